Background: an optimization exercise with open tools, aiming at small area. Do not read the settings as production practice.
Function was checked by simulation only, so behaviour that the tests miss may differ from the original.
Runs are listed by start time; runs that overlapped did not see each other's results, and the first one shown may already differ from the original design.
The series may have gaps, and a smaller design here may also do less where the tests do not look.
In runs 6 to 13 the design's own scripts or RTL, not TritonCTS, make the clock network.
The clock port is modelled as an ideal driver, which makes a skipped or thinned clock tree look cheaper than it is; a real chip needs a root buffer or a tree.

==> design/flow/run.sh <==
#!/bin/bash
# synth_recipe.tcl (not shown) runs the flow's synth.tcl, then flattens the netlist and writes it again
# the make line also repeats each setting of config.mk as NAME=value (left out here)
make -C /OpenROAD-flow-scripts/flow DESIGN_CONFIG=/design/flow/config.mk WORK_HOME=/design/flow/orfs CLKGATE_MAP_FILE= SYNTH_SCRIPT=/design/flow/synth_recipe.tcl finish
==> design/flow/config.mk <==
export PLATFORM = sky130hd
export DESIGN_NAME = reaction_timer_top
export DESIGN_NICKNAME = reaction_timer_top
export VERILOG_FILES = /design/flow/design.v
export SDC_FILE = /design/flow/constraint.sdc
export NUM_CORES = 4
export LEC_CHECK = 0
export CAP_MARGIN = 20
export CORE_MARGIN = 2
export CORE_UTILIZATION = 40
export SLEW_MARGIN = 20
==> design/flow/constraint.sdc <==
create_clock -name core_clock -period 18.0 [get_ports {clk}]
set_input_delay 3.6000 -clock core_clock [delete_from_list [all_inputs] [get_ports {clk}]]
set_output_delay 3.6000 -clock core_clock [all_outputs]
set_load 0.01 [all_outputs]
==> design/flow/design.v <==
module clock_divider
	#(parameter DIVISOR = 50000)	 
	(input logic clk_in,	 
	input logic rst,	 
	output logic clk_out,	 
	output logic tick);	 
	logic [$clog2(DIVISOR)-1:0] counter;
	assign tick = (counter == DIVISOR-1) && !clk_out;
	always_ff @(posedge clk_in, posedge rst)	 
		if (rst) begin
			counter <= '0;
			clk_out <= 1'b0;
		end
		else if (counter == DIVISOR-1) begin
			counter <= '0;
			clk_out <= ~clk_out;
		end
		else counter <= counter + 1;
endmodule
module random_number_generator(input logic clk,
								input logic rst,	 
								input logic generate_num,	 
								output logic [7:0] random_number);
	always_ff @(posedge clk, posedge rst)
		if (rst) 
			random_number <= 'd100;	 
		else if (generate_num)
			random_number <= {random_number[6:0], random_number[7] ^ random_number[5] ^ random_number[4] ^ random_number[3]};
endmodule
module seven_segment_digit(input logic [3:0] digit,
							output logic [6:0] display_bits	 
);
	always_comb
		case(digit)
			0:			display_bits = 7'b000_0001;
			1:			display_bits = 7'b100_1111;
			2:			display_bits = 7'b001_0010;
			3:			display_bits = 7'b000_0110;
			4:			display_bits = 7'b100_1100;
			5:			display_bits = 7'b010_0100;
			6:			display_bits = 7'b010_0000;
			7:			display_bits = 7'b000_1111;
			8:			display_bits = 7'b000_0000;
			9:			display_bits = 7'b000_1100;
			default:	display_bits = 7'b111_1111;
		endcase
endmodule
module stopwatch(input logic clk,	 
				input logic rst,	 
				input logic start_watch,	 
				output logic [$clog2(10000)-1:0] elapsed_time
);
	logic clk_in;	 
	logic tick;	 
	clock_divider #(10) my_clk(clk, rst, clk_in, tick);	 
	always_ff @(posedge clk, posedge rst)
		if (rst)
			elapsed_time <= '0;
		else if (tick) begin
			if (elapsed_time == 9999 && start_watch == 1)
				elapsed_time <= '0;
			else if (start_watch == 1)
				elapsed_time <= elapsed_time + 1;
		end
endmodule
module binary_to_ssd(input logic [$clog2(10000)-1:0] binary_in,	 
					output logic [27:0] display_out	 
);
	logic [3:0] decimal_in_0, decimal_in_1, decimal_in_2, decimal_in_3;
	logic [6:0] display_bits_0, display_bits_1, display_bits_2, display_bits_3;
	always_comb begin
		decimal_in_0 = binary_in % 10;
		decimal_in_1 = (binary_in/10) % 10;
		decimal_in_2 = (binary_in/100) % 10;
		decimal_in_3 = (binary_in/1000) % 10;
	end
	seven_segment_digit ssd_0(decimal_in_0, display_bits_0);
	seven_segment_digit ssd_1(decimal_in_1, display_bits_1);
	seven_segment_digit ssd_2(decimal_in_2, display_bits_2);
	seven_segment_digit ssd_3(decimal_in_3, display_bits_3);
	always_comb begin
		display_out[6:0]   = display_bits_0;		 
		display_out[13:7]  = display_bits_1;		 
		display_out[20:14] = display_bits_2;		 
		display_out[27:21] = display_bits_3;		 
	end
endmodule
module basys_ssd(input logic clk,	 
				input logic rst,	 
				input logic [27:0] ssd_in,	 
				output logic [3:0] an,	 
				output logic [6:0] seg	 
);
	logic clk_in;	 
	logic tick;	 
	clock_divider #(10) my_clock(clk, rst, clk_in, tick);	 
	logic [1:0] counter;	 
	always_ff @(posedge clk, posedge rst)
		if (rst) counter <= 0;
		else if (tick) counter <= counter + 1;
	always_comb begin
		case (counter)
			2'd0:	an = 4'b1110;	 
			2'd1:	an = 4'b1101;	 
			2'd2:	an = 4'b1011;	 
			default:	an = 4'b0111;	 
		endcase
		case (counter)
			2'd0:	seg = ssd_in[6:0];
			2'd1:	seg = ssd_in[13:7];
			2'd2:	seg = ssd_in[20:14];
			default:	seg = ssd_in[27:21];
		endcase
	end
endmodule
module reaction_timer_top(
	input logic 		clk,			 
	input logic 		rst,			 
	input logic 		start_stop_btn,	 
	output logic 		led,			 
	output logic [3:0] 	an,				 
	output logic [6:0] 	seg				 
);
	typedef enum logic [1:0] {S0, S1, S2, S3} statetype;
	statetype state, nextstate;
	logic start_btn_d;
	logic start_pulse;
	logic my_clk;
	logic my_tick;
	logic [7:0] delay;
	logic [7:0] delay_counter;
	logic delay_done;
	logic stopwatch_en;
	logic [$clog2(10000)-1:0] elapsed_time;
	logic [$clog2(10000)-1:0] display_value;
	logic [27:0] ssd_digits;
	random_number_generator my_rng(clk, rst, state == S0, delay);
	stopwatch my_stopwatch(clk, rst, stopwatch_en, elapsed_time);
	binary_to_ssd my_b2ssd(display_value, ssd_digits);
	basys_ssd my_ssd(clk, rst, ssd_digits, an, seg);
	clock_divider #(100) my_clock_divider(clk, rst, my_clk, my_tick);	 
	always_ff @(posedge clk or posedge rst) begin
		if (rst) begin
			start_btn_d <= 0;
			start_pulse <= 0;
		end 
		else begin
			start_pulse <= start_stop_btn & ~start_btn_d;
			start_btn_d <= start_stop_btn;
		end
	end
	always_ff @(posedge clk, posedge rst) begin
		if (rst) begin
			delay_counter <= 0;
			delay_done <= 0;
		end
		else if (!my_tick) begin
		end
		else if (state == S1) begin
			if (delay_counter >= delay)
				delay_done <= 1;
			else begin
				delay_counter <= delay_counter + 1;
				delay_done <= 0;
			end
		end
		else begin
			delay_counter <= 0;
			delay_done <= 0;
		end
	end
	always_ff @(posedge clk, posedge rst)
		if (rst) state <= S0;
		else state <= nextstate;
	always_comb begin
		nextstate = state;
		stopwatch_en = 0;
		led = 0;
		case(state)
			S0:	begin	 
				if (start_pulse) nextstate = S1;
				else nextstate = S0;
			end
			S1: begin 	 
				if (delay_done) nextstate = S2;
				else nextstate = S1;
			end
			S2:	begin	 
				stopwatch_en = 1;	 
				led = 1;	 
				if (start_pulse)
					nextstate = S3;
				else nextstate = S2;
			end
			S3:	begin	 
			end
		endcase
	end
	always_comb begin		
		if (state == S2 || state == S3)
			display_value = elapsed_time;
		else
			display_value = 0;
	end
endmodule
==> flow_metrics.py, run 1 <==
metrics = {
    "run_status": {
        "status": "complete, no violations",
    },
    "clock_network": {
        "clockRootBuffer": "clkbuf_16",
        "clkLatencyLatePin_ps": 310,
        "cts_sinks": 55,
        "cts_inserted_buffers": 5,
        "h-tree-depth": 2,
        "ctsHoldBuffers": 0,
        "cts_resized": 0,
        "cts_setup_buffers": 0,
        "path_clk_slew_ps": 80,
        "cts_buffer_depth": 2,
        "cts_tree": "yes",
    },
    "critical_path": {
        "reg2reg_from": "delay_counter[0]$_DFFE_PP0P_",
        "timing.reg2reg.setup_slack_ps": 14820,
        "critPathLaunchType": "flop",
        "startpoint": "state[0]$_DFFE_PP0N_",
        "arrival_ps": 12530,
        "endpoint_kind": "primary output",
        "critPathMaxFanout": 20,
        "cpMostUsedCell": "o21a_1",
        "cp.required_ps": 14400,
        "worst_r2r_path_depth": 18,
        "critPathMaxStageDelay_ps": 600,
        "crit_type": "reg2out",
        "worst_path_max_delay_cell": "nand3_1",
        "timing.rr.end": "delay_counter[5]$_DFFE_PP0P_",
    },
    "logic_synthesis": {
        "synth_commonest_cells": "nand2_1, nor2_1, o21ai_0, a21oi_1, ha_1",
        "avgSynthCellArea_um2": 7.002,
        "yosysTopAreaCellShare_pct": 11.83,
        "syn_inst": 1571,
        "synth.distinct_cells": 112,
        "synth_area_leaders": "dfrtp_1, ha_1, nand2_1",
        "synth-main-ff-cell": "dfrtp_1",
        "ys_warn_count": 8,
        "synth_area_um2": 11000,
        "async_flop_share_pct": 100.0,
        "synth.most_common_cell": "nand2_1",
        "synth_edf_count": 0,
        "ys_seq_area_share_pct": 12.55,
        "post-synth-top-area-cell": "dfrtp_1",
        "syn-num-nets": 1638,
        "ys_ff_latch": 55,
    },
    "drt": {
        "ant_nets": 0,
        "wl_um": 34730,
        "drc": 0,
        "vias": 12120,
        "first_iter_violations": 1118,
        "first_pass_iters": 5,
        "viasPerCell": 6.503,
        "wl_per_cell_um": 18.63,
    },
    "placement": {
        "port_buffers": 14,
        "pre_cts_ws_ps": 2307,
        "globalplace.congestion": 0.9547,
        "dp.final_hpwl_um": 26670,
    },
    "grt": {
        "antenna_found_initial": 0,
        "grt_first_pass_wirelength_um": 57540,
        "grt_pass1_vias": 11270,
        "grt_max_degree": 56,
        "track_usage_pct": 24.04,
        "gr-total-overflow": 0,
    },
    "floorplan": {
        "start_util_pct": 40.82,
        "dieArea_um2": 28840,
        "die_y_um": 169.8,
        "fp.dieW_um": 169.8,
        "rows": 60,
        "io-pin-count": 15,
        "core-area_um2": 26950,
    },
    "finish": {
        "final_nets": 1589,
        "diodes": 0,
        "drive_above_1_share_pct": 6.369,
        "area_delta_synth_final_pct": 4.242,
    },
    "timing": {
        "post-route-period-util_pct": 89.64,
        "slew_violations": 0,
        "fmax_mhz": 61.98,
        "setup_tns_ps": 0,
        "tightest_slew_ps": 1041,
        "fin_skew_ps": 11.59,
        "layout_setup_ws_ps": 1865,
        "relSlewSlack_pct": 30.59,
        "finalHoldViolations": 0,
        "period_needed_ps": 16130,
        "rsz0062_at_grt": "false",
        "setup_viol": 0,
    },
    "flow_run": {
        "max_cap_violations": 0,
    },
    "min_path": {
        "hold_start": "start_btn_d$_DFF_PP0_",
        "hp-class": "reg2reg",
        "min_delay_path_depth": 1,
        "hold_path_end": "start_pulse$_DFF_PP0_",
    },
}
-- registers in the layout, indices dropped and copies added, names as in the netlist --
register                     cells
delay_counter                    8
delay_done                       1
my_clock_divider.clk_out         1
my_clock_divider.counter         7
my_rng.random_number             8
my_ssd.counter                   2
my_ssd.my_clock.clk_out          1
my_ssd.my_clock.counter          4
my_stopwatch.elapsed_time       14
my_stopwatch.my_clk.clk_out      1
my_stopwatch.my_clk.counter      4
start_btn_d                      1
start_pulse                      1
state                            2
-- layout by cell type (no fill, tap or decap), drive strengths merged, types with 13 or more instances in the layout --
cell type,instances
a21o,19
a211oi,30
xor2,21
o21a,25
dfrtp,52
nor2,160
or3,24
a221oi,13
buf,13
ha,64
nand2,165
o22ai,16
o211ai,34
clkdlybuf4s50,14
a21oi,101
a31oi,29
and2,24
nand4,24
nor4,14
mux2i,17
o221ai,18
nand3,62
nor3,48
nand2b,19
inv,64
and3,16
o31ai,15
xnor2,63
o21ai,134
-- worst max-delay path by stage --
stage / end / slack (ps) / cells after the start
floorplan: seg[2] / 5650 / 38
global placement: seg[3] / 2720 / 32
detailed placement: seg[3] / 2310 / 32
CTS: seg[3] / 1970 / 32
global route: seg[2] / 810 / 36
finish: seg[2] / 1870 / 36
-- cell families (layout without fill, tap and decap cells) --
family          after synthesis  after routing  synth area share (%)
simple gates                609            609                 27.23
compound gates              577            577                 37.19
buf+inv                     150            102                 5.755
xor+xnor                     84             84                 6.824
fa+ha+maj                    71             71                 7.939
flops                        55             55                 12.55
mux                          25             25                 2.514
-- through the flow --
step | std cells | hold WS (ps) | util (%) | area [µm²]
after floorplan | 1571 | 377.7 | - | 11000
after global placement | 1855 | 425.3 | 41.86 | 11280
after detailed placement | 1855 | 425.6 | 41.86 | 11280
after CTS | 1863 | 429.3 | 42.51 | 11460
after global routing | 1864 | 451.5 | 42.55 | 11470
final | 1864 | 432.5 | 42.55 | 11470
-- area by class of cell --
type / count / area, µm²
clock buffers: 5 / 125.1
clock inverters: 3 / 50.05
fillers: 2784 / 15480
inverters: 66 / 250.2
multi-input cells: 1366 / 8992
flip-flops and latches: 55 / 1380
well taps: 341 / 426.7
repair buffers: 28 / 242.7
-- worst max-delay path, delay by kind of cell (launching register included) --
| family | cells | cell delay (ps) |
|---|---|---|
| flip-flops | 1 | 400 |
| AO/OA/AOI/OAI | 17 | 5200 |
| adder cells (fa/ha/maj) | 3 | 1080 |
| buffers and inverters | 3 | 840 |
| AND/OR/NAND/NOR | 11 | 4000 |
| multiplexers | 1 | 440 |
| XOR/XNOR | 1 | 210 |
-- metal layers --
| metal | global-route usage, % | vias up | wire length [µm] |
|---|---|---|---|
| met3 | 1.698 | 54 | 1938 |
| li1 | - | 5845 | - |
| met5 | 0 | - | 0 |
| met2 | 39.47 | 464 | 15900 |
| met4 | 7.358 | 0 | 828 |
| met1 | 33.72 | 5759 | 16060 |
Power of run 1 is not shown: the default activity estimate is doubtful for this run.
==> inputs of run 2 (changes only) <==
==> design/flow/design.v (replaced) <==
module reaction_timer_top(
	input  logic       clk,
	input  logic       rst,
	input  logic       start_stop_btn,
	output logic       led,
	output logic [3:0] an,
	output logic [6:0] seg
);
	localparam logic [1:0] S0 = 2'd0, S1 = 2'd1, S2 = 2'd2, S3 = 2'd3;
	logic [1:0] state;
	logic btn_d1, btn_d2;
	always_ff @(posedge clk, posedge rst)
		if (rst) btn_d1 <= 1'b0;
		else btn_d1 <= start_stop_btn;
	always_ff @(posedge clk)
		btn_d2 <= btn_d1;
	wire pulse = btn_d1 & ~btn_d2;
	logic [1:0] m4;
	logic [2:0] m5;
	always_ff @(posedge clk, posedge rst)
		if (rst) begin
			m4 <= 2'd0;
			m5 <= 3'd0;
		end else begin
			m4 <= m4 + 2'd1;
			m5 <= m5[2] ? 3'd0 : m5 + 3'd1;
		end
	wire p9  = m5[2] & m4[0] & ~m4[1];	 
	wire p19 = m5[2] & m4[0] &  m4[1];	 
	wire tick = p9;
	logic [1:0] dcnt;
	logic [2:0] t5;
	always_ff @(posedge clk, posedge rst)
		if (rst) begin
			dcnt <= 2'd0;
			t5 <= 3'd4;
		end else if (tick) begin
			dcnt <= dcnt + 2'd1;
			t5 <= t5[2] ? 3'd0 : t5 + 3'd1;
		end
	wire dtick = p19 & dcnt[0] & t5[2];
	logic [15:0] r;
	wire inc = (state == S1) ? dtick : (state == S2) ? tick : 1'b0;
	wire bin = (state == S1);
	logic [15:0] rinc;
	logic c1, c2, c3;
	always_comb begin
		logic w0, w1, wb0, wb1;
		w0 = bin ? &r[3:0] : (r[3] & r[0]);
		wb0 = ~bin & r[3] & r[0];
		rinc[0] = ~r[0];
		rinc[1] = (r[1] ^ r[0]) & ~wb0;
		rinc[2] = r[2] ^ (r[1] & r[0]);
		rinc[3] = (r[3] ^ (r[2] & r[1] & r[0])) & ~wb0;
		c1 = w0;
		w1 = bin ? &r[7:4] : (r[7] & r[4]);
		wb1 = ~bin & r[7] & r[4];
		rinc[4] = r[4] ^ c1;
		rinc[5] = (r[5] ^ (c1 & r[4])) & ~(c1 & wb1);
		rinc[6] = r[6] ^ (c1 & r[5] & r[4]);
		rinc[7] = (r[7] ^ (c1 & r[6] & r[5] & r[4])) & ~(c1 & wb1);
		c2 = c1 & w1;
		rinc[8] = r[8] ^ c2;
		rinc[9] = (r[9] ^ (c2 & r[8])) & ~(c2 & r[11] & r[8]);
		rinc[10] = r[10] ^ (c2 & r[9] & r[8]);
		rinc[11] = (r[11] ^ (c2 & r[10] & r[9] & r[8])) & ~(c2 & r[11] & r[8]);
		c3 = c2 & r[11] & r[8];
		rinc[12] = r[12] ^ c3;
		rinc[13] = (r[13] ^ (c3 & r[12])) & ~(c3 & r[15] & r[12]);
		rinc[14] = r[14] ^ (c3 & r[13] & r[12]);
		rinc[15] = (r[15] ^ (c3 & r[14] & r[13] & r[12])) & ~(c3 & r[15] & r[12]);
	end
	wire done = (state == S1) & r[8];
	always_ff @(posedge clk, posedge rst)
		if (rst) r[7:0] <= 8'h9B;	 
		else if (state == S0) r[7:0] <= {r[6:0], ~(r[7] ^ r[5] ^ r[4] ^ r[3])};
		else if (inc) r[7:0] <= rinc[7:0];
	always_ff @(posedge clk)
		if (state == S0 || done) r[11:8] <= 4'd0;
		else if (inc) r[11:8] <= rinc[11:8];
	always_ff @(posedge clk, posedge rst)
		if (rst) r[15:12] <= 4'd0;
		else if (inc) r[15:12] <= rinc[15:12];
	always_ff @(posedge clk, posedge rst)
		if (rst) state <= S0;
		else case (state)
			S0: if (pulse) state <= S1;
			S1: if (done) state <= S2;
			S2: if (pulse) state <= S3;
			default: ;
		endcase
	assign led = (state == S2);
	wire [1:0] sel = dcnt | {2{~state[1]}};
	logic [3:0] dig;
	always_comb
		case (sel)
			2'd0: dig = r[3:0];
			2'd1: dig = r[7:4];
			2'd2: dig = r[11:8];
			default: dig = r[15:12];
		endcase
	always_comb
		case (dcnt)
			2'd0: an = 4'b1110;
			2'd1: an = 4'b1101;
			2'd2: an = 4'b1011;
			default: an = 4'b0111;
		endcase
	always_comb
		case (dig)
			4'd0: seg = 7'b0000001;
			4'd1: seg = 7'b1001111;
			4'd2: seg = 7'b0010010;
			4'd3: seg = 7'b0000110;
			4'd4: seg = 7'b1001100;
			4'd5: seg = 7'b0100100;
			4'd6: seg = 7'b0100000;
			4'd7: seg = 7'b0001111;
			4'd8: seg = 7'b0000000;
			4'd9: seg = 7'b0001100;
			default: seg = 7'bxxxxxxx;
		endcase
endmodule
==> run 2 against run 1 <==
  * Sequential share of layout area is 21 points higher
  * Largest cell class unchanged
  * Clock-buffer cell count up 1
  * Critical path depth fell by 30
  * Via count decreased by 88%
  * Global-route usage is 9.0 points lower
  * Still clean
  * Register-to-register slack better by 480 ps
==> flow_metrics.py, run 2 <==
metrics = {
    "critical_path": {
        "endpoint_kind": "primary output",
        "critPathMaxFanout": 12,
        "timing.reg2reg.setup_slack_ps": 15300,
        "path_delay_family": "flip-flops",
        "path_cells": "mux2_2, o22ai_1, a21o_1, ha_1, o22ai_1, clkdlybuf4s50_1",
        "critPathMaxStageDelay_ps": 590,
        "arrival_ps": 2620,
        "worst_path_max_delay_cell": "dfrtp_1",
        "reg2reg_from": "state[1]$_DFFE_PP0P_",
        "cpMostUsedCell": "o22ai_1",
        "timing.rr.end": "r[11]$_SDFFE_PP0P_",
        "crit_buf_inv": 1,
        "crit_type": "reg2out",
        "worst_r2r_path_depth": 7,
        "critPathLaunchType": "flop",
        "cp.required_ps": 14400,
    },
    "drt": {
        "first_iter_violations": 125,
        "wl_um": 3589,
        "drc": 0,
        "vias": 1451,
        "wl_per_cell_um": 12.96,
        "ant_nets": 0,
        "first_pass_iters": 4,
        "viasPerCell": 5.238,
    },
    "logic_synthesis": {
        "avgSynthCellArea_um2": 9.187,
        "ys_ff_latch": 30,
        "synth_area_leaders": "dfrtp_1, ha_1, dfstp_2",
        "ys_warn_count": 1,
        "syn_inst": 210,
        "post-synth-top-area-cell": "dfrtp_1",
        "yosysTopAreaCellShare_pct": 24.64,
        "synth.distinct_cells": 45,
        "ys_seq_area_share_pct": 38.00,
        "syn-num-nets": 231,
        "synth_edf_count": 0,
        "synth_commonest_cells": "dfrtp_1, ha_1, nand2_1, inv_1",
        "synth.most_common_cell": "dfrtp_1",
        "synth-main-ff-cell": "dfrtp_1",
        "synth_area_um2": 1929,
        "async_flop_share_pct": 83.33,
    },
    "min_path": {
        "hold_start": "btn_d1$_DFF_PP0_",
        "min_delay_path_depth": 0,
        "hold_path_end": "btn_d2$_DFF_P_",
        "hp-class": "reg2reg",
    },
    "floorplan": {
        "start_util_pct": 41.12,
        "fp.dieW_um": 73.45,
        "core-area_um2": 4692,
        "die_y_um": 73.45,
        "rows": 25,
        "dieArea_um2": 5395,
        "io-pin-count": 15,
    },
    "placement": {
        "dp.final_hpwl_um": 2561,
        "numPlacedInstances": 268,
        "port_buffers": 14,
        "globalplace.congestion": 0.8094,
        "place_area_um2": 2095,
    },
    "grt": {
        "grt_pass1_vias": 1351,
        "grt_max_degree": 26,
        "track_usage_pct": 14.99,
        "gr-total-overflow": 0,
        "antenna_found_initial": 0,
        "grt_first_pass_wirelength_um": 6244,
    },
    "finish": {
        "layout_common_cells": "dfrtp_1, nand2_1, ha_1",
        "diodes": 0,
        "drive_above_1_share_pct": 11.21,
        "largest-register": "r",
        "final_nets": 243,
        "largestRegisters": "r x16, m5 x3, t5 x3",
        "mostFrequentLayoutCell": "dfrtp_1",
        "largest_reg_flops": 16,
        "area_delta_synth_final_pct": 14.92,
        "stdcell_count": 277,
        "final_cell_area_um2": 2217,
        "fillCellCount": 464,
    },
    "clock_network": {
        "cts_setup_buffers": 0,
        "cts_inserted_buffers": 5,
        "cts_tree": "yes",
        "cts_resized": 0,
        "cts_buffer_depth": 2,
        "cts_sinks": 30,
        "clockRootBuffer": "clkbuf_8",
        "h-tree-depth": 2,
        "clkLatencyLatePin_ps": 280,
        "path_clk_slew_ps": 70,
        "ctsHoldBuffers": 0,
    },
    "timing": {
        "tightest_slew_ps": 554.8,
        "fin_skew_ps": 8.022,
        "finalHoldWorstSlack_ps": 369.3,
        "setup_viol": 0,
        "post-route-period-util_pct": 34.56,
        "setup_tns_ps": 0,
        "slew_violations": 0,
        "fmax_mhz": 160.8,
        "finalHoldViolations": 0,
        "period_needed_ps": 6221,
        "relSlewSlack_pct": 62.93,
        "rsz0062_at_grt": "false",
    },
    "run_status": {
        "status": "complete, no violations",
    },
    "flow_run": {
        "max_cap_violations": 0,
    },
}
run 2: how the worst max path moves through the flow:
stage	from	to	depth (start not counted)
after floorplan	state[1]$_DFFE_PP0P_	seg[1]	8
after global placement	dcnt[0]$_DFFE_PP0P_	seg[3]	6
final	dcnt[0]$_DFFE_PP0P_	seg[3]	6
after global routing	dcnt[0]$_DFFE_PP0P_	seg[1]	8
after detailed placement	dcnt[0]$_DFFE_PP0P_	seg[3]	6
after CTS	dcnt[0]$_DFFE_PP0P_	seg[3]	6
run 2: layout make-up:
cell class	count	area, µm²	share of cell area [%]
multi-input combinational	153	1090	49.15
sequential	30	733.2	33.07
timing repair buffer	15	167.7	7.562
clock buffer	6	82.58	3.725
tap	54	67.56	3.047
inverter	17	63.81	2.878
clock inverter	2	12.51	0.5643
run 2: logic make-up (layout without fill, tap and decap cells):
logic type | count (synthesis) | in the layout | share of synthesized area, %
compound gates | 50 | 50 | 16.80
xor+xnor | 10 | 10 | 4.539
fa+ha+maj | 18 | 18 | 11.67
buf+inv | 27 | 40 | 5.512
flops | 30 | 30 | 38.00
mux | 11 | 11 | 6.031
simple gates | 64 | 64 | 17.45
run 2: worst reg2reg max path: stages, from the launching register on:
cell and delay, ps:
dfrtp_1 540, inv_1 150, ha_1 340, or3b_4 430
a21oi_4 490, nand4_2 180, or3b_1 370, a21oi_1 140
run 2: per-stage QoR:
stage / util (%) / worst slack [ps]
2_1_floorplan: - / 12690
3_3_place_gp: 44.64 / 12130
3_5_place_dp: 44.64 / 12060
4_1_cts: 46.67 / 11760
5_1_grt: 47.25 / 11550
6_report: 47.25 / 11780
run 2: per-layer routing:
layer  vias up  GRT usage [%]  part of all wire [%]
li1        743              -                     -
met5         -              0                     0
met1       687          20.10                    50
met4         0          6.667                   2.1
met2        13          23.41                    45
met3         8          2.881                   2.2
Power of run 2 is not shown: the default activity estimate is doubtful for this run.
==> inputs of run 3 (changes only) <==
==> design/flow/flow/run.sh (new file) <==
#!/bin/bash
# Own layout flow: the standard synthesis, then an area-oriented ABC
# re-mapping of the combinational logic only (every flip-flop instance is
# kept as synthesised, with its name and cell), then the standard layout
# with small port buffers and a clock tree without dummy loads.
set -euo pipefail
W=$PWD
R=$W/orfs/results/$FLOW_PLATFORM/reaction_timer_top/base
LIB=$FLOW_HOME/platforms/$FLOW_PLATFORM/lib/sky130_fd_sc_hd__tt_025C_1v80.lib

# 1. standard synthesis (netlist only)
bash standard.sh $R/1_2_yosys.v > $W/log_1_synth.txt 2>&1
cp $R/1_2_yosys.v $W/1_2_yosys_standard.v

# 2. re-map the combinational logic for area
sed -e "s|@IN@|$W/1_2_yosys_standard.v|" -e "s|@OUT@|$R/1_2_yosys.v|" -e "s|@LIB@|$LIB|g" \
	$W/flow/reopt.ys > $W/reopt_run.ys
yosys -s $W/reopt_run.ys > $W/log_2_reopt.txt 2>&1

# 3. standard layout from the re-mapped netlist
bash standard.sh \
	"BUFFER_PORTS_ARGS=-buffer_cell sky130_fd_sc_hd__buf_1" \
	"CTS_ARGS=-sink_clustering_enable -repair_clock_nets -dont_use_dummy_load" \
	finish > $W/log_3_layout.txt 2>&1
==> design/flow/flow/reopt.ys (new file) <==
read_liberty -ignore_miss_func @LIB@
read_verilog @IN@
hierarchy -top reaction_timer_top
blackbox sky130_fd_sc_hd__df* sky130_fd_sc_hd__conb_1
flatten
opt_clean -purge
abc -liberty @LIB@ -dont_use sky130_fd_sc_hd__lpflow_* -dont_use sky130_fd_sc_hd__probe* -script +strash;&get,-n;&deepsyn,-T,60;&put;dch,-f;map,-a;topo
opt_clean -purge
hilomap -singleton -hicell sky130_fd_sc_hd__conb_1 HI -locell sky130_fd_sc_hd__conb_1 LO
splitnets
opt_clean -purge
stat -liberty @LIB@
write_verilog -noattr -nohex -nodec @OUT@
==> design/flow/standard.sh (new file) <==
#!/bin/bash
# synth_recipe.tcl (not shown) runs the flow's synth.tcl, then flattens the netlist and writes it again
# the make line also repeats each setting of config.mk as NAME=value (left out here)
make -C /OpenROAD-flow-scripts/flow DESIGN_CONFIG=/design/flow/config.mk WORK_HOME=/design/flow/orfs CLKGATE_MAP_FILE= SYNTH_SCRIPT=/design/flow/synth_recipe.tcl "${@:-finish}"
removed: design/flow/run.sh
==> run 3 against run 2 <==
  * Final area down 28%
  * Highest routed layer unchanged
  * Synthesized area down 25%
  * Critical endpoint is now seg[1]
  * Flip-flop and latch count unchanged
  * Clock skew up 6.4 ps
  * Critical path type unchanged
  * Critical path depth up 9
==> flow_metrics.py, run 3 <==
metrics = {
    "run_status": {
        "status": "complete, no violations",
    },
    "floorplan": {
        "dieArea_um2": 4106,
        "fp.dieW_um": 64.08,
        "core-area_um2": 3390,
        "rows": 21,
        "io-pin-count": 15,
        "start_util_pct": 42.60,
        "die_y_um": 64.08,
    },
    "clock_network": {
        "cts_setup_buffers": 0,
        "cts_inserted_buffers": 5,
        "cts_resized": 0,
        "clockRootBuffer": "clkbuf_4",
        "ctsHoldBuffers": 0,
        "cts_buffer_depth": 2,
        "path_clk_slew_ps": 80,
        "h-tree-depth": 2,
        "cts_sinks": 30,
        "cts_tree": "yes",
        "clkLatencyLatePin_ps": 330,
    },
    "critical_path": {
        "path_delay_family": "simple AND/OR/NAND/NOR gates",
        "startpoint": "dcnt[1]$_DFFE_PP0P_",
        "path_cells": "nor2_1, clkinv_1, o221ai_1, o21ai_0, clkinv_1, nand3_1, nand2_1, clkinv_1, o21ai_0, clkinv_1, nor3_1, nor3_1, nand2_1, nand2_1, buf_1",
        "critPathLaunchType": "flop",
        "cp.required_ps": 14400,
        "arrival_ps": 2780,
        "cpMostUsedCell": "clkinv_1",
        "worst_path_max_delay_cell": "dfrtp_1",
        "crit_buf_inv": 5,
        "reg2reg_from": "dcnt[0]$_DFFE_PP0P_",
        "endpoint_kind": "primary output",
        "timing.reg2reg.setup_slack_ps": 14640,
        "critPathMaxStageDelay_ps": 460,
        "timing.rr.end": "r[15]$_DFFE_PP0P_",
        "worst_r2r_path_depth": 17,
        "critPathMaxFanout": 7,
        "crit_type": "reg2out",
    },
    "timing": {
        "setup_viol": 0,
        "tightest_slew_ps": 857.3,
        "setup_tns_ps": 0,
        "post-route-period-util_pct": 35.42,
        "finalHoldViolations": 0,
        "slew_violations": 0,
        "rsz0062_at_grt": "false",
        "fmax_mhz": 156.9,
        "relSlewSlack_pct": 42.49,
        "period_needed_ps": 6375,
        "fin_skew_ps": 14.44,
    },
    "logic_synthesis": {
        "ys_warn_count": 1,
        "syn-num-nets": 191,
        "avgSynthCellArea_um2": 7.680,
        "syn_inst": 188,
        "synth_area_um2": 1444,
    },
    "grt": {
        "gr-total-overflow": 0,
        "grt_max_degree": 26,
        "grt_pass1_vias": 1230,
        "antenna_found_initial": 0,
        "grt_first_pass_wirelength_um": 5444,
        "track_usage_pct": 17.34,
    },
    "placement": {
        "globalplace.congestion": 0.8570,
        "place_area_um2": 1554,
        "dp.final_hpwl_um": 2341,
        "port_buffers": 14,
    },
    "min_path": {
        "min_delay_path_depth": 0,
        "hp-class": "reg2reg",
        "hold_start": "btn_d1$_DFF_PP0_",
        "hold_path_end": "btn_d2$_DFF_P_",
    },
    "drt": {
        "met1Wirelength_um": 1427,
        "wl_um": 2987,
        "met2WireLength_um": 1444,
        "wl_per_cell_um": 11.81,
        "vias": 1263,
        "first_iter_violations": 51,
        "viasPerCell": 4.992,
        "first_pass_iters": 4,
        "drc": 0,
        "top_layer": "met4",
        "met3WireLength_um": 74,
        "ant_nets": 0,
    },
    "finish": {
        "largest-register": "r",
        "largest_reg_flops": 16,
        "mostFrequentLayoutCell": "nor2_1",
        "diodes": 0,
        "layout_common_cells": "nor2_1, clkinv_1, nand2_1",
        "seqCellArea_um2": 733.2,
        "area_delta_synth_final_pct": 10.23,
        "multiInputGateArea_um2": 579.3,
        "fillCellCount": 345,
        "largestRegisters": "r x16, m5 x3, t5 x3",
        "drive_above_1_share_pct": 5.797,
        "final_cell_area_um2": 1592,
        "final_nets": 212,
    },
    "flow_run": {
        "max_cap_violations": 0,
    },
}
==> run 3: layout make-up <==
type | count | area share (%)
multi-input combinational | 123 | 36.40
tap | 46 | 3.616
sequential | 30 | 46.07
timing repair buffer | 14 | 3.302
inverter | 35 | 8.255
clock buffer | 5 | 2.358
==> run 3: worst max-delay path by stage <==
stage                         to  slack, ps  cells after the start
after global routing      seg[1]      11330                     14
after global placement    seg[1]      12140                     15
after floorplan           seg[1]      12010                     14
final                     seg[1]      11620                     15
after CTS                 seg[1]      11670                     15
after detailed placement  seg[1]      12040                     15
==> run 3: per-stage QoR <==
step,util [%],std cells,hold slack (ps),setup slack (ps)
2_1_floorplan,-,188,347.4,12010
3_5_place_dp,45.85,248,371.7,12040
6_report,46.95,253,391.5,11620
5_1_grt,46.95,253,413.5,11330
3_3_place_gp,45.85,248,353.8,12140
4_1_cts,46.95,253,395.5,11670
==> run 3: per-layer routing <==
layer	vias up	GRT usage [%]
li1	652	-
met1	591	20.16
met2	15	29.43
met3	5	6.338
met4	0	5.707
met5	-	0
Power of run 3 is not shown: the default activity estimate is doubtful for this run.
==> inputs of run 4 (changes only) <==
==> design/flow/flow/reopt.ys (replaced) <==
read_liberty -ignore_miss_func @LIB@
read_verilog @IN@
hierarchy -top reaction_timer_top
blackbox sky130_fd_sc_hd__df* sky130_fd_sc_hd__conb_1
flatten
opt_clean -purge
abc -liberty @LIB@ -dont_use sky130_fd_sc_hd__lpflow_* -dont_use sky130_fd_sc_hd__probe* -script +strash;&get,-n;&deepsyn,-T,60;&put;&get,-n;&nf,-R,1000,-p;&put
opt_clean -purge
hilomap -singleton -hicell sky130_fd_sc_hd__conb_1 HI -locell sky130_fd_sc_hd__conb_1 LO
splitnets
opt_clean -purge
stat -liberty @LIB@
write_verilog -noattr -nohex -nodec @OUT@
==> run 4 against run 3 <==
  * Non-clock buffer count unchanged
  * Core utilization shrank 0.90 points
  * Final area shrank 2.7%
  * Worst setup slack lost 140 ps
  * Clock skew shrank 1.1 ps
  * Hold slack got worse by 12 ps
  * Critical path depth fell by 5
  * Global-route usage down 0.30 points
  * Wire length down 3.1%
  * Synthesized area fell by 2.9%
  * Maximum frequency down 2.2%
  * Flip-flop and latch count unchanged
  * Critical endpoint unchanged
  * Largest cell class unchanged
==> flow_metrics.py, run 4 <==
metrics = {
    "run_status": {
        "status": "complete, no violations",
    },
    "clock_network": {
        "cts_inserted_buffers": 5,
        "ctsHoldBuffers": 0,
        "h-tree-depth": 2,
        "clkLatencyLatePin_ps": 340,
        "cts_resized": 0,
        "cts_tree": "yes",
        "clockRootBuffer": "clkbuf_4",
        "cts_setup_buffers": 0,
        "cts_buffer_depth": 2,
        "path_clk_slew_ps": 90,
        "cts_sinks": 30,
    },
    "finish": {
        "fillCellCount": 359,
        "drive_above_1_share_pct": 6.215,
        "final_cell_area_um2": 1549,
        "final_nets": 182,
        "diodes": 0,
        "mostFrequentLayoutCell": "nand2_1",
        "layout_common_cells": "nand2_1, nor2_1, dfrtp_1",
        "largest-register": "r",
        "fin_util_pct": 46.06,
        "area_delta_synth_final_pct": 10.54,
        "largest_reg_flops": 16,
        "largestRegisters": "r x16, m5 x3, t5 x3",
    },
    "drt": {
        "drc": 0,
        "wl_um": 2895,
        "first_pass_iters": 4,
        "vias": 1180,
        "wl_per_cell_um": 12.98,
        "viasPerCell": 5.291,
        "ant_nets": 0,
        "first_iter_violations": 37,
    },
    "grt": {
        "grt_pass1_vias": 1178,
        "grt_max_degree": 26,
        "grt_first_pass_wirelength_um": 5202,
        "antenna_found_initial": 0,
        "gr-total-overflow": 0,
        "track_usage_pct": 17.04,
    },
    "critical_path": {
        "cpMostUsedCell": "a21oi_1",
        "crit_type": "reg2out",
        "worst_path_max_delay_cell": "dfrtp_1",
        "worst_r2r_path_depth": 14,
        "critPathMaxStageDelay_ps": 470,
        "critPathLaunchType": "flop",
        "arrival_ps": 2920,
        "cp_num_cells": 10,
        "path_delay_family": "compound AO/OA/AOI/OAI gates",
        "crit_buf_inv": 2,
        "critPathMaxFanout": 7,
        "cp.required_ps": 14400,
        "path_cells": "clkinv_1, nor2_1, a222oi_1, o21ai_0, or3_1, a21oi_1, a21oi_1, nor3_1, o41ai_1, buf_1",
        "endpoint_kind": "primary output",
    },
    "floorplan": {
        "start_util_pct": 41.67,
        "rows": 21,
        "fp.dieW_um": 63.19,
        "dieArea_um2": 3993,
        "io-pin-count": 15,
        "core-area_um2": 3363,
        "die_y_um": 63.19,
    },
    "timing": {
        "setup_tns_ps": 0,
        "tightest_slew_ps": 891.8,
        "relSlewSlack_pct": 40.18,
        "fin_skew_ps": 13.35,
        "period_needed_ps": 6518,
        "fmax_mhz": 153.4,
        "rsz0062_at_grt": "false",
        "slew_violations": 0,
        "post-route-period-util_pct": 36.21,
        "finalHoldViolations": 0,
        "setup_viol": 0,
    },
    "placement": {
        "globalplace.congestion": 0.8102,
        "dp.final_hpwl_um": 2195,
        "place_area_um2": 1511,
        "port_buffers": 14,
    },
    "logic_synthesis": {
        "syn_inst": 158,
        "synth_area_um2": 1401,
        "avgSynthCellArea_um2": 8.869,
        "syn-num-nets": 161,
        "ys_warn_count": 1,
    },
    "flow_run": {
        "max_cap_violations": 0,
    },
    "min_path": {
        "hp-class": "reg2reg",
        "min_delay_path_depth": 0,
    },
}
[run 4: path summary, 6_finish.rpt]
path                                 startpoint                  end  slack, ps
setup / recovery            dcnt[0]$_DFFE_PP0P_               seg[1]      11480
hold / removal                 btn_d1$_DFF_PP0_       btn_d2$_DFF_P_        380
setup reg to reg           state[0]$_DFFE_PP0P_    r[14]$_DFFE_PP0P_      14390
hold reg to reg                btn_d1$_DFF_PP0_       btn_d2$_DFF_P_        380
max in group asynchronous                   rst  dcnt[1]$_DFFE_PP0P_      14270
min in group asynchronous                   rst      m5[0]$_DFF_PP0_       3300
[run 4: area by class of cell]
type                    instances  area (µm²)  area share, %
clock buffers                   5       37.54          2.423
inverters                      11       41.29          2.666
multi-input cells             117       626.9          40.47
well taps                      46       57.56          3.716
flip-flops and latches         30       733.2          47.33
repair buffers                 14       52.55          3.393
[run 4: per-layer routing]
layer	wire length, µm	vias to the layer above	share of wire, %	global-route usage [%]
li1	-	594	-	-
met1	1271	551	44	19.52
met4	80	0	2.8	10.60
met5	0	-	0	0
met3	150	8	5.2	4.643
met2	1393	27	48	28.19
[run 4: worst reg2reg max path, delay by kind of cell (launching register included)]
family	cells	cell delay [ps]
DFF	1	490
and+or+nand+nor	9	2020
AOI/OAI and AO/OA	3	680
buffers and inverters	1	200
xor gates and xnor gates	1	130
[run 4: stage by stage]
step / cells / hold slack [ps] / setup WS [ps]
3_3_place_gp: 218 / 355.0 / 12120
2_1_floorplan: 158 / 347.5 / 12010
3_5_place_dp: 218 / 362.1 / 11930
4_1_cts: 223 / 384.1 / 11510
5_1_grt: 223 / 402.2 / 11170
6_report: 223 / 380.0 / 11480
Power of run 4 is not shown: the default activity estimate is doubtful for this run.
==> inputs of run 5 (changes only) <==
--- a/design/flow/flow/run.sh
+++ b/design/flow/flow/run.sh
@@ -20,5 +20,5 @@
 # 3. standard layout from the re-mapped netlist
 bash standard.sh \
 	"BUFFER_PORTS_ARGS=-buffer_cell sky130_fd_sc_hd__buf_1" \
-	"CTS_ARGS=-sink_clustering_enable -repair_clock_nets -dont_use_dummy_load" \
+	"CTS_ARGS=-sink_clustering_enable -repair_clock_nets -dont_use_dummy_load -sink_clustering_size 40 -sink_clustering_max_diameter 300" \
 	finish > $W/log_3_layout.txt 2>&1
==> run 5 against run 4 <==
  * Hold slack is the same
  * Maximum frequency is the same
  * Core utilization is the same
  * Synthesized cell count is the same
  * Non-clock buffer count is the same
  * Still clean on timing, DRC and antenna
  * Highest routed layer unchanged
  * Flip-flop and latch count is the same
  * Synthesized area is the same
  * First-iteration DRC count is the same
  * Critical path type unchanged
  * Via count is the same
  * Register-to-register slack is essentially flat
==> flow_metrics.py, run 5 <==
metrics = {
    "run_status": {
        "status": "complete, no violations",
    },
    "timing": {
        "finalHoldViolations": 0,
        "period_needed_ps": 6518,
        "setup_viol": 0,
        "setup_tns_ps": 0,
        "relSlewSlack_pct": 40.18,
        "fmax_mhz": 153.4,
        "fin_skew_ps": 13.35,
        "rsz0062_at_grt": "false",
        "slew_violations": 0,
        "post-route-period-util_pct": 36.21,
        "tightest_slew_ps": 891.8,
    },
    "finish": {
        "largest-register": "r",
        "final_nets": 182,
        "diodes": 0,
        "largest_reg_flops": 16,
        "drive_above_1_share_pct": 6.215,
        "mostFrequentLayoutCell": "nand2_1",
        "area_delta_synth_final_pct": 10.54,
        "layout_common_cells": "nand2_1, nor2_1, dfrtp_1",
        "largestRegisters": "r x16, m5 x3, t5 x3",
    },
    "drt": {
        "viasPerCell": 5.291,
        "vias": 1180,
        "first_pass_iters": 4,
        "wl_per_cell_um": 12.98,
        "drc": 0,
        "ant_nets": 0,
        "wl_um": 2895,
        "first_iter_violations": 37,
    },
    "placement": {
        "port_buffers": 14,
        "globalplace.congestion": 0.8102,
        "dp.final_hpwl_um": 2195,
    },
    "critical_path": {
        "crit_buf_inv": 2,
        "critPathLaunchType": "flop",
        "worst_r2r_path_depth": 14,
        "critPathMaxStageDelay_ps": 470,
        "arrival_ps": 2920,
        "path_delay_family": "compound AO/OA/AOI/OAI gates",
        "cp_num_cells": 10,
        "endpoint_kind": "primary output",
        "crit_type": "reg2out",
        "cp.required_ps": 14400,
        "cpMostUsedCell": "a21oi_1",
        "worst_path_max_delay_cell": "dfrtp_1",
        "path_cells": "clkinv_1, nor2_1, a222oi_1, o21ai_0, or3_1, a21oi_1, a21oi_1, nor3_1, o41ai_1, buf_1",
        "critPathMaxFanout": 7,
    },
    "grt": {
        "track_usage_pct": 17.04,
        "gr-total-overflow": 0,
        "grt_max_degree": 26,
        "grt_pass1_vias": 1178,
        "grt_first_pass_wirelength_um": 5202,
        "antenna_found_initial": 0,
    },
    "floorplan": {
        "die_y_um": 63.19,
        "core-area_um2": 3363,
        "io-pin-count": 15,
        "start_util_pct": 41.67,
        "dieArea_um2": 3993,
        "rows": 21,
        "fp.dieW_um": 63.19,
    },
    "clock_network": {
        "ctsHoldBuffers": 0,
        "cts_buffer_depth": 2,
        "cts_inserted_buffers": 5,
        "clkLatencyLatePin_ps": 340,
        "h-tree-depth": 2,
        "clockRootBuffer": "clkbuf_4",
        "cts_sinks": 30,
        "cts_tree": "yes",
        "path_clk_slew_ps": 90,
        "cts_setup_buffers": 0,
        "cts_resized": 0,
    },
    "logic_synthesis": {
        "syn_inst": 158,
        "synth_area_um2": 1401,
        "avgSynthCellArea_um2": 8.869,
        "ys_warn_count": 1,
        "syn-num-nets": 161,
    },
    "min_path": {
        "min_delay_path_depth": 0,
        "hp-class": "reg2reg",
    },
    "flow_run": {
        "max_cap_violations": 0,
    },
}
-- run 5: worst reg2reg max path, delay by kind of cell, from the launching register on --
family | cells | cell delay, ps
buffers and inverters | 1 | 200
flip-flops | 1 | 490
AND/OR/NAND/NOR | 9 | 2020
AO/OA/AOI/OAI | 3 | 680
XOR/XNOR | 1 | 130
-- run 5: cell type report --
class	instances	area (µm²)
Inverter	11	41.29
Fill cell	359	1814
Sequential cell	30	733.2
Multi-Input combinational cell	117	626.9
Clock buffer	5	37.54
Timing Repair Buffer	14	52.55
Tap cell	46	57.56
-- run 5: worst paths after layout --
kind,start,to,slack [ps]
hold / removal,btn_d1$_DFF_PP0_,btn_d2$_DFF_P_,380
setup / recovery,dcnt[0]$_DFFE_PP0P_,seg[1],11480
max in group asynchronous,rst,dcnt[1]$_DFFE_PP0P_,14270
setup reg to reg,state[0]$_DFFE_PP0P_,r[14]$_DFFE_PP0P_,14390
min in group asynchronous,rst,m5[0]$_DFF_PP0_,3300
hold reg to reg,btn_d1$_DFF_PP0_,btn_d2$_DFF_P_,380
-- run 5: per-layer routing --
layer / share of wire, % / track usage, % / wire (µm) / vias to the layer above
li1: - / - / - / 594
met1: 44 / 19.52 / 1271 / 551
met2: 48 / 28.19 / 1393 / 27
met3: 5.2 / 4.643 / 150 / 8
met4: 2.8 / 10.60 / 80 / 0
met5: 0 / 0 / 0 / -
-- run 5: through the flow --
stage | util [%] | cell area (µm²) | setup WS [ps] | instances | hold WS [ps]
6_report | 46.06 | 1549 | 11480 | 223 | 380.0
5_1_grt | 46.06 | 1549 | 11170 | 223 | 402.2
4_1_cts | 46.06 | 1549 | 11510 | 223 | 384.1
3_5_place_dp | 44.94 | 1511 | 11930 | 218 | 362.1
3_3_place_gp | 44.94 | 1511 | 12120 | 218 | 355.0
2_1_floorplan | - | 1401 | 12010 | 158 | 347.5
Power of run 5 is not shown: the default activity estimate is doubtful for this run.
==> inputs of run 6 (changes only) <==
--- a/design/flow/design.v
+++ b/design/flow/design.v
@@ -8,6 +8,7 @@
 );
 	localparam logic [1:0] S0 = 2'd0, S1 = 2'd1, S2 = 2'd2, S3 = 2'd3;
 	logic [1:0] state;
+	logic [15:0] r;	 
 	logic btn_d1, btn_d2;
 	always_ff @(posedge clk, posedge rst)
 		if (rst) btn_d1 <= 1'b0;
@@ -29,17 +30,13 @@
 	wire p19 = m5[2] & m4[0] &  m4[1];	 
 	wire tick = p9;
 	logic [1:0] dcnt;
+	always_ff @(posedge clk, posedge rst)
+		if (rst) dcnt <= 2'd0;
+		else if (tick) dcnt <= dcnt + 2'd1;
 	logic [2:0] t5;
-	always_ff @(posedge clk, posedge rst)
-		if (rst) begin
-			dcnt <= 2'd0;
-			t5 <= 3'd4;
-		end else if (tick) begin
-			dcnt <= dcnt + 2'd1;
-			t5 <= t5[2] ? 3'd0 : t5 + 3'd1;
-		end
+	assign t5 = r[11:9];
+	wire [2:0] t5n = t5[2] ? 3'd0 : t5 + 3'd1;
 	wire dtick = p19 & dcnt[0] & t5[2];
-	logic [15:0] r;
 	wire inc = (state == S1) ? dtick : (state == S2) ? tick : 1'b0;
 	wire bin = (state == S1);
 	logic [15:0] rinc;
@@ -76,8 +73,14 @@
 		else if (state == S0) r[7:0] <= {r[6:0], ~(r[7] ^ r[5] ^ r[4] ^ r[3])};
 		else if (inc) r[7:0] <= rinc[7:0];
 	always_ff @(posedge clk)
-		if (state == S0 || done) r[11:8] <= 4'd0;
-		else if (inc) r[11:8] <= rinc[11:8];
+		if (state == S0 || done) r[8] <= 1'b0;
+		else if (inc) r[8] <= rinc[8];
+	always_ff @(posedge clk, posedge rst)
+		if (rst) r[11:9] <= 3'd4;
+		else if (!state[1]) begin
+			if (done) r[11:9] <= 3'd0;
+			else if (tick) r[11:9] <= t5n;
+		end else if (inc) r[11:9] <= rinc[11:9];
 	always_ff @(posedge clk, posedge rst)
 		if (rst) r[15:12] <= 4'd0;
 		else if (inc) r[15:12] <= rinc[15:12];
==> design/flow/flow/run.sh (replaced) <==
#!/bin/bash
# Own layout flow: the standard synthesis, then an area-oriented ABC
# re-mapping of the combinational logic only (every flip-flop instance is
# kept as synthesised, with its name and cell), then the standard layout
# with small port buffers and a one-buffer clock tree.
set -euo pipefail
W=$PWD
R=$W/orfs/results/$FLOW_PLATFORM/reaction_timer_top/base
LIB=$FLOW_HOME/platforms/$FLOW_PLATFORM/lib/sky130_fd_sc_hd__tt_025C_1v80.lib

# 1. standard synthesis (netlist only)
bash standard.sh $R/1_2_yosys.v > $W/log_1_synth.txt 2>&1
cp $R/1_2_yosys.v $W/1_2_yosys_standard.v

# 2. re-map the combinational logic for area
sed -e "s|@IN@|$W/1_2_yosys_standard.v|" -e "s|@OUT@|$R/1_2_yosys.v|" -e "s|@LIB@|$LIB|g" \
	$W/flow/reopt.ys > $W/reopt_run.ys
yosys -s $W/reopt_run.ys > $W/log_2_reopt.txt 2>&1

# 3. standard floorplan and placement from the re-mapped netlist
bash standard.sh \
	"BUFFER_PORTS_ARGS=-buffer_cell sky130_fd_sc_hd__buf_1" \
	$R/3_place.odb $R/3_place.sdc > $W/log_3_place.txt 2>&1

# 4. clock tree: one buffer between the clock port and all flip-flops
MCTS_RESULTS=$R MCTS_LIB=$LIB MCTS_PLATFORM_DIR=$FLOW_HOME/platforms/$FLOW_PLATFORM \
	MCTS_CLK=clk MCTS_CELL=sky130_fd_sc_hd__buf_12 \
	openroad -no_init -exit $W/flow/manual_cts.tcl > $W/log_4_cts.txt 2>&1

# 5. standard routing and finishing
bash standard.sh \
	"BUFFER_PORTS_ARGS=-buffer_cell sky130_fd_sc_hd__buf_1" \
	finish > $W/log_5_finish.txt 2>&1
==> design/flow/flow/manual_cts.tcl (new file) <==
# Manual clock tree: the clock port drives one buffer (MCTS_CELL), placed at
# the centre of the flip-flops, which drives every clock sink.
set R $::env(MCTS_RESULTS)
read_db $R/3_place.odb
read_liberty $::env(MCTS_LIB)
read_sdc $R/3_place.sdc
source $::env(MCTS_PLATFORM_DIR)/setRC.tcl
set db [ord::get_db]
set block [ord::get_db_block]
set clkNet [$block findNet $::env(MCTS_CLK)]
set master [$db findMaster $::env(MCTS_CELL)]
set sinks [$clkNet getITerms]
set sx 0; set sy 0; set n 0
foreach it $sinks {
	set inst [$it getInst]
	set loc [$inst getLocation]
	incr sx [lindex $loc 0]; incr sy [lindex $loc 1]; incr n
}
puts "manual_cts: [llength $sinks] sinks"
set buf [odb::dbInst_create $block $master clkbuf_manual_0]
set net [odb::dbNet_create $block clknet_manual_0]
$net setSigType CLOCK
foreach it $sinks {
	$it disconnect
	$it connect $net
}
[$buf findITerm A] connect $clkNet
[$buf findITerm X] connect $net
$buf setLocation [expr {$sx / $n}] [expr {$sy / $n}]
$buf setPlacementStatus PLACED
detailed_placement
check_placement
set_propagated_clock [all_clocks]
estimate_parasitics -placement
set m 0
foreach p [get_pins -hierarchical */CLK] {
	set s [get_property $p slew_max]
	if {$s > $m} { set m $s }
}
puts "manual_cts: worst clock pin slew $m"
report_checks -path_delay min -format end -group_path_count 3
write_db $R/4_1_cts.odb
write_sdc -no_timestamp $R/4_cts.sdc
==> run 6 against run 5 <==
  * Still clean on timing, DRC and antenna
  * Clock skew fell by 11 ps
  * Largest cell class unchanged
  * Final cell count fell by 5.8%
  * First-iteration DRC count fell by 41%
  * Highest routed layer unchanged
==> flow_metrics.py, run 6 <==
metrics = {
    "run_status": {
        "status": "complete, no violations",
    },
    "timing": {
        "slew_violations": 0,
        "relSlewSlack_pct": 41.58,
        "tightest_slew_ps": 870.8,
        "fin_skew_ps": 2.524,
        "period_needed_ps": 6385,
        "rsz0062_at_grt": "false",
        "post-route-period-util_pct": 35.47,
        "finalHoldViolations": 0,
        "setup_tns_ps": 0,
        "setup_viol": 0,
        "layout_setup_ws_ps": 11610,
        "fmax_mhz": 156.6,
    },
    "floorplan": {
        "dieArea_um2": 3799,
        "fp.dieW_um": 61.64,
        "die_y_um": 61.64,
        "rows": 20,
        "io-pin-count": 15,
        "start_util_pct": 42.82,
        "core-area_um2": 3103,
    },
    "drt": {
        "first_iter_violations": 22,
        "viasPerCell": 5.290,
        "wl_per_cell_um": 12.95,
        "ant_nets": 0,
        "met1Wirelength_um": 1269,
        "drc": 0,
        "top_layer": "met4",
        "vias": 1111,
        "first_pass_iters": 4,
        "met3WireLength_um": 137,
        "wl_um": 2720,
        "met2WireLength_um": 1289,
    },
    "grt": {
        "grt_pass1_vias": 1054,
        "track_usage_pct": 15.51,
        "antenna_found_initial": 0,
        "grt_max_degree": 28,
        "grt_first_pass_wirelength_um": 4623,
        "gr-total-overflow": 0,
    },
    "logic_synthesis": {
        "syn-num-nets": 154,
        "syn_inst": 151,
        "synth_area_um2": 1329,
        "ys_warn_count": 1,
        "avgSynthCellArea_um2": 8.800,
    },
    "critical_path": {
        "timing.rr.end": "r[15]$_DFFE_PP0P_",
        "critPathMaxStageDelay_ps": 480,
        "worst_r2r_path_depth": 14,
        "endpoint_kind": "primary output",
        "cpMostUsedCell": "a21oi_1",
        "arrival_ps": 2790,
        "crit_type": "reg2out",
        "cp_num_cells": 12,
        "startpoint": "state[1]$_DFFE_PP0P_",
        "path_cells": "clkinv_1, a21oi_1, o221ai_1, a21oi_1, a21oi_1, nor3_1, or2_0, nand2_1, nor2b_1, nand3b_1, a21boi_0, buf_1",
        "cp.required_ps": 14400,
        "timing.reg2reg.setup_slack_ps": 14790,
        "reg2reg_from": "state[1]$_DFFE_PP0P_",
        "cp-endpoint": "seg[0]",
        "path_delay_family": "compound AO/OA/AOI/OAI gates",
        "crit_buf_inv": 2,
        "critPathMaxFanout": 8,
        "critPathLaunchType": "flop",
        "worst_path_max_delay_cell": "dfrtp_1",
    },
    "flow_run": {
        "max_cap_violations": 0,
    },
    "finish": {
        "stdcell_count": 210,
        "largestRegisters": "r x16, m5 x3",
        "mostFrequentLayoutCell": "nand2_1",
        "largest_reg_flops": 16,
        "final_cell_area_um2": 1456,
        "largest-register": "r",
        "layout_common_cells": "nand2_1, dfrtp_1, nor2_1",
        "final_nets": 171,
        "fillCellCount": 313,
        "area_delta_synth_final_pct": 9.605,
        "diodes": 0,
        "drive_above_1_share_pct": 4.217,
    },
    "min_path": {
        "hp-class": "reg2reg",
        "min_delay_path_depth": 0,
    },
    "clock_network": {
        "path_clk_slew_ps": 100,
        "clkLatencyLatePin_ps": 130,
    },
    "placement": {
        "numPlacedInstances": 209,
        "globalplace.congestion": 0.8946,
        "place_area_um2": 1436,
        "pre_cts_ws_ps": 11850,
        "port_buffers": 14,
        "dp.final_hpwl_um": 2136,
    },
}
[run 6: area by class of cell]
class                      count  area (µm²)  area share, %
tap                           44       55.05          3.780
inverter                      11       41.29          2.835
buffer                         1       20.02          1.375
sequential                    27       673.1          46.22
timing repair buffer          14       52.55          3.608
multi-input combinational    113       614.3          42.18
[run 6: worst min path at each step]
stage,startpoint,endpoint,slack [ps]
5_1_grt,btn_d1$_DFF_PP0_,btn_d2$_DFF_P_,430
3_5_place_dp,btn_d1$_DFF_PP0_,btn_d2$_DFF_P_,370
2_1_floorplan,btn_d1$_DFF_PP0_,btn_d2$_DFF_P_,350
6_report,btn_d1$_DFF_PP0_,btn_d2$_DFF_P_,390
3_3_place_gp,btn_d1$_DFF_PP0_,btn_d2$_DFF_P_,360
[run 6: stage by stage]
step | utilization (%) | hold slack [ps]
floorplan | - | 347.5
global placement | 46.29 | 356.8
detailed placement | 46.29 | 366.5
global route | 46.94 | 425.2
finish | 46.94 | 393.7
[run 6: worst reg2reg max path: stages, from the launching register on]
cell and delay, ps:
dfrtp_1 480, clkinv_1 230, nor3_1 340, o21ai_0 240
a22oi_1 250, nand2_1 170, o21ai_0 260, nand2_1 120
nor2_1 110, a21oi_1 80, nor2b_1 210, and3_1 280
and3_1 200, nor2_1 50, a21oi_1 120
[run 6: per-layer routing]
| layer | vias to the layer above | global-route usage, % |
|---|---|---|
| li1 | 559 | - |
| met4 | 0 | 2.432 |
| met1 | 521 | 20.83 |
| met3 | 2 | 1.261 |
| met5 | - | 0 |
| met2 | 29 | 27.82 |
Power of run 6 is not shown: the default activity estimate is doubtful for this run.
==> inputs of run 7 (changes only) <==
--- a/design/flow/flow/run.sh
+++ b/design/flow/flow/run.sh
@@ -13,9 +13,22 @@
 cp $R/1_2_yosys.v $W/1_2_yosys_standard.v
 
 # 2. re-map the combinational logic for area
-sed -e "s|@IN@|$W/1_2_yosys_standard.v|" -e "s|@OUT@|$R/1_2_yosys.v|" -e "s|@LIB@|$LIB|g" \
-	$W/flow/reopt.ys > $W/reopt_run.ys
-yosys -s $W/reopt_run.ys > $W/log_2_reopt.txt 2>&1
+#    ABC's deepsyn is run with several seeds; the smallest netlist is kept.
+reopt() {
+	sed -e "s|@IN@|$W/1_2_yosys_standard.v|" -e "s|@OUT@|$W/reopt_$1.v|" -e "s|@LIB@|$LIB|g" \
+		-e "s|@SEED@|$1|" $W/flow/reopt.ys > $W/reopt_$1.ys
+	yosys -s $W/reopt_$1.ys > $W/log_2_reopt_$1.txt 2>&1 || true
+}
+for s in 1 2 3 4; do reopt $s & done; wait
+for s in 5 6 7 8; do reopt $s & done; wait
+best=""; best_area=""
+for s in 1 2 3 4 5 6 7 8; do
+	a=$(grep "Chip area" $W/log_2_reopt_$s.txt | tail -n 1 | awk '{print $NF}')
+	[[ -n "$a" && -f $W/reopt_$s.v ]] || continue
+	if [[ -z "$best" ]] || awk -v a="$a" -v b="$best_area" 'BEGIN{exit !(a<b)}'; then best=$s; best_area=$a; fi
+done
+echo "reopt: seed $best, area $best_area" > $W/log_2_reopt.txt
+cp $W/reopt_$best.v $R/1_2_yosys.v
 
 # 3. standard floorplan and placement from the re-mapped netlist
 bash standard.sh \
==> design/flow/flow/reopt.ys (replaced) <==
read_liberty -ignore_miss_func @LIB@
read_verilog @IN@
hierarchy -top reaction_timer_top
blackbox sky130_fd_sc_hd__df* sky130_fd_sc_hd__conb_1
flatten
opt_clean -purge
abc -liberty @LIB@ -dont_use sky130_fd_sc_hd__lpflow_* -dont_use sky130_fd_sc_hd__probe* -script +strash;&get,-n;&deepsyn,-T,60,-S,@SEED@;&put;&get,-n;&nf,-R,1000,-p;&put
opt_clean -purge
hilomap -singleton -hicell sky130_fd_sc_hd__conb_1 HI -locell sky130_fd_sc_hd__conb_1 LO
splitnets
opt_clean -purge
stat -liberty @LIB@
write_verilog -noattr -nohex -nodec @OUT@
==> run 7 against run 6 <==
  * Wire length down 8.3%
  * Synthesized cell count decreased by 5.3%
  * Register-to-register slack better by 450 ps
  * Largest cell class unchanged
  * Flip-flop and latch count stayed put
  * Critical path depth is 4 lower
  * First-iteration DRC count up 110%
  * Final cell count shrank 3.8%
  * Highest routed layer unchanged
  * Sequential share of layout area rose by 0.60 points
  * Still clean on timing, DRC and antenna
==> flow_metrics.py, run 7 <==
metrics = {
    "logic_synthesis": {
        "avgSynthCellArea_um2": 9.161,
        "syn-num-nets": 146,
        "syn_inst": 143,
        "synth_area_um2": 1310,
        "ys_warn_count": 1,
    },
    "drt": {
        "viasPerCell": 5.228,
        "first_pass_iters": 5,
        "first_iter_violations": 46,
        "ant_nets": 0,
        "drc": 0,
        "wl_per_cell_um": 12.34,
        "wl_um": 2493,
        "vias": 1056,
    },
    "finish": {
        "area_delta_synth_final_pct": 9.742,
        "drive_above_1_share_pct": 4.430,
        "layout_common_cells": "nand2_1, dfrtp_1, buf_1",
        "final_nets": 163,
        "largest_reg_flops": 16,
        "stdcell_count": 202,
        "fin_util_pct": 46.71,
        "largestRegisters": "r x16, m5 x3",
        "largest-register": "r",
        "mostFrequentLayoutCell": "nand2_1",
        "diodes": 0,
        "fillCellCount": 305,
    },
    "critical_path": {
        "critPathMaxFanout": 7,
        "cp.required_ps": 14400,
        "path_delay_family": "compound AO/OA/AOI/OAI gates",
        "crit_type": "reg2out",
        "arrival_ps": 2150,
        "path_cells": "or2_0, nor2_1, o31ai_1, a21o_1, and3_1, o21a_1, nor2b_1, buf_1",
        "timing.reg2reg.setup_slack_ps": 15240,
        "timing.rr.end": "r[13]$_DFFE_PP0P_",
        "startpoint": "dcnt[0]$_DFFE_PP0P_",
        "endpoint_kind": "primary output",
        "worst_r2r_path_depth": 10,
        "worst_path_max_delay_cell": "dfrtp_1",
        "crit_buf_inv": 1,
        "reg2reg_from": "state[1]$_DFFE_PP0P_",
        "cp-endpoint": "seg[6]",
        "critPathLaunchType": "flop",
        "cp_num_cells": 8,
        "critPathMaxStageDelay_ps": 460,
    },
    "timing": {
        "rsz0062_at_grt": "false",
        "fin_skew_ps": 4.103,
        "relSlewSlack_pct": 42.47,
        "finalHoldWorstSlack_ps": 378.4,
        "slew_violations": 0,
        "post-route-period-util_pct": 31.94,
        "fmax_mhz": 173.9,
        "period_needed_ps": 5749,
        "setup_tns_ps": 0,
        "setup_viol": 0,
        "tightest_slew_ps": 857.6,
        "finalHoldViolations": 0,
    },
    "grt": {
        "track_usage_pct": 14.86,
        "grt_max_degree": 28,
        "grt_first_pass_wirelength_um": 4381,
        "gr-total-overflow": 0,
        "antenna_found_initial": 0,
        "grt_pass1_vias": 970,
    },
    "floorplan": {
        "die_y_um": 61.23,
        "io-pin-count": 15,
        "core-area_um2": 3078,
        "dieArea_um2": 3749,
        "fp.dieW_um": 61.23,
        "rows": 20,
        "start_util_pct": 42.56,
    },
    "min_path": {
        "hp-class": "reg2reg",
        "hold_start": "btn_d1$_DFF_PP0_",
    },
    "placement": {
        "port_buffers": 14,
        "globalplace.congestion": 0.8400,
        "dp.final_hpwl_um": 1906,
        "numPlacedInstances": 201,
    },
    "flow_run": {
        "max_cap_violations": 0,
    },
    "run_status": {
        "status": "complete, no violations",
    },
    "clock_network": {
        "path_clk_slew_ps": 110,
        "clkLatencyLatePin_ps": 140,
    },
}
## run 7: cell type report
type	count	area (µm²)	area share (%)
inverter	5	18.77	1.305
multi-input combinational	111	618.1	42.99
timing repair buffer	14	52.55	3.655
buffer	1	20.02	1.393
sequential	27	673.1	46.82
tap	44	55.05	3.829
## run 7: through the flow
stage               area (µm²)  setup WS [ps]
global placement          1418          12540
detailed placement        1418          12390
floorplan                 1310          12470
global route              1438          11940
finish                    1438          12250
## run 7: worst min path at each step
stage | endpoint | cells after the start
after global placement | btn_d2$_DFF_P_ | 0
after detailed placement | btn_d2$_DFF_P_ | 0
final | btn_d2$_DFF_P_ | 0
after global routing | btn_d2$_DFF_P_ | 0
after floorplan | btn_d2$_DFF_P_ | 0
## run 7: per-layer routing
| layer | global-route usage, % | routed length [µm] | vias up |
|---|---|---|---|
| li1 | - | - | 534 |
| met1 | 21.66 | 1250 | 498 |
| met2 | 25.84 | 1131 | 22 |
| met3 | 0.6303 | 95 | 2 |
| met4 | 0.9317 | 16 | 0 |
| met5 | 0 | 0 | - |
Power of run 7 is not shown: the default activity estimate is doubtful for this run.
==> inputs of run 8 (changes only) <==
--- a/design/flow/design.v
+++ b/design/flow/design.v
@@ -16,18 +16,13 @@
 	always_ff @(posedge clk)
 		btn_d2 <= btn_d1;
 	wire pulse = btn_d1 & ~btn_d2;
-	logic [1:0] m4;
-	logic [2:0] m5;
+	logic [4:0] ph;
+	localparam logic [7:0] PH_FB = 8'd180;	 
 	always_ff @(posedge clk, posedge rst)
-		if (rst) begin
-			m4 <= 2'd0;
-			m5 <= 3'd0;
-		end else begin
-			m4 <= m4 + 2'd1;
-			m5 <= m5[2] ? 3'd0 : m5 + 3'd1;
-		end
-	wire p9  = m5[2] & m4[0] & ~m4[1];	 
-	wire p19 = m5[2] & m4[0] &  m4[1];	 
+		if (rst) ph <= 5'd8;
+		else ph <= {ph[3:0], PH_FB[{ph[4], ph[3], ph[0]}]};
+	wire p9  = (ph[2:0] == 3'b101);	 
+	wire p19 = (ph[3:1] == 3'b010);	 
 	wire tick = p9;
 	logic [1:0] dcnt;
 	always_ff @(posedge clk, posedge rst)
@@ -77,7 +72,7 @@
 		else if (inc) r[8] <= rinc[8];
 	always_ff @(posedge clk, posedge rst)
 		if (rst) r[11:9] <= 3'd4;
-		else if (!state[1]) begin
+		else if (!(state == S2 || state == S3)) begin
 			if (done) r[11:9] <= 3'd0;
 			else if (tick) r[11:9] <= t5n;
 		end else if (inc) r[11:9] <= rinc[11:9];
@@ -93,7 +88,7 @@
 			default: ;
 		endcase
 	assign led = (state == S2);
-	wire [1:0] sel = dcnt | {2{~state[1]}};
+	wire [1:0] sel = dcnt | {2{~(state == S2 || state == S3)}};
 	logic [3:0] dig;
 	always_comb
 		case (sel)
--- a/design/flow/flow/run.sh
+++ b/design/flow/flow/run.sh
@@ -19,10 +19,14 @@
 		-e "s|@SEED@|$1|" $W/flow/reopt.ys > $W/reopt_$1.ys
 	yosys -s $W/reopt_$1.ys > $W/log_2_reopt_$1.txt 2>&1 || true
 }
-for s in 1 2 3 4; do reopt $s & done; wait
-for s in 5 6 7 8; do reopt $s & done; wait
+SEEDS=$(seq 1 16)
+for s in $SEEDS; do
+	reopt $s &
+	while (( $(jobs -rp | wc -l) >= ${NUM_CORES:-4} )); do sleep 1; done
+done
+wait
 best=""; best_area=""
-for s in 1 2 3 4 5 6 7 8; do
+for s in $SEEDS; do
 	a=$(grep "Chip area" $W/log_2_reopt_$s.txt | tail -n 1 | awk '{print $NF}')
 	[[ -n "$a" && -f $W/reopt_$s.v ]] || continue
 	if [[ -z "$best" ]] || awk -v a="$a" -v b="$best_area" 'BEGIN{exit !(a<b)}'; then best=$s; best_area=$a; fi
==> run 8 against run 7 <==
  * Global-route usage up 0.13 points
  * Core utilization down 0.40 points
  * Final cell count unchanged
  * Critical path depth up 2
  * Critical path type unchanged
==> flow_metrics.py, run 8 <==
metrics = {
    "placement": {
        "port_buffers": 14,
        "dp.final_hpwl_um": 1871,
        "globalplace.congestion": 0.8132,
        "numPlacedInstances": 201,
    },
    "finish": {
        "drive_above_1_share_pct": 5.063,
        "area_delta_synth_final_pct": 9.922,
        "seqCellArea_um2": 674.4,
        "largestRegisters": "r x16, ph x5",
        "mostFrequentLayoutCell": "nand2_1",
        "stdcell_count": 202,
        "layout_common_cells": "nand2_1, dfrtp_1, nor2_1, a21oi_1, buf_1",
        "fillCellCount": 320,
        "multiInputGateArea_um2": 570.5,
        "final_nets": 163,
        "diodes": 0,
        "largest_reg_flops": 16,
        "largest-register": "r",
    },
    "grt": {
        "track_usage_pct": 14.99,
        "grt_max_degree": 28,
        "grt_first_pass_wirelength_um": 4374,
        "gr-total-overflow": 0,
        "grt_pass1_vias": 973,
        "antenna_found_initial": 0,
    },
    "timing": {
        "post-route-period-util_pct": 34.18,
        "finalHoldWorstSlack_ps": 379.5,
        "setup_tns_ps": 0,
        "rsz0062_at_grt": "false",
        "setup_viol": 0,
        "relSlewSlack_pct": 41.24,
        "fmax_mhz": 162.5,
        "fin_skew_ps": 6.213,
        "slew_violations": 0,
        "tightest_slew_ps": 876.0,
        "finalHoldViolations": 0,
        "period_needed_ps": 6152,
    },
    "floorplan": {
        "core-area_um2": 3053,
        "fp.dieW_um": 60.71,
        "rows": 20,
        "die_y_um": 60.71,
        "dieArea_um2": 3685,
        "io-pin-count": 15,
        "start_util_pct": 42.13,
    },
    "drt": {
        "viasPerCell": 5.243,
        "first_pass_iters": 4,
        "first_iter_violations": 55,
        "wl_um": 2515,
        "wl_per_cell_um": 12.45,
        "drc": 0,
        "vias": 1059,
        "ant_nets": 0,
    },
    "clock_network": {
        "clkLatencyLatePin_ps": 140,
        "path_clk_slew_ps": 100,
    },
    "critical_path": {
        "endpoint_kind": "primary output",
        "critPathMaxFanout": 6,
        "arrival_ps": 2550,
        "crit_type": "reg2out",
        "critPathLaunchType": "flop",
        "cp.required_ps": 14400,
    },
    "logic_synthesis": {
        "synth_area_um2": 1286,
        "avgSynthCellArea_um2": 8.995,
        "syn_inst": 143,
        "syn-num-nets": 146,
        "ys_warn_count": 1,
    },
    "min_path": {
        "hp-class": "reg2reg",
    },
    "flow_run": {
        "max_cap_violations": 0,
    },
    "run_status": {
        "status": "complete, no violations",
    },
}
[run 8: stage by stage]
stage / setup WS, ps / area [µm²] / utilization, %
finish: 11850 / 1414 / 46.31
global route: 11560 / 1414 / 46.31
detailed placement: 12060 / 1394 / 45.66
global placement: 12240 / 1394 / 45.66
floorplan: 12170 / 1286 / -
[run 8: critical path: stages (launching register included)]
cell and delay (ps):
dfrtp_1 460, clkinv_1 140, nor2_1 220, a222oi_1 150, o21ai_0 520, nor3b_1 100
nor2_1 210, a21oi_1 100, nor3b_1 280, nor3b_1 80, buf_1 150
[run 8: path summary, 6_finish.rpt]
| path | cells past startpoint | startpoint | slack, ps | end |
|---|---|---|---|---|
| hold / removal | 0 | ph[2]$_DFF_PP0_ | 380 | ph[3]$_DFF_PP1_ |
| max in group asynchronous | 2 | rst | 14090 | dcnt[1]$_DFFE_PP0N_ |
| min in group asynchronous | 2 | rst | 3500 | ph[4]$_DFF_PP0_ |
| setup / recovery | 10 | dcnt[0]$_DFFE_PP0N_ | 11850 | seg[0] |
| setup reg to reg | 11 | state[1]$_DFFE_PP0P_ | 14770 | r[14]$_DFFE_PP0P_ |
| hold reg to reg | 0 | ph[2]$_DFF_PP0_ | 380 | ph[3]$_DFF_PP1_ |
[run 8: area by class of cell]
type                            count  share of cell area, %
Sequential cell                    27                  47.70
Multi-Input combinational cell    105                  40.35
Tap cell                           44                  3.894
Timing Repair Buffer               14                  3.717
Inverter                           11                  2.920
Buffer                              1                  1.416
[run 8: routing by layer]
layer | GRT usage [%] | vias up | wire length (µm)
met4 | 1.553 | 0 | 30
met5 | 0 | - | 0
met2 | 25.96 | 19 | 1189
met3 | 0.6397 | 2 | 87
li1 | - | 525 | -
met1 | 21.74 | 513 | 1208
Power of run 8 is not shown: the default activity estimate is doubtful for this run.
==> inputs of run 9 (changes only) <==
--- a/design/flow/design.v
+++ b/design/flow/design.v
@@ -76,8 +76,8 @@
 			if (done) r[11:9] <= 3'd0;
 			else if (tick) r[11:9] <= t5n;
 		end else if (inc) r[11:9] <= rinc[11:9];
-	always_ff @(posedge clk, posedge rst)
-		if (rst) r[15:12] <= 4'd0;
+	always_ff @(posedge clk)
+		if (state == S0) r[15:12] <= 4'd0;
 		else if (inc) r[15:12] <= rinc[15:12];
 	always_ff @(posedge clk, posedge rst)
 		if (rst) state <= S0;
@@ -88,15 +88,15 @@
 			default: ;
 		endcase
 	assign led = (state == S2);
-	wire [1:0] sel = dcnt | {2{~(state == S2 || state == S3)}};
-	logic [3:0] dig;
+	logic [3:0] dsel;
 	always_comb
-		case (sel)
-			2'd0: dig = r[3:0];
-			2'd1: dig = r[7:4];
-			2'd2: dig = r[11:8];
-			default: dig = r[15:12];
+		case (dcnt)
+			2'd0: dsel = r[3:0];
+			2'd1: dsel = r[7:4];
+			2'd2: dsel = r[11:8];
+			default: dsel = r[15:12];
 		endcase
+	wire [3:0] dig = dsel & {4{state == S2 || state == S3}};
 	always_comb
 		case (dcnt)
 			2'd0: an = 4'b1110;
==> run 9 against run 8 <==
  * Still clean
  * Die area fell by 0.64%
  * Via count rose by 2.5%
  * Sequential share of layout area fell by 1.1 points
  * Core utilization fell by 0.29 points
  * Wire length rose by 11%
  * Final cell count rose by 1.5%
  * Largest cell class unchanged
  * Highest routed layer unchanged
==> flow_metrics.py, run 9 <==
metrics = {
    "logic_synthesis": {
        "avgSynthCellArea_um2": 8.750,
        "syn-num-nets": 149,
        "synth_area_um2": 1277,
        "syn_inst": 146,
        "ys_warn_count": 1,
    },
    "floorplan": {
        "die_y_um": 60.51,
        "start_util_pct": 41.84,
        "dieArea_um2": 3661,
        "core-area_um2": 3053,
        "fp.dieW_um": 60.51,
        "rows": 20,
        "io-pin-count": 15,
    },
    "grt": {
        "track_usage_pct": 16.36,
        "antenna_found_initial": 0,
        "grt_max_degree": 28,
        "gr-total-overflow": 0,
        "grt_pass1_vias": 1046,
        "grt_first_pass_wirelength_um": 4664,
    },
    "timing": {
        "fmax_mhz": 175.6,
        "post-route-period-util_pct": 31.64,
        "fin_skew_ps": 3.206,
        "finalHoldViolations": 0,
        "slew_violations": 0,
        "tightest_slew_ps": 728.4,
        "setup_viol": 0,
        "rsz0062_at_grt": "false",
        "layout_setup_ws_ps": 12300,
        "relSlewSlack_pct": 51.14,
        "period_needed_ps": 5695,
        "setup_tns_ps": 0,
    },
    "drt": {
        "wl_um": 2792,
        "first_iter_violations": 54,
        "vias": 1085,
        "ant_nets": 0,
        "first_pass_iters": 4,
        "wl_per_cell_um": 13.62,
        "viasPerCell": 5.293,
        "drc": 0,
    },
    "placement": {
        "globalplace.congestion": 0.8474,
        "dp.final_hpwl_um": 2146,
        "numPlacedInstances": 204,
        "port_buffers": 14,
        "pre_cts_ws_ps": 12500,
    },
    "finish": {
        "drive_above_1_share_pct": 4.969,
        "final_nets": 166,
        "fin_util_pct": 46.02,
        "largest-register": "r",
        "largestRegisters": "r x16, ph x5",
        "largest_reg_flops": 16,
        "layout_common_cells": "nand2_1, a21oi_1, o21ai_0, dfrtp_1, buf_1",
        "diodes": 0,
        "mostFrequentLayoutCell": "nand2_1",
        "area_delta_synth_final_pct": 9.990,
        "stdcell_count": 205,
    },
    "critical_path": {
        "worst_path_max_delay_cell": "dfrtp_1",
        "critPathMaxStageDelay_ps": 420,
        "critPathLaunchType": "flop",
        "cp.required_ps": 14400,
        "cpMostUsedCell": "nand2_1",
        "crit_type": "reg2out",
        "critPathMaxFanout": 5,
        "path_cells": "clkinv_1, nand2_1, o22ai_1, nor2_1, nand2_1, nand2_1, o31ai_1, a211o_1, nor2_1, buf_1",
        "endpoint_kind": "primary output",
        "arrival_ps": 2100,
    },
    "min_path": {
        "hp-class": "reg2reg",
    },
    "run_status": {
        "status": "complete, no violations",
    },
    "clock_network": {
        "clkLatencyLatePin_ps": 140,
        "path_clk_slew_ps": 100,
    },
    "flow_run": {
        "max_cap_violations": 0,
    },
}
## run 9: changes by cell type in the layout (fill, tap and decap cells not counted), sizes merged, moves of 3 or more
cell	delta
clkinv	-4
dfxtp	+4
dfrtp	-4
a222oi	-3
o22ai	+8
nor3b	-3
nor3	+3
nand2b	+6
## run 9: per-layer routing
metal | routed length (µm) | part of all wire, % | up-vias | global-route usage, %
met1 | 1271 | 46 | 525 | 20.43
met5 | 0 | 0 | - | 0
met4 | 57 | 2.0 | 0 | 3.727
li1 | - | - | 541 | -
met2 | 1410 | 51 | 15 | 31.06
met3 | 53 | 1.9 | 4 | 0.8529
## run 9: final timing paths
kind | start | end | slack (ps) | depth (start not counted)
worst max register to register | state[1]$_DFFE_PP0P_ | r[14]$_SDFFE_PP0P_ | 14850 | 9
max in group asynchronous | rst | r[0]$_DFFE_PP1P_ | 14180 | 2
min in group asynchronous | rst | r[6]$_DFFE_PP0P_ | 3450 | 2
worst min register to register | btn_d1$_DFF_PP0_ | btn_d2$_DFF_P_ | 380 | 0
worst min-delay path | btn_d1$_DFF_PP0_ | btn_d2$_DFF_P_ | 380 | 0
worst max-delay path | dcnt[0]$_DFFE_PP0N_ | seg[6] | 12300 | 10
## run 9: critical path: cells and delay by family, from the launching register on
family	cells	cell delay, ps
AOI/OAI and AO/OA	3	520
buffers and inverters	2	300
DFF	1	420
and+or+nand+nor	5	720
## run 9: layout make-up
class | instances | area, µm²
buffer | 1 | 20.02
fill | 316 | 1648
inverter | 7 | 26.28
multi-input combinational | 112 | 596.8
sequential | 27 | 654.4
tap | 44 | 55.05
timing repair buffer | 14 | 52.55
## run 9: stage by stage
| step | hold WS, ps | instance area, µm² |
|---|---|---|
| floorplan | 345.6 | 1277 |
| global placement | 355.2 | 1385 |
| detailed placement | 353.0 | 1385 |
| global route | 390.0 | 1405 |
| finish | 375.7 | 1405 |
Power of run 9 is not shown: the default activity estimate is doubtful for this run.
==> inputs of run 10 (changes only) <==
--- a/design/flow/design.v
+++ b/design/flow/design.v
@@ -10,7 +10,7 @@
 	logic [1:0] state;
 	logic [15:0] r;	 
 	logic btn_d1, btn_d2;
-	always_ff @(posedge clk, posedge rst)
+	always_ff @(posedge clk)
 		if (rst) btn_d1 <= 1'b0;
 		else btn_d1 <= start_stop_btn;
 	always_ff @(posedge clk)
@@ -18,7 +18,7 @@
 	wire pulse = btn_d1 & ~btn_d2;
 	logic [4:0] ph;
 	localparam logic [7:0] PH_FB = 8'd180;	 
-	always_ff @(posedge clk, posedge rst)
+	always_ff @(posedge clk)
 		if (rst) ph <= 5'd8;
 		else ph <= {ph[3:0], PH_FB[{ph[4], ph[3], ph[0]}]};
 	wire p9  = (ph[2:0] == 3'b101);	 
@@ -63,14 +63,14 @@
 		rinc[15] = (r[15] ^ (c3 & r[14] & r[13] & r[12])) & ~(c3 & r[15] & r[12]);
 	end
 	wire done = (state == S1) & r[8];
-	always_ff @(posedge clk, posedge rst)
+	always_ff @(posedge clk)
 		if (rst) r[7:0] <= 8'h9B;	 
 		else if (state == S0) r[7:0] <= {r[6:0], ~(r[7] ^ r[5] ^ r[4] ^ r[3])};
 		else if (inc) r[7:0] <= rinc[7:0];
 	always_ff @(posedge clk)
 		if (state == S0 || done) r[8] <= 1'b0;
 		else if (inc) r[8] <= rinc[8];
-	always_ff @(posedge clk, posedge rst)
+	always_ff @(posedge clk)
 		if (rst) r[11:9] <= 3'd4;
 		else if (!(state == S2 || state == S3)) begin
 			if (done) r[11:9] <= 3'd0;
==> run 10 against run 9 <==
  * Maximum frequency fell by 6.6%
  * Sequential share of layout area decreased by 6.0 points
  * Flip-flop and latch count unchanged
  * Via count rose by 4.9%
  * Global-route usage increased by 0.33 points
  * Wire length is 2.7% higher
  * Highest routed layer unchanged
  * Final area decreased by 1.6%
==> flow_metrics.py, run 10 <==
metrics = {
    "min_path": {
        "hold_start": "btn_d1$_SDFF_PP0_",
        "hp-class": "reg2reg",
    },
    "logic_synthesis": {
        "syn_inst": 152,
        "synth_area_um2": 1255,
        "avgSynthCellArea_um2": 8.256,
        "ys_warn_count": 1,
        "syn-num-nets": 155,
    },
    "finish": {
        "mostFrequentLayoutCell": "dfxtp_1",
        "diodes": 0,
        "fin_util_pct": 45.66,
        "area_delta_synth_final_pct": 10.17,
        "layout_common_cells": "dfxtp_1, nor2_1, a21oi_1",
        "drive_above_1_share_pct": 0.5988,
        "largest-register": "r",
        "final_nets": 172,
        "largest_reg_flops": 16,
        "largestRegisters": "r x16, ph x5",
    },
    "floorplan": {
        "fp.dieW_um": 60.01,
        "die_y_um": 60.01,
        "start_util_pct": 41.45,
        "io-pin-count": 15,
        "core-area_um2": 3028,
        "dieArea_um2": 3601,
        "rows": 20,
    },
    "drt": {
        "drc": 0,
        "wl_um": 2868,
        "ant_nets": 0,
        "first_iter_violations": 51,
        "vias": 1138,
        "first_pass_iters": 4,
        "wl_per_cell_um": 13.59,
        "viasPerCell": 5.393,
    },
    "timing": {
        "fmax_mhz": 163.9,
        "rsz0062_at_grt": "false",
        "setup_viol": 0,
        "setup_tns_ps": 0,
        "post-route-period-util_pct": 33.89,
        "finalHoldViolations": 0,
        "relSlewSlack_pct": 54.63,
        "slew_violations": 0,
        "tightest_slew_ps": 680.5,
        "period_needed_ps": 6100,
        "fin_skew_ps": 1.655,
        "layout_setup_ws_ps": 11900,
    },
    "placement": {
        "port_buffers": 14,
        "dp.final_hpwl_um": 2181,
        "pre_cts_ws_ps": 12160,
        "globalplace.congestion": 0.9328,
    },
    "clock_network": {
        "clkLatencyLatePin_ps": 140,
        "path_clk_slew_ps": 110,
    },
    "critical_path": {
        "critPathMaxFanout": 7,
        "crit_type": "reg2out",
        "arrival_ps": 2500,
        "critPathLaunchType": "flop",
        "timing.reg2reg.setup_slack_ps": 14940,
        "startpoint": "dcnt[0]$_DFFE_PP0N_",
        "endpoint_kind": "primary output",
        "cp.required_ps": 14400,
        "reg2reg_from": "state[1]$_DFFE_PP0P_",
    },
    "flow_run": {
        "max_cap_violations": 0,
    },
    "run_status": {
        "status": "complete, no violations",
    },
    "grt": {
        "track_usage_pct": 16.70,
        "antenna_found_initial": 0,
        "grt_pass1_vias": 1099,
        "gr-total-overflow": 0,
        "grt_first_pass_wirelength_um": 4823,
        "grt_max_degree": 28,
    },
}
-- run 10: cell count changes in the layout (fill, tap and decap cells not counted), moves of 3 or more --
| cell | change |
|---|---|
| dfrtp_1 | -10 |
| dfstp_2 | -7 |
| dfxtp_1 | +17 |
| nand2_1 | -12 |
| nor2_1 | +7 |
| nor2b_1 | +6 |
| o21a_1 | +3 |
| o21ai_0 | -5 |
-- run 10: worst paths after layout --
| kind | to | cells after the start |
|---|---|---|
| setup / recovery | seg[5] | 10 |
| hold / removal | btn_d2$_DFF_P_ | 0 |
| setup reg to reg | r[15]$_SDFFE_PP0P_ | 11 |
| hold reg to reg | btn_d2$_DFF_P_ | 0 |
| max in group asynchronous | state[0]$_DFFE_PP0P_ | 2 |
| min in group asynchronous | dcnt[0]$_DFFE_PP0N_ | 2 |
-- run 10: stage by stage --
stage / cell area, µm² / hold slack [ps] / instances
6_report: 1383 / 361.4 / 211
3_5_place_dp: 1363 / 344.1 / 210
3_3_place_gp: 1363 / 340.5 / 210
5_1_grt: 1383 / 370.5 / 211
2_1_floorplan: 1255 / 331.1 / 152
-- run 10: layer usage --
| metal | wire length, µm | GRT usage [%] |
|---|---|---|
| met5 | 0 | 0 |
| met4 | 29 | 3.492 |
| met3 | 116 | 0.6494 |
| met2 | 1393 | 27.95 |
| met1 | 1328 | 23.87 |
-- run 10: area by class of cell --
cell class	count	area (µm²)
Fill cell	313	1645
Multi-Input combinational cell	120	675.6
Sequential cell	27	560.5
Tap cell	44	55.05
Timing Repair Buffer	14	52.55
Buffer	1	20.02
Inverter	5	18.77
-- run 10: worst max-delay path, cell delays in order, from the launching register on --
cell and delay, ps:
dfrtp_1 460, or2_0 350, o22ai_1 240, nor2_1 130, nor3_1 320, a21oi_1 140, nor2_1 190, o21a_1 140
nor2b_1 180, nor4_1 60, buf_1 140
Power of run 10 is not shown: the default activity estimate is doubtful for this run.
==> inputs of run 11 (changes only) <==
--- a/design/flow/design.v
+++ b/design/flow/design.v
@@ -24,10 +24,11 @@
 	wire p9  = (ph[2:0] == 3'b101);	 
 	wire p19 = (ph[3:1] == 3'b010);	 
 	wire tick = p9;
-	logic [1:0] dcnt;
+	logic [1:0] dj;
 	always_ff @(posedge clk, posedge rst)
-		if (rst) dcnt <= 2'd0;
-		else if (tick) dcnt <= dcnt + 2'd1;
+		if (rst) dj <= 2'd0;
+		else if (tick) dj <= {dj[0], ~dj[1]};
+	wire [1:0] dcnt = {dj[1], dj[1] ^ dj[0]};
 	logic [2:0] t5;
 	assign t5 = r[11:9];
 	wire [2:0] t5n = t5[2] ? 3'd0 : t5 + 3'd1;
--- a/design/flow/flow/run.sh
+++ b/design/flow/flow/run.sh
@@ -19,7 +19,7 @@
 		-e "s|@SEED@|$1|" $W/flow/reopt.ys > $W/reopt_$1.ys
 	yosys -s $W/reopt_$1.ys > $W/log_2_reopt_$1.txt 2>&1 || true
 }
-SEEDS=$(seq 1 16)
+SEEDS=$(seq 1 24)
 for s in $SEEDS; do
 	reopt $s &
 	while (( $(jobs -rp | wc -l) >= ${NUM_CORES:-4} )); do sleep 1; done
==> run 11 against run 10 <==
  * Die area fell by 0.83%
  * Clock skew is 1.3 ps higher
  * Synthesized area down 0.90%
  * Final cell count shrank 6.6%
  * Critical path depth fell by 3
  * Maximum frequency is 6.2% higher
  * Final area fell by 1.8%
  * Core utilization decreased by 0.45 points
  * Largest cell class unchanged
  * Flip-flop and latch count unchanged
==> flow_metrics.py, run 11 <==
metrics = {
    "grt": {
        "use_met1_pct": 21.40,
        "globalRouteMet2Util_pct": 27.17,
        "grt_pass1_vias": 1021,
        "use_met3_pct": 1.732,
        "grt_first_pass_wirelength_um": 4512,
        "antenna_found_initial": 0,
        "track_usage_pct": 15.81,
        "top_usage_layer": "met2",
        "gr-total-overflow": 0,
        "grt_max_degree": 28,
    },
    "drt": {
        "wl_per_cell_um": 13.20,
        "vias": 1084,
        "wl_um": 2601,
        "viasPerCell": 5.503,
        "first_iter_violations": 51,
        "ant_nets": 0,
        "first_pass_iters": 4,
        "drc": 0,
    },
    "floorplan": {
        "io-pin-count": 15,
        "die_y_um": 59.76,
        "start_util_pct": 41.42,
        "dieArea_um2": 3571,
        "fp.dieW_um": 59.76,
        "core-area_um2": 3003,
        "rows": 20,
    },
    "timing": {
        "slew_violations": 0,
        "setup_tns_ps": 0,
        "period_needed_ps": 5745,
        "tightest_slew_ps": 650.0,
        "relSlewSlack_pct": 56.67,
        "setup_viol": 0,
        "fmax_mhz": 174.1,
        "rsz0062_at_grt": "false",
        "finalHoldViolations": 0,
        "fin_skew_ps": 2.935,
        "post-route-period-util_pct": 31.91,
    },
    "critical_path": {
        "crit_type": "reg2out",
        "path_delay_family": "multiplexers",
        "crit_buf_inv": 1,
        "critPathLaunchType": "flop",
        "worst_path_max_delay_cell": "mux4_2",
        "path_cells": "mux4_2, nor2_1, a21oi_1, nor2_1, a21boi_0, and2_0, buf_1",
        "cpMostUsedCell": "nor2_1",
        "cp.required_ps": 14400,
        "endpoint_kind": "primary output",
        "arrival_ps": 2140,
        "critPathMaxStageDelay_ps": 580,
        "critPathMaxFanout": 9,
    },
    "finish": {
        "final_nets": 169,
        "area_delta_synth_final_pct": 9.155,
        "largestRegisters": "r x16, ph x5",
        "mostFrequentLayoutCell": "dfxtp_1",
        "drive_above_1_share_pct": 2.439,
        "diodes": 0,
        "layout_common_cells": "dfxtp_1, nor2_1, nand2_1",
        "largest-register": "r",
        "fin_util_pct": 45.21,
        "largest_reg_flops": 16,
    },
    "placement": {
        "port_buffers": 14,
        "globalplace.congestion": 0.8033,
        "dp.final_hpwl_um": 2056,
    },
    "clock_network": {
        "clkLatencyLatePin_ps": 140,
        "path_clk_slew_ps": 110,
    },
    "logic_synthesis": {
        "syn_inst": 149,
        "syn-num-nets": 152,
        "avgSynthCellArea_um2": 8.347,
        "ys_warn_count": 1,
        "synth_area_um2": 1244,
    },
    "run_status": {
        "status": "complete, no violations",
    },
    "flow_run": {
        "max_cap_violations": 0,
    },
    "min_path": {
        "hp-class": "reg2reg",
    },
}
[run 11: changes by cell type in the layout (fill, tap and decap cells not counted), sizes merged, moves of 2 or more]
cell    previous run  this run
a211oi             2         0
a221o              2         0
mux4               0         3
nand2             11        19
nand2b             8         3
nor4b              2         0
o21ai              9        15
o22ai              8         1
xor2               3         1
[run 11: final cells by class]
class	count	area [µm²]
Timing Repair Buffer	14	52.55
Buffer	1	20.02
Tap cell	33	41.29
Fill cell	313	1645
Multi-Input combinational cell	116	660.6
Inverter	6	22.52
Sequential cell	27	560.5
[run 11: stage by stage]
stage / instances / hold WS [ps] / instance area [µm²] / setup WS, ps
2_1_floorplan: 149 / 331.1 / 1244 / 12340
5_1_grt: 197 / 365.4 / 1358 / 12020
6_report: 197 / 359.6 / 1358 / 12260
3_5_place_dp: 196 / 343.6 / 1338 / 12440
3_3_place_gp: 196 / 337.5 / 1338 / 12530
[run 11: final timing paths]
check,from,endpoint,slack [ps],cells after the start
max in group asynchronous,rst,dj[1]$_DFFE_PP0N_,14200,2
min,btn_d1$_SDFF_PP0_,btn_d2$_DFF_P_,360,0
min reg2reg,btn_d1$_SDFF_PP0_,btn_d2$_DFF_P_,360,0
max reg2reg,state[1]$_DFFE_PP0P_,r[14]$_SDFFE_PP0P_,14550,14
max,dj[1]$_DFFE_PP0N_,seg[6],12260,7
min in group asynchronous,rst,state[0]$_DFFE_PP0P_,3630,2
[run 11: routing by layer]
metal  share of wire [%]  wire length (µm)  up-vias
met5                   0                 0        -
met4                 1.4                36        0
met3                 4.2               108        4
met2                  47              1222       22
met1                  47              1233      496
li1                    -                 -      562
[run 11: worst reg2reg max path: stages, from the launching register on]
cell	delay [ps]
dfrtp_1	530
clkinv_1	240
nor3_1	350
a31o_1	160
and2_0	180
o21ai_0	170
o21ai_0	250
nand2b_1	170
nand2_1	80
nor2_1	270
a41o_1	300
nand4_1	160
nor2b_1	260
o21ai_0	120
a21oi_1	140
Power of run 11 is not shown: the default activity estimate is doubtful for this run.
==> inputs of run 12 (changes only) <==
--- a/design/flow/design.v
+++ b/design/flow/design.v
@@ -19,10 +19,10 @@
 	logic [4:0] ph;
 	localparam logic [7:0] PH_FB = 8'd180;	 
 	always_ff @(posedge clk)
-		if (rst) ph <= 5'd8;
-		else ph <= {ph[3:0], PH_FB[{ph[4], ph[3], ph[0]}]};
-	wire p9  = (ph[2:0] == 3'b101);	 
-	wire p19 = (ph[3:1] == 3'b010);	 
+		if (rst) ph <= 5'd1;
+		else ph <= {ph[3:0], PH_FB[{ph[4], ph[2], ph[1]}]};
+	wire p9  = ph[4] & ~ph[2] & ph[0];	 
+	wire p19 = ph[4] & ~ph[2] & ~ph[1];	 
 	wire tick = p9;
 	logic [1:0] dj;
 	always_ff @(posedge clk, posedge rst)
==> run 12 against run 11 <==
  * Worst setup slack got worse by 72 ps
  * Flip-flop and latch count unchanged
  * Die area decreased by 1.5%
  * Critical path depth grew 2
  * Global-route usage rose by 0.82 points
  * Critical path type unchanged
  * Critical endpoint unchanged
==> flow_metrics.py, run 12 <==
metrics = {
    "critical_path": {
        "critPathMaxStageDelay_ps": 450,
        "cp-endpoint": "seg[6]",
        "arrival_ps": 2220,
        "timing.rr.end": "r[14]$_SDFFE_PP0P_",
        "cpMostUsedCell": "nor2_1",
        "worst_r2r_path_depth": 14,
        "critPathMaxFanout": 7,
        "endpoint_kind": "primary output",
        "timing.reg2reg.setup_slack_ps": 14680,
        "path_cells": "or2_0, o22ai_1, nor2_1, nor2_1, a21oi_1, nor2_1, a21boi_0, and2_0, buf_1",
        "startpoint": "dj[0]$_DFFE_PP0P_",
        "critPathLaunchType": "flop",
        "crit_type": "reg2out",
        "reg2reg_from": "state[1]$_DFFE_PP0P_",
        "cp.required_ps": 14400,
        "worst_path_max_delay_cell": "dfrtp_1",
    },
    "logic_synthesis": {
        "avgSynthCellArea_um2": 8.324,
        "syn_inst": 147,
        "ys_warn_count": 1,
        "synth_area_um2": 1224,
        "syn-num-nets": 150,
    },
    "timing": {
        "period_needed_ps": 5817,
        "rsz0062_at_grt": "false",
        "tightest_slew_ps": 715.0,
        "fin_skew_ps": 5.611,
        "finalHoldWorstSlack_ps": 359.3,
        "relSlewSlack_pct": 52.34,
        "setup_viol": 0,
        "setup_tns_ps": 0,
        "slew_violations": 0,
        "finalHoldViolations": 0,
        "post-route-period-util_pct": 32.31,
        "fmax_mhz": 171.9,
    },
    "finish": {
        "fillCellCount": 307,
        "mostFrequentLayoutCell": "dfxtp_1",
        "layout_common_cells": "dfxtp_1, nor2_1, a21oi_1",
        "area_delta_synth_final_pct": 9.304,
        "largest-register": "r",
        "diodes": 0,
        "largestRegisters": "r x16, ph x5",
        "largest_reg_flops": 16,
        "final_nets": 167,
        "drive_above_1_share_pct": 1.235,
    },
    "drt": {
        "first_iter_violations": 62,
        "drc": 0,
        "wl_um": 2690,
        "first_pass_iters": 4,
        "wl_per_cell_um": 13.79,
        "vias": 1079,
        "viasPerCell": 5.533,
        "ant_nets": 0,
    },
    "min_path": {
        "hp-class": "reg2reg",
    },
    "placement": {
        "dp.final_hpwl_um": 2144,
        "globalplace.congestion": 0.8109,
        "port_buffers": 14,
    },
    "grt": {
        "grt_pass1_vias": 947,
        "track_usage_pct": 16.63,
        "grt_max_degree": 28,
        "antenna_found_initial": 0,
        "grt_first_pass_wirelength_um": 4671,
        "gr-total-overflow": 0,
    },
    "floorplan": {
        "dieArea_um2": 3518,
        "start_util_pct": 41.09,
        "die_y_um": 59.31,
        "io-pin-count": 15,
        "rows": 20,
        "core-area_um2": 2978,
        "fp.dieW_um": 59.31,
    },
    "flow_run": {
        "max_cap_violations": 0,
    },
    "clock_network": {
        "clkLatencyLatePin_ps": 140,
        "path_clk_slew_ps": 100,
    },
    "run_status": {
        "status": "complete, no violations",
    },
}
-- run 12: changes by cell type in the layout (fill, tap and decap cells not counted), sizes merged, moves of 2 or more --
cell	before	now
a211oi	0	2
and2	3	5
clkinv	6	3
mux4	3	1
nand2	19	16
nand3	2	4
nor3	5	2
o21a	3	0
o21ai	15	12
o22ai	1	6
o31ai	0	3
-- run 12: worst max-delay path: cells and delay by family, from the launching register on --
family                 cells  cell delay [ps]
buffers and inverters      1              150
flip-flops                 1              450
AND/OR/NAND/NOR            5              870
AO/OA/AOI/OAI              3              590
-- run 12: area by class of cell --
cell class / count / area [µm²] / share of cell area [%]
Tap cell: 33 / 41.29 / 3.087
Buffer: 1 / 20.02 / 1.497
Inverter: 3 / 11.26 / 0.8419
Sequential cell: 27 / 560.5 / 41.91
Timing Repair Buffer: 14 / 52.55 / 3.929
Multi-Input combinational cell: 117 / 651.9 / 48.74
-- run 12: metal layers --
metal / global-route usage [%] / wire length (µm)
met4: 0.3247 / 0
met5: 0 / 0
met2: 27.32 / 1263
met3: 0.6550 / 59
met1: 25.58 / 1367
-- run 12: through the flow --
step | cell area, µm² | std cells | utilization, % | setup slack (ps)
6_report | 1338 | 195 | 44.92 | 12180
5_1_grt | 1338 | 195 | 44.92 | 12010
3_5_place_dp | 1318 | 194 | 44.24 | 12390
3_3_place_gp | 1318 | 194 | 44.24 | 12560
2_1_floorplan | 1224 | 147 | - | 12330
-- run 12: worst min path at each step --
stage / startpoint / endpoint / cells after the start
3_3_place_gp: btn_d1$_SDFF_PP0_ / btn_d2$_DFF_P_ / 0
3_5_place_dp: btn_d1$_SDFF_PP0_ / btn_d2$_DFF_P_ / 0
5_1_grt: btn_d1$_SDFF_PP0_ / btn_d2$_DFF_P_ / 0
6_report: btn_d1$_SDFF_PP0_ / btn_d2$_DFF_P_ / 0
2_1_floorplan: btn_d1$_SDFF_PP0_ / btn_d2$_DFF_P_ / 0
Power of run 12 is not shown: the default activity estimate is doubtful for this run.
==> inputs of run 13 (changes only) <==
--- a/design/flow/flow/run.sh
+++ b/design/flow/flow/run.sh
@@ -19,7 +19,7 @@
 		-e "s|@SEED@|$1|" $W/flow/reopt.ys > $W/reopt_$1.ys
 	yosys -s $W/reopt_$1.ys > $W/log_2_reopt_$1.txt 2>&1 || true
 }
-SEEDS=$(seq 1 24)
+SEEDS=$(seq 1 40)
 for s in $SEEDS; do
 	reopt $s &
 	while (( $(jobs -rp | wc -l) >= ${NUM_CORES:-4} )); do sleep 1; done
==> run 13 against run 12 <==
  * Via count stayed put
  * Sequential share of layout area stayed put
  * Wire length stayed put
  * Synthesized cell count stayed put
  * Register-to-register slack hardly changed
  * Worst setup slack stayed put
  * Critical path type unchanged
  * Largest cell class unchanged
==> flow_metrics.py, run 13 <==
metrics = {
    "run_status": {
        "status": "complete, no violations",
    },
    "drt": {
        "wl_um": 2690,
        "viasPerCell": 5.533,
        "vias": 1079,
        "wl_per_cell_um": 13.79,
        "first_pass_iters": 4,
        "ant_nets": 0,
        "drc": 0,
        "first_iter_violations": 62,
    },
    "grt": {
        "grt_first_pass_wirelength_um": 4671,
        "track_usage_pct": 16.63,
        "gr-total-overflow": 0,
        "grt_max_degree": 28,
        "antenna_found_initial": 0,
        "grt_pass1_vias": 947,
    },
    "finish": {
        "multiInputGateArea_um2": 651.9,
        "largest-register": "r",
        "layout_common_cells": "dfxtp_1, nor2_1, a21oi_1",
        "final_nets": 167,
        "final_cell_area_um2": 1338,
        "area_delta_synth_final_pct": 9.304,
        "stdcell_count": 195,
        "largestRegisters": "r x16, ph x5",
        "largest_reg_flops": 16,
        "fillCellCount": 307,
        "drive_above_1_share_pct": 1.235,
        "diodes": 0,
        "mostFrequentLayoutCell": "dfxtp_1",
        "seqCellArea_um2": 560.5,
    },
    "flow_run": {
        "max_cap_violations": 0,
    },
    "floorplan": {
        "die_y_um": 59.31,
        "io-pin-count": 15,
        "rows": 20,
        "dieArea_um2": 3518,
        "start_util_pct": 41.09,
        "core-area_um2": 2978,
        "fp.dieW_um": 59.31,
    },
    "critical_path": {
        "critPathMaxStageDelay_ps": 450,
        "arrival_ps": 2220,
        "path_delay_family": "simple AND/OR/NAND/NOR gates",
        "endpoint_kind": "primary output",
        "crit_buf_inv": 1,
        "critPathLaunchType": "flop",
        "cpMostUsedCell": "nor2_1",
        "cp.required_ps": 14400,
        "critPathMaxFanout": 7,
        "worst_path_max_delay_cell": "dfrtp_1",
        "path_cells": "or2_0, o22ai_1, nor2_1, nor2_1, a21oi_1, nor2_1, a21boi_0, and2_0, buf_1",
        "crit_type": "reg2out",
    },
    "logic_synthesis": {
        "synth_area_um2": 1224,
        "syn-num-nets": 150,
        "ys_warn_count": 1,
        "syn_inst": 147,
        "avgSynthCellArea_um2": 8.324,
    },
    "timing": {
        "finalHoldViolations": 0,
        "period_needed_ps": 5817,
        "setup_viol": 0,
        "relSlewSlack_pct": 52.34,
        "rsz0062_at_grt": "false",
        "slew_violations": 0,
        "tightest_slew_ps": 715.0,
        "fmax_mhz": 171.9,
        "setup_tns_ps": 0,
        "fin_skew_ps": 5.611,
        "post-route-period-util_pct": 32.31,
        "layout_setup_ws_ps": 12180,
    },
    "placement": {
        "dp.final_hpwl_um": 2144,
        "globalplace.congestion": 0.8109,
        "pre_cts_ws_ps": 12390,
        "place_area_um2": 1318,
        "port_buffers": 14,
        "numPlacedInstances": 194,
    },
    "clock_network": {
        "clkLatencyLatePin_ps": 140,
        "path_clk_slew_ps": 100,
    },
    "min_path": {
        "hp-class": "reg2reg",
    },
}
## run 13: cell counts in the layout (fill, tap and decap cells not counted)
Identical to the previous run, type by type.
## run 13: layer usage
| layer | track usage (%) | wire length [µm] |
|---|---|---|
| met5 | 0 | 0 |
| met1 | 25.58 | 1367 |
| met2 | 27.32 | 1263 |
| met4 | 0.3247 | 0 |
| met3 | 0.6550 | 59 |
## run 13: worst register-to-register path, delay by kind of cell, from the launching register on
family,cells,cell delay (ps)
simple gates,8,1730
flops,1,480
compound gates,5,830
buf+inv,1,230
## run 13: layout make-up
type	count	share of cell area (%)
Multi-Input combinational cell	117	48.74
Sequential cell	27	41.91
Timing Repair Buffer	14	3.929
Tap cell	33	3.087
Buffer	1	1.497
Inverter	3	0.8419
## run 13: metrics by stage
step | hold WS, ps | utilization, %
2_1_floorplan | 331.1 | -
3_3_place_gp | 340.3 | 44.24
3_5_place_dp | 344.9 | 44.24
5_1_grt | 369.5 | 44.92
6_report | 359.3 | 44.92
## run 13: worst paths after layout
path,from,to,slack (ps),depth (start not counted)
min in group asynchronous,rst,state[1]$_DFFE_PP0P_,3650,2
hold / removal,btn_d1$_SDFF_PP0_,btn_d2$_DFF_P_,360,0
setup reg to reg,state[1]$_DFFE_PP0P_,r[14]$_SDFFE_PP0P_,14680,14
setup / recovery,dj[0]$_DFFE_PP0P_,seg[6],12180,9
max in group asynchronous,rst,dj[0]$_DFFE_PP0P_,14190,2
hold reg to reg,btn_d1$_SDFF_PP0_,btn_d2$_DFF_P_,360,0
Power of run 13 is not shown: the default activity estimate is doubtful for this run.

[static timing again, ports no longer ideal]
No port has a modelled driver above. Below, the same layouts with a new extraction and two added sets of constraints.
Step 1 assumes that a clkbuf_16 drives the clock port and a buf_2 every other input.
Step 2 also shifts input and output timing later by t, the mid clock arrival at the registers, as if the neighbouring blocks saw the same clock.
a / b / c = ideal ports / drivers / drivers and shift; a / b = the first two.
run | t, ns | slack for setup (ns) | worst hold slack (ns) | slew at the worst register clock pin (ns) | worst data-port slew with drivers (ns)
run 1 | 0.342 | 1.865 / 1.828 / 2.169 | 0.432 / 0.432 / 0.432 | 0.08 / 0.08 | 0.03
run 2 | 0.305 | 11.779 / 11.755 / 12.060 | 0.369 / 0.369 / 0.369 | 0.07 / 0.07 | 0.03
run 3 | 0.342 | 11.625 / 11.603 / 11.944 | 0.392 / 0.392 / 0.392 | 0.09 / 0.09 | 0.03
run 4 | 0.350 | 11.482 / 11.461 / 11.811 | 0.380 / 0.380 / 0.380 | 0.09 / 0.09 | 0.03
run 5 | 0.350 | 11.482 / 11.461 / 11.811 | 0.380 / 0.380 / 0.380 | 0.09 / 0.09 | 0.03
run 6 | 0.162 | 11.615 / 11.583 / 11.745 | 0.394 / 0.394 / 0.394 | 0.10 / 0.10 | 0.03
run 7 | 0.165 | 12.251 / 12.222 / 12.387 | 0.378 / 0.378 / 0.378 | 0.11 / 0.11 | 0.03
run 8 | 0.166 | 11.848 / 11.815 / 11.981 | 0.380 / 0.379 / 0.379 | 0.10 / 0.10 | 0.03
run 9 | 0.168 | 12.304 / 12.271 / 12.439 | 0.376 / 0.376 / 0.376 | 0.10 / 0.10 | 0.03
run 10 | 0.169 | 11.900 / 11.871 / 12.039 | 0.361 / 0.361 / 0.361 | 0.11 / 0.11 | 0.03
run 11 | 0.168 | 12.256 / 12.226 / 12.393 | 0.360 / 0.360 / 0.360 | 0.11 / 0.11 | 0.03
run 12 | 0.160 | 12.183 / 12.156 / 12.316 | 0.359 / 0.359 / 0.359 | 0.10 / 0.10 | 0.03
run 13 | 0.160 | 12.183 / 12.156 / 12.316 | 0.359 / 0.359 / 0.359 | 0.10 / 0.10 | 0.03
After both steps every run listed still meets setup and hold.
